This design comes from an exercise in tuning for small area and a short achievable clock period on the open sky130 flow, not from production work.
RTL that was checked went through simulation tests only; none was proved equivalent to the original.
Runs are listed by start time; runs that overlapped did not see each other's results, and the first one shown may already differ from the original design.
Not every run is shown, and edits may drop behaviour that the tests do not exercise.
Function not checked in run 3: the RTL went through the layout flow alone.
Power and IR drop assume default switching activity.

==> design/flow/design.v <==
`timescale 1ns / 1ps
module darkriscv
#(
    parameter CPTR = 0
)
(
    input             CLK,    
    input             RES,    
    input             HLT,    
    input      [31:0] IDATA,  
    output     [31:0] IADDR,  
    input      [31:0] DATAI,  
    output     [31:0] DATAO,  
    output     [31:0] DADDR,  
    output     [ 2:0] DLEN,  
    output            DRW,   
    output            DRD,   
    output            DWR,   
    output            DAS,   
    output [3:0]  DEBUG        
);
    wire [31:0] ALL0  = 0;
    wire [31:0] ALL1  = -1;
    reg XRES;
    reg        HLT2;
    reg [31:0] IDATA2;
    always@(posedge CLK)
    begin
        HLT2 <= HLT;
        if(HLT2^HLT) IDATA2 <= IDATA;    
    end
    wire[31:0] IDATAX = XRES ? 0 : HLT2 ? IDATA2 : IDATA;
    reg [31:0] XIDATA;
    reg XLUI, XAUIPC, XJAL, XJALR, XBCC, XLCC, XSCC, XMCC, XRCC, XCUS, XSYS;  
    reg [31:0] XSIMM;
    reg [31:0] XUIMM;
    always@(posedge CLK)
    begin
        XIDATA <= HLT ? XIDATA : IDATAX;
        XLUI   <= HLT ? XLUI   : IDATAX[6:0]==7'b01101_11;
        XAUIPC <= HLT ? XAUIPC : IDATAX[6:0]==7'b00101_11;
        XJAL   <= HLT ? XJAL   : IDATAX[6:0]==7'b11011_11;
        XJALR  <= HLT ? XJALR  : IDATAX[6:0]==7'b11001_11;
        XBCC   <= HLT ? XBCC   : IDATAX[6:0]==7'b11000_11;
        XLCC   <= HLT ? XLCC   : IDATAX[6:0]==7'b00000_11;
        XSCC   <= HLT ? XSCC   : IDATAX[6:0]==7'b01000_11;
        XMCC   <= HLT ? XMCC   : IDATAX[6:0]==7'b00100_11;
        XRCC   <= HLT ? XRCC   : IDATAX[6:0]==7'b01100_11;
        XCUS   <= HLT ? XRCC   : IDATAX[6:0]==7'b00010_11;
        XSYS   <= HLT ? XSYS   : IDATAX[6:0]==7'b11100_11;
        XSIMM  <= HLT ? XSIMM :
                 IDATAX[6:0]==7'b01000_11 ? { IDATAX[31] ? ALL1[31:12]:ALL0[31:12], IDATAX[31:25],IDATAX[11:7] } :  
                 IDATAX[6:0]==7'b11000_11 ? { IDATAX[31] ? ALL1[31:13]:ALL0[31:13], IDATAX[31],IDATAX[7],IDATAX[30:25],IDATAX[11:8],ALL0[0] } :  
                 IDATAX[6:0]==7'b11011_11 ? { IDATAX[31] ? ALL1[31:21]:ALL0[31:21], IDATAX[31], IDATAX[19:12], IDATAX[20], IDATAX[30:21], ALL0[0] } :  
                 IDATAX[6:0]==7'b01101_11||
                 IDATAX[6:0]==7'b00101_11 ? { IDATAX[31:12], ALL0[11:0] } :  
                                      { IDATAX[31] ? ALL1[31:12]:ALL0[31:12], IDATAX[31:20] };  
        XUIMM  <= HLT ? XUIMM :
                 IDATAX[6:0]==7'b01000_11 ? { ALL0[31:12], IDATAX[31:25],IDATAX[11:7] } :  
                 IDATAX[6:0]==7'b11000_11 ? { ALL0[31:13], IDATAX[31],IDATAX[7],IDATAX[30:25],IDATAX[11:8],ALL0[0] } :  
                 IDATAX[6:0]==7'b11011_11 ? { ALL0[31:21], IDATAX[31], IDATAX[19:12], IDATAX[20], IDATAX[30:21], ALL0[0] } :  
                 IDATAX[6:0]==7'b01101_11||
                 IDATAX[6:0]==7'b00101_11 ? { IDATAX[31:12], ALL0[11:0] } :  
                                      { ALL0[31:12], IDATAX[31:20] };  
    end
    reg [1:0] FLUSH;   
        wire [4:0] DPTR   = XIDATA[11: 7];  
        wire [4:0] S1PTR  = XIDATA[19:15];
        wire [4:0] S2PTR  = XIDATA[24:20];
    wire [6:0] OPCODE = FLUSH ? 0 : XIDATA[6:0];
    wire [2:0] FCT3   = XIDATA[14:12];
    wire [6:0] FCT7   = XIDATA[31:25];
    wire [31:0] SIMM  = XSIMM;
    wire [31:0] UIMM  = XUIMM;
    wire    LUI = FLUSH ? 0 : XLUI;    
    wire  AUIPC = FLUSH ? 0 : XAUIPC;  
    wire    JAL = FLUSH ? 0 : XJAL;    
    wire   JALR = FLUSH ? 0 : XJALR;   
    wire    BCC = FLUSH ? 0 : XBCC;  
    wire    LCC = FLUSH ? 0 : XLCC;  
    wire    SCC = FLUSH ? 0 : XSCC;  
    wire    MCC = FLUSH ? 0 : XMCC;  
    wire    RCC = FLUSH ? 0 : XRCC;  
    wire    CUS = FLUSH ? 0 : XCUS;  
    wire    SYS = FLUSH ? 0 : XSYS;  
        reg [31:0] NXPC2;        
    reg [31:0] REGS [0:32-1];	 
    reg [31:0] NXPC;         
    reg [31:0] PC;		     
    wire          [31:0] U1REG = REGS[S1PTR];
    wire          [31:0] U2REG = REGS[S2PTR];
    wire signed   [31:0] S1REG = U1REG;
    wire signed   [31:0] S2REG = U2REG;
    wire [31:0] LDATA = FCT3[1:0]==0 ? { FCT3[2]==0&&DATAI[ 7] ? ALL1[31: 8]:ALL0[31: 8] , DATAI[ 7: 0] } :
                        FCT3[1:0]==1 ? { FCT3[2]==0&&DATAI[15] ? ALL1[31:16]:ALL0[31:16] , DATAI[15: 0] } :
                                        DATAI;
    wire EBRK = SYS && FCT3==0 && XIDATA[31:20]==12'b000000000001;  
    wire signed [31:0] S2REGX = XMCC ? SIMM : S2REG;
    wire        [31:0] U2REGX = XMCC ? UIMM : U2REG;
    wire [31:0] RMDATA = FCT3==7 ? U1REG&S2REGX :
                         FCT3==6 ? U1REG|S2REGX :
                         FCT3==4 ? U1REG^S2REGX :
                         FCT3==3 ? U1REG<U2REGX :  
                         FCT3==2 ? S1REG<S2REGX :  
                         FCT3==0 ? (XRCC&&FCT7[5] ? U1REG-S2REGX : U1REG+S2REGX) :
                         FCT3==1 ? S1REG<<U2REGX[4:0] :
                         !FCT7[5] ? S1REG>>U2REGX[4:0] :
                                   $signed(S1REG>>>U2REGX[4:0]);   
    wire BMUX       = FCT3==7 && U1REG>=U2REG  ||  
                      FCT3==6 && U1REG< U2REGX ||  
                      FCT3==5 && S1REG>=S2REG  ||  
                      FCT3==4 && S1REG< S2REGX ||  
                      FCT3==1 && U1REG!=U2REGX ||  
                      FCT3==0 && U1REG==U2REGX;  
    wire [31:0] PCSIMM = PC+SIMM;
    wire        JREQ = JAL||JALR||(BCC && BMUX);
    wire [31:0] JVAL = JALR ? DADDR : PCSIMM;  
    always@(posedge CLK)
    begin
        XRES <= RES;
	    FLUSH <= XRES ? 2 : HLT ? FLUSH :         
	                       FLUSH ? FLUSH-1 :
	                       JREQ ? 2 : 0;   
        REGS[DPTR] <=   XRES||DPTR[4:0]==0 ? 0  :         
                       HLT ? REGS[DPTR] :         
                       LCC ? LDATA :
                     AUIPC ? PCSIMM :
                      JAL||
                      JALR ? NXPC :
                       LUI ? SIMM :
                  MCC||RCC ? RMDATA:
                             REGS[DPTR];
        NXPC <=   HLT ? NXPC : NXPC2;
	    NXPC2 <=  XRES ? 32'd0 : HLT ? NXPC2 :    
	                 JREQ ? JVAL :                     
	                        NXPC2+4;                    
        PC   <=   HLT ? PC : NXPC;  
    end
    assign DATAO = U2REG;
    assign DADDR = U1REG + SIMM;
    assign DRW      = !SCC;
    assign DLEN[0] = (SCC||LCC)&&FCT3[1:0]==0;  
    assign DLEN[1] = (SCC||LCC)&&FCT3[1:0]==1;  
    assign DLEN[2] = (SCC||LCC)&&FCT3[1:0]==2;  
    assign DWR     = SCC;
    assign DRD     = LCC;
    assign DAS     = SCC||LCC;
        assign IADDR = NXPC2;
    assign DEBUG = { XRES, |FLUSH, SCC, LCC };
endmodule
==> design/flow/run.sh <==
#!/bin/bash
# synth_recipe.tcl (not shown) runs the flow's synth.tcl, then flattens the netlist and writes it again
# the make line also repeats each setting of config.mk as NAME=value (left out here)
make -C /OpenROAD-flow-scripts/flow DESIGN_CONFIG=/design/flow/config.mk WORK_HOME=/design/flow/orfs CLKGATE_MAP_FILE= SYNTH_SCRIPT=/design/flow/synth_recipe.tcl finish
==> design/flow/config.mk <==
export PLATFORM = sky130hd
export DESIGN_NAME = darkriscv
export DESIGN_NICKNAME = darkriscv
export VERILOG_FILES = /design/flow/design.v
export SDC_FILE = /design/flow/constraint.sdc
export NUM_CORES = 4
export LEC_CHECK = 0
export CAP_MARGIN = 20
export CORE_MARGIN = 2
export CORE_UTILIZATION = 40
export SLEW_MARGIN = 20
==> design/flow/constraint.sdc <==
create_clock -name core_clock -period 11.0 [get_ports {CLK}]
set_input_delay 2.2000 -clock core_clock [delete_from_list [all_inputs] [get_ports {CLK}]]
set_output_delay 2.2000 -clock core_clock [all_outputs]
set_load 0.01 [all_outputs]
==> results.py, run 1 <==
metrics = {
    "logic_synthesis": {
        "yosys.area.top_type_share": 0.499,
        "synth_warnings": 1,
        "synth_edf_count": 1200,
        "synth_xor_area_frac": 0.00897,
        "syn_area_um2": 72200,
        "synth_cell_types": 123,
        "synthSimpleGateAreaFrac": 0.0731,
        "yosysSeqAreaShare": 0.512,
        "synth-compound-area-share": 0.118,
        "synth_top_cell_by_area": "edfxtp_1",
        "synthesis.nets": 5652,
        "muxShareOfSynthArea": 0.215,
        "synth_fa_ha_area_frac": 0.0365,
        "synth-seq-cells": 1246,
        "yosys-top-cells-area": "edfxtp_1 50%, mux4_2 15%, mux2i_1 5.2%, ha_1 3.5%, nor2_1 2.0%",
        "syn_avg_cell_area_um2": 13.4,
        "synth_cells": 5378,
        "synth_top_family_by_area": "multiplexers",
        "async_flop_share": 0,
        "synthFlopType": "edfxtp_1",
    },
    "pwr": {
        "power_per_cell_area_nw_per_um2": 182,
        "p_sw_mw": 5.20,
        "leakage_nw": 28.0,
        "power_mw": 14.9,
        "p_seq_frac": 0.378,
        "p_int_mw": 9.70,
        "peakVddDrop_mv": 0.188,
        "p_clk_frac": 0.311,
        "power_switching_share": 0.349,
        "power.share.combinational": 0.311,
    },
    "die": {
        "fp.coreArea_um2": 179000,
        "die_h_um": 429,
        "die_area_um2": 184000,
        "ios": 174,
        "initial_core_util": 0.404,
        "die_x_um": 429,
        "rows": 155,
    },
    "timing": {
        "worstMarginPinSlew_ps": 1220,
        "slew_violations": 0,
        "min_period_ps": 10610,
        "fin_tns_setup_ps": 0,
        "skew_ps": 54.3,
        "period_share": 0.964,
        "hold_viol": 0,
        "max_freq_mhz": 94.3,
        "max_slew_margin": 0.179,
        "rsz0062_at_grt": "false",
        "setup_viol": 0,
    },
    "detailed_routing": {
        "drc_errors": 0,
        "ant_nets": 0,
        "drt-initial-drc-count": 7668,
        "avgViaCountPerCell": 6.74,
        "num_vias": 54093,
        "routed_wirelength_mm": 298,
        "wl_per_cell_um": 37.2,
        "drt_pass1_iterations": 7,
    },
    "finish": {
        "drive_gt1_frac": 0.201,
        "syn_to_final_growth_pct": 13.2,
        "layout_commonest_cell": "edfxtp_1",
        "mostFrequentLayoutCells": "1,200 x edfxtp_1, 472 x mux4_2, 373 x mux2i_1",
        "fin_nets": 5824,
    },
    "setup_path": {
        "cp_max_fo": 53,
        "cp-start-kind": "register",
        "worstSetupEndpointType": "primary output",
        "crit_type": "reg -> out",
        "required_ps": 8800,
        "path_cells": "buf_4 > mux4_2 > mux2i_1 > o221ai_2 > ha_1 > a211o_1 > a2111oi_0 > o32ai_1 > buf_4 > o211ai_1 > a31oi_1 > a31oi_1 > o21ba_2 > o22ai_1 > or4_1 > a31oi_1 > xnor2_1 > clkdlybuf4s50_1",
        "cp.arrival_ps": 8410,
        "cpMaxStageDelayCell": "dfxtp_4",
        "crit_path_frequent_cell": "a31oi_1",
        "slowest_delay_ps": 990,
    },
    "min_path": {
        "hold_class": "reg -> reg",
    },
    "global_route": {
        "grt-ovfl-total": 0,
        "grt_usage": 0.318,
        "grt_max_degree": 102,
        "antenna_found_initial": 17,
        "grt_first_pass_wirelength_mm": 413,
        "grt_pass1_vias": 51981,
    },
    "run_status": {
        "status": "no timing/DRC/antenna violations",
    },
    "placed_design": {
        "dp_hpwl_mm": 200,
        "port_buffers": 173,
        "place.gp.congestion": 1.05,
    },
    "job": {
        "maxCapViolCount": 0,
    },
    "clock_tree": {
        "cts_tree": "done",
        "cts_sinks": 1246,
        "htree_levels": 4,
        "cts_buffer_depth": 3,
        "root_buffer": "clkbuf_16",
        "postCtsSetupBuffers": 0,
        "clk_latency_ps": 850,
        "cts_buffers": 139,
        "post_cts_resized": 0,
        "path_clk_slew_ps": 60,
        "postCtsHoldBufs": 0,
    },
}
## critical path, delay by kind of cell (launching register included)
kind | cells | cell delay [ps]
adders and majority gates | 1 | 500
and+or+nand+nor | 1 | 430
xor gates and xnor gates | 1 | 240
muxes | 2 | 750
AOI/OAI and AO/OA | 10 | 3240
DFF | 1 | 990
buffers and inverters | 3 | 1360
## logic make-up (layout without fill, tap and decap cells)
logic type	count (synthesis)	after routing
flops	1246	1246
compound gates	1241	1241
simple gates	1124	1124
mux	928	928
buf+inv	556	843
fa+ha+maj	209	209
xor+xnor	74	74
other cells	0	5
## cell usage after synthesis (all sizes together) (86+ instances only)
cell,n
ha,203
o21ai,263
a21oi,267
edfxtp,1200
nand2,302
nor2,379
nor3,86
buf,166
mux4,486
inv,191
a22oi,94
clkbuf,193
mux2i,378
## cell type report
cell class / count / area (um^2)
timing repair buffer: 392 / 3450
multi-input combinational: 3576 / 33100
inverter: 195 / 738
clock buffer: 172 / 3640
antenna: 5 / 12.5
sequential: 1246 / 37000
clock inverter: 84 / 866
tap: 2355 / 2950
fill: 15850 / 97200
## power by group through the flow
stage               sequential (mW)  combinational (mW)  clock [mW]
floorplan                      5.64                2.70           0
global placement               5.72                4.48           0
detailed placement             5.72                4.48           0
CTS                            5.62                4.50        4.68
global route                   5.63                4.81        4.88
finish                         5.62                4.64        4.63
## sequential cells by signal, summed over array words and instances (netlist names), 2 cells and up, named ones only
register / cells
FLUSH: 2
IDATA2: 32
NXPC: 32
NXPC2: 32
PC: 32
REGS: 1024
XIDATA: 19
XSIMM: 32
XUIMM: 20
## worst paths after layout
| check | start | endpoint | slack, ps | cells past startpoint |
|---|---|---|---|---|
| worst max-delay path | register | DADDR[31] | 390 | 18 |
| worst min-delay path | XIDATA[24] | register | 460 | 2 |
| worst max register to register | register | REGS[31][27] | 2080 | 23 |
| worst min register to register | XIDATA[24] | register | 460 | 2 |
## metal layers
metal,vias up,GRT usage,part of all wire
met5,-,0,0.00031
met4,10,0.167,0.062
met3,773,0.0743,0.11
met2,3640,0.495,0.45
met1,27754,0.413,0.38
li1,21916,-,-
## through the flow
stage,instances,setup slack [ps],hold slack (ps),util,instance area (um^2)
floorplan,5378,2760,421,-,72200
global placement,7764,1440,442,0.431,77200
detailed placement,7764,1470,451,0.432,77200
CTS,8020,506,465,0.457,81800
global route,8023,51.3,477,0.457,81800
finish,8025,392,463,0.457,81800
==> run 2, diff against run 1 <==
==> design/flow/design.v (replaced) <==
`timescale 1ns / 1ps
module darkriscv
(
    input             CLK,    
    input             RES,    
    input             HLT,    
    input      [31:0] IDATA,  
    output     [31:0] IADDR,  
    input      [31:0] DATAI,  
    output     [31:0] DATAO,  
    output     [31:0] DADDR,  
    output     [ 2:0] DLEN,  
    output            DRW,   
    output            DRD,   
    output            DWR,   
    output            DAS,   
    output [3:0]  DEBUG        
);
    reg XRES;
    reg        HLT2;
    reg [31:0] IDATA2;
    always@(posedge CLK)
    begin
        HLT2 <= HLT;
        if(HLT2^HLT) IDATA2 <= IDATA;
    end
    wire [31:0] IDATAX = XRES ? 0 : HLT2 ? IDATA2 : IDATA;
    wire [6:0] NOP  = IDATAX[6:0];
    wire [2:0] NF3  = IDATAX[14:12];
    wire [4:0] NRS1 = IDATAX[19:15];
    wire [4:0] NRS2 = IDATAX[24:20];
    wire NLUI   = NOP==7'b01101_11;
    wire NAUIPC = NOP==7'b00101_11;
    wire NJAL   = NOP==7'b11011_11;
    wire NJALR  = NOP==7'b11001_11;
    wire NBCC   = NOP==7'b11000_11;
    wire NLCC   = NOP==7'b00000_11;
    wire NSCC   = NOP==7'b01000_11;
    wire NMCC   = NOP==7'b00100_11;
    wire NRCC   = NOP==7'b01100_11;
    wire [31:0] NSIMM =
                 NSCC ? { {20{IDATAX[31]}}, IDATAX[31:25],IDATAX[11:7] } :
                 NBCC ? { {19{IDATAX[31]}}, IDATAX[31],IDATAX[7],IDATAX[30:25],IDATAX[11:8],1'b0 } :
                 NJAL ? { {11{IDATAX[31]}}, IDATAX[31], IDATAX[19:12], IDATAX[20], IDATAX[30:21], 1'b0 } :
                 NLUI||NAUIPC ? { IDATAX[31:12], 12'd0 } :
                        { {20{IDATAX[31]}}, IDATAX[31:20] };
    reg [4:0]  DPTR;
    reg [2:0]  FCT3;
    reg        F7B5;
    reg [31:0] SIMM;
    reg        XLUI, XAUIPC, XJAL, XJALR, XBCC, XLCC, XSCC, XWR, XSGN, XSUB;
    reg        SADD, SSLL, SLT, SXOR, SSR, SOR, SAND, SLD, SPC, SLNK, SIMMS;
    reg [1:0]  FLUSH;
    reg [31:0] NXPC2;
    reg [31:0] A, B;      
    reg [31:0] REGS [1:31];
    wire        NF = FLUSH==0;
    wire    LUI = NF && XLUI;
    wire  AUIPC = NF && XAUIPC;
    wire    JAL = NF && XJAL;
    wire   JALR = NF && XJALR;
    wire    BCC = NF && XBCC;
    wire    LCC = NF && XLCC;
    wire    SCC = NF && XSCC;
    wire [31:0] LDATA = FCT3[1:0]==0 ? { FCT3[2]==0&&DATAI[ 7] ? 24'hffffff : 24'd0 , DATAI[ 7: 0] } :
                        FCT3[1:0]==1 ? { FCT3[2]==0&&DATAI[15] ? 16'hffff   : 16'd0 , DATAI[15: 0] } :
                                        DATAI;
    wire [31:0] ADDSUB = XSUB ? A-B : A+B;
    wire [32:0] CMPD = {XSGN&A[31],A} - {XSGN&B[31],B};
    wire        LT = CMPD[32];
    wire        EQ = A==B;
    wire [31:0] SLL = A << B[4:0];
    wire [31:0] SRX = $signed({F7B5&A[31],A}) >>> B[4:0];
    wire [31:0] RMDATA = (SADD ? ADDSUB : 0) |
                         (SSLL ? SLL : 0) |
                         (SLT  ? {31'd0,LT} : 0) |
                         (SXOR ? A^B : 0) |
                         (SSR  ? SRX : 0) |
                         (SOR  ? A|B : 0) |
                         (SAND ? A&B : 0);
    wire BMUX = FCT3[2] ? LT^FCT3[0] : !FCT3[1] && (EQ^FCT3[0]);
    wire [31:0] PC     = NXPC2 - 8;
    wire [31:0] NXPC   = NXPC2 - 4;
    wire [31:0] PCSIMM = PC + SIMM;
    assign DADDR = A + SIMM;
    wire        JREQ = JAL||JALR||(BCC && BMUX);
    wire [31:0] JVAL = JALR ? DADDR : PCSIMM;
    wire [31:0] WDATA = SLD   ? LDATA :
                        SPC   ? PCSIMM :
                        SLNK  ? NXPC :
                        SIMMS ? SIMM :
                                RMDATA;
    wire WEN = NF && XWR && !XRES && !HLT;
    integer i;
    always@(posedge CLK)
    begin
        XRES <= RES;
        FLUSH <= XRES ? 2 : HLT ? FLUSH :
                 FLUSH ? FLUSH-1 :
                 JREQ ? 2 : 0;
        NXPC2 <= XRES ? 32'd0 : HLT ? NXPC2 :
                 JREQ ? JVAL :
                        NXPC2+4;
        for(i=1;i!=32;i=i+1)
            if(WEN && DPTR==i) REGS[i] <= WDATA;
        if(!HLT)
        begin
            DPTR   <= IDATAX[11:7];
            FCT3   <= NF3;
            F7B5   <= IDATAX[30];
            SIMM   <= NSIMM;
            XLUI   <= NLUI;
            XAUIPC <= NAUIPC;
            XJAL   <= NJAL;
            XJALR  <= NJALR;
            XBCC   <= NBCC;
            XLCC   <= NLCC;
            XSCC   <= NSCC;
            XWR    <= IDATAX[11:7]!=0 && (NLCC||NAUIPC||NJAL||NJALR||NLUI||NMCC||NRCC);
            XSGN   <= NBCC ? !NF3[1] : !NF3[0];
            XSUB   <= NRCC && NF3==0 && IDATAX[30];
            SLD    <= NLCC;
            SPC    <= NAUIPC;
            SLNK   <= NJAL||NJALR;
            SIMMS  <= NLUI;
            SADD   <= NF3==0;
            SSLL   <= NF3==1;
            SLT    <= NF3==2||NF3==3;
            SXOR   <= NF3==4;
            SSR    <= NF3==5;
            SOR    <= NF3==6;
            SAND   <= NF3==7;
            A <= NRS1==0 ? 0 :
                 WEN && DPTR==NRS1 ? WDATA : REGS[NRS1];
            B <= NMCC ? (NF3==3 ? { 20'd0, IDATAX[31:20] } : NSIMM) :
                 NRS2==0 ? 0 :
                 WEN && DPTR==NRS2 ? WDATA : REGS[NRS2];
        end
    end
    assign DATAO = B;
    assign DRW     = !SCC;
    assign DLEN[0] = (SCC||LCC)&&FCT3[1:0]==0;  
    assign DLEN[1] = (SCC||LCC)&&FCT3[1:0]==1;  
    assign DLEN[2] = (SCC||LCC)&&FCT3[1:0]==2;  
    assign DWR     = SCC;
    assign DRD     = LCC;
    assign DAS     = SCC||LCC;
    assign IADDR = NXPC2;
    assign DEBUG = { XRES, |FLUSH, SCC, LCC };
endmodule
==> results.py, run 2 <==
metrics = {
    "detailed_routing": {
        "routed_wirelength_mm": 356,
        "drt-initial-drc-count": 12968,
        "wl_per_cell_um": 44.1,
        "drc_errors": 0,
        "drt_pass1_iterations": 13,
        "avgViaCountPerCell": 7.64,
        "num_vias": 61609,
        "ant_nets": 0,
    },
    "timing": {
        "max_freq_mhz": 139,
        "period_share": 0.654,
        "min_period_ps": 7190,
        "hold_viol": 0,
        "rsz0062_at_grt": "false",
        "slew_violations": 0,
        "fin_tns_setup_ps": 0,
        "max_slew_margin": 0.126,
        "worstMarginPinSlew_ps": 1300,
        "skew_ps": 100,
        "finalWorstSetupSlack_ps": 3810,
        "setup_viol": 0,
    },
    "die": {
        "die_h_um": 407,
        "die_x_um": 407,
        "die_area_um2": 166000,
        "initial_core_util": 0.404,
        "ios": 174,
        "rows": 147,
        "fp.coreArea_um2": 161000,
    },
    "clock_tree": {
        "root_buffer": "clkbuf_16",
        "cts_sinks": 1183,
        "cts_tree": "done",
        "cts_buffer_depth": 3,
        "htree_levels": 3,
        "post_cts_resized": 0,
        "postCtsSetupBuffers": 0,
        "clk_latency_ps": 800,
        "postCtsHoldBufs": 0,
        "cts_buffers": 121,
        "path_clk_slew_ps": 70,
    },
    "setup_path": {
        "cpMaxStageDelayCell": "clkdlybuf4s50_1",
        "cp-start-kind": "register",
        "crit_end": "DADDR[30]",
        "r2r-start": "B[2]",
        "worstSetupEndpointType": "primary output",
        "ff2ff_path_depth": 13,
        "cp.arrival_ps": 4990,
        "required_ps": 8800,
        "r2r_slack_ps": 4730,
        "r2r-end": "REGS[17][24]",
        "crit_type": "reg -> out",
        "crit_path_frequent_cell": "a211oi_1",
        "cp_max_fo": 6,
        "slowest_delay_ps": 620,
        "path_cells": "ha_1 > fa_1 > a211oi_1 > o21a_1 > o31a_1 > o21ai_0 > a211oi_1 > o31ai_1 > nand2_1 > nand2b_1 > a21oi_1 > xnor2_1 > clkdlybuf4s50_1",
        "cp-startpoint": "A[0]",
    },
    "global_route": {
        "grt_max_degree": 74,
        "grt_first_pass_wirelength_mm": 475,
        "antenna_found_initial": 19,
        "grt-ovfl-total": 0,
        "grt_pass1_vias": 56745,
        "grt_usage": 0.411,
    },
    "placed_design": {
        "place_area_um2": 70300,
        "dp_hpwl_mm": 220,
        "placedCellCount": 7818,
        "port_buffers": 173,
        "dpl_worst_slack_ps": 4390,
        "place.gp.congestion": 1.04,
    },
    "logic_synthesis": {
        "yosys.area.top_type_share": 0.530,
        "synthesis.nets": 5945,
        "synthFlopType": "edfxtp_1",
        "synth_cell_types": 92,
        "synth_edf_count": 1147,
        "synth-seq-cells": 1183,
        "yosys-top-cells-area": "edfxtp_1 53%, a22oi_1 4.4%, a221oi_1 4.0%, ha_1 3.7%, a22o_1 3.3%",
        "synth_top_cell_by_area": "edfxtp_1",
        "synth_commonest_cells": "1,147 x edfxtp_1, 382 x a22oi_1, 346 x nor2_1",
        "synth_most_common_cell": "edfxtp_1",
        "synth_cells": 5682,
        "syn_area_um2": 65000,
        "async_flop_share": 0,
        "yosysSeqAreaShare": 0.541,
        "syn_avg_cell_area_um2": 11.4,
        "synth_warnings": 34,
    },
    "finish": {
        "syn_to_final_growth_pct": 14.6,
        "fin_nets": 6048,
        "largest_register_ffs": 992,
        "final_area_um2": 74500,
        "fin_cells": 8067,
        "layout_commonest_cell": "edfxtp_1",
        "mostFrequentLayoutCells": "1,147 x edfxtp_1, 382 x a22oi_1, 308 x nand2_1",
        "top_register": "REGS",
        "drive_gt1_frac": 0.113,
    },
    "pwr": {
        "power_mw": 12.8,
        "power_per_cell_area_nw_per_um2": 172,
        "peakVddDrop_mv": 0.159,
        "leakage_nw": 24.9,
    },
    "run_status": {
        "status": "no timing/DRC/antenna violations",
    },
    "job": {
        "maxCapViolCount": 0,
    },
    "min_path": {
        "hold_class": "reg -> reg",
    },
}
[run 2: changes by cell type in the layout (fill, tap and decap cells not counted), moves of 76 or more]
cell,delta
a221oi_1,+269
a22oi_1,+288
nand4_1,+136
mux2i_1,-272
mux4_2,-419
a22o_1,+226
inv_1,+76
[run 2: area by class of cell]
| cell class | instances | area (um^2) |
|---|---|---|
| Inverter | 264 | 996 |
| Sequential cell | 1183 | 35200 |
| Timing Repair Buffer | 389 | 3440 |
| Tap cell | 2160 | 2700 |
| Antenna cell | 18 | 45.0 |
| Clock inverter | 83 | 946 |
| Multi-Input combinational cell | 3826 | 28000 |
| Fill cell | 14592 | 86400 |
| Clock buffer | 144 | 3160 |
[run 2: routing by layer]
metal | global-route usage | vias to the layer above | share of wire
met5 | 0.00144 | - | 0.00051
met4 | 0.331 | 18 | 0.11
met1 | 0.479 | 29577 | 0.33
li1 | - | 23084 | -
met3 | 0.189 | 2247 | 0.17
met2 | 0.580 | 6683 | 0.40
[run 2: per-stage QoR]
| step | utilization | hold slack [ps] |
|---|---|---|
| CTS | 0.462 | 473 |
| floorplan | - | 442 |
| finish | 0.463 | 470 |
| global route | 0.463 | 520 |
| detailed placement | 0.437 | 461 |
| global placement | 0.436 | 451 |
[run 2: how the worst min path moves through the flow]
| stage | to | depth (start not counted) | slack [ps] | start |
|---|---|---|---|---|
| finish | FLUSH[0] | 2 | 470 | FLUSH[1] |
| global route | FLUSH[0] | 2 | 520 | FLUSH[1] |
| CTS | FLUSH[0] | 2 | 470 | FLUSH[1] |
| detailed placement | FLUSH[0] | 2 | 460 | FLUSH[1] |
| global placement | FLUSH[0] | 2 | 450 | FLUSH[1] |
| floorplan | FLUSH[0] | 2 | 440 | FLUSH[1] |
[run 2: cell families (layout without fill, tap and decap cells)]
kind of cell	after synthesis	in the layout	synth area share
adder cells (fa/ha/maj)	196	196	0.0382
AND/OR/NAND/NOR	1344	1344	0.100
XOR/XNOR	112	112	0.0151
buffers and inverters	673	880	0.0410
multiplexers	185	185	0.0393
AO/OA/AOI/OAI	1989	1989	0.225
other	0	18	0
flip-flops	1183	1183	0.541
[run 2: critical path, delay by kind of cell (launching register included)]
family | cells | cell delay, ps
and+or+nand+nor | 2 | 190
buffers and inverters | 1 | 620
adders and majority gates | 2 | 760
AOI/OAI and AO/OA | 7 | 1840
xor gates and xnor gates | 1 | 250
DFF | 1 | 580
[run 2: report_power, final]
part / switching, mW / internal [mW] / leakage, nW
Sequential: 0.163 / 5.22 / 10.7
Combinational: 2.15 / 0.969 / 12.2
Clock: 1.90 / 2.43 / 2.00
Total: 4.22 / 8.62 / 24.9
==> run 3, diff against run 2 <==
--- a/design/flow/design.v
+++ b/design/flow/design.v
@@ -49,7 +49,7 @@
     reg        F7B5;
     reg [31:0] SIMM;
     reg        XLUI, XAUIPC, XJAL, XJALR, XBCC, XLCC, XSCC, XWR, XSGN, XSUB;
-    reg        SADD, SSLL, SLT, SXOR, SSR, SOR, SAND, SLD, SPC, SLNK, SIMMS;
+    reg        SADD, SSH, SLT, SXOR, SOR, SAND, SLD, SPC, SLNK, SIMMS;
     reg [1:0]  FLUSH;
     reg [31:0] NXPC2;
     reg [31:0] A, B;      
@@ -65,24 +65,54 @@
     wire [31:0] LDATA = FCT3[1:0]==0 ? { FCT3[2]==0&&DATAI[ 7] ? 24'hffffff : 24'd0 , DATAI[ 7: 0] } :
                         FCT3[1:0]==1 ? { FCT3[2]==0&&DATAI[15] ? 16'hffff   : 16'd0 , DATAI[15: 0] } :
                                         DATAI;
-    wire [31:0] ADDSUB = XSUB ? A-B : A+B;
-    wire [32:0] CMPD = {XSGN&A[31],A} - {XSGN&B[31],B};
-    wire        LT = CMPD[32];
+    wire [32:0] ASX = {XSGN&A[31],A};
+    wire [32:0] BSX = {XSGN&B[31],B} ^ {33{XSUB}};
+    wire [32:0] ADDSUB = ASX + BSX + {32'd0,XSUB};
+    wire        LT = ADDSUB[32];
     wire        EQ = A==B;
-    wire [31:0] SLL = A << B[4:0];
-    wire [31:0] SRX = $signed({F7B5&A[31],A}) >>> B[4:0];
-    wire [31:0] RMDATA = (SADD ? ADDSUB : 0) |
-                         (SSLL ? SLL : 0) |
+    wire        SLEFT = !FCT3[2];
+    wire [31:0] SHIN;
+    wire [31:0] SHOUT;
+    wire [31:0] SRX = $signed({F7B5&A[31]&!SLEFT,SHIN}) >>> B[4:0];
+    genvar g;
+    generate
+        for(g=0;g!=32;g=g+1)
+        begin : rev
+            assign SHIN[g]  = SLEFT ? A[31-g]   : A[g];
+            assign SHOUT[g] = SLEFT ? SRX[31-g] : SRX[g];
+        end
+    endgenerate
+    wire [31:0] RMDATA = (SADD ? ADDSUB[31:0] : 0) |
+                         (SSH  ? SHOUT : 0) |
                          (SLT  ? {31'd0,LT} : 0) |
                          (SXOR ? A^B : 0) |
-                         (SSR  ? SRX : 0) |
                          (SOR  ? A|B : 0) |
                          (SAND ? A&B : 0);
     wire BMUX = FCT3[2] ? LT^FCT3[0] : !FCT3[1] && (EQ^FCT3[0]);
     wire [31:0] PC     = NXPC2 - 8;
     wire [31:0] NXPC   = NXPC2 - 4;
     wire [31:0] PCSIMM = PC + SIMM;
-    assign DADDR = A + SIMM;
+    wire [12:0] DLO   = {1'b0,A[11:0]} + {1'b0,SIMM[11:0]};
+    wire [19:0] AHINC;
+    wire [19:0] AHDEC;
+    genvar h;
+    generate
+        for(h=0;h!=20;h=h+1)
+        begin : incdec
+            if(h==0)
+            begin
+                assign AHINC[h] = !A[12];
+                assign AHDEC[h] = !A[12];
+            end
+            else
+            begin
+                assign AHINC[h] = A[12+h] ^  (&A[12+h-1:12]);
+                assign AHDEC[h] = A[12+h] ^ !(|A[12+h-1:12]);
+            end
+        end
+    endgenerate
+    wire [19:0] DHI   = DLO[12]==SIMM[11] ? A[31:12] : DLO[12] ? AHINC : AHDEC;
+    assign DADDR = { DHI, DLO[11:0] };
     wire        JREQ = JAL||JALR||(BCC && BMUX);
     wire [31:0] JVAL = JALR ? DADDR : PCSIMM;
     wire [31:0] WDATA = SLD   ? LDATA :
@@ -118,16 +148,15 @@
             XSCC   <= NSCC;
             XWR    <= IDATAX[11:7]!=0 && (NLCC||NAUIPC||NJAL||NJALR||NLUI||NMCC||NRCC);
             XSGN   <= NBCC ? !NF3[1] : !NF3[0];
-            XSUB   <= NRCC && NF3==0 && IDATAX[30];
+            XSUB   <= NRCC && NF3==0 && IDATAX[30] || NF3==2 || NF3==3 || NBCC;
             SLD    <= NLCC;
             SPC    <= NAUIPC;
             SLNK   <= NJAL||NJALR;
             SIMMS  <= NLUI;
             SADD   <= NF3==0;
-            SSLL   <= NF3==1;
+            SSH    <= NF3==1||NF3==5;
             SLT    <= NF3==2||NF3==3;
             SXOR   <= NF3==4;
-            SSR    <= NF3==5;
             SOR    <= NF3==6;
             SAND   <= NF3==7;
             A <= NRS1==0 ? 0 :
--- a/design/flow/config.mk
+++ b/design/flow/config.mk
@@ -8,4 +8,5 @@
 export CAP_MARGIN = 20
 export CORE_MARGIN = 2
 export CORE_UTILIZATION = 40
+export SETUP_SLACK_MARGIN = 4
 export SLEW_MARGIN = 20
==> results.py, run 3 <==
metrics = {
    "logic_synthesis": {
        "synth_top_family_by_area": "compound AO/OA/AOI/OAI gates",
        "yosysSeqAreaShare": 0.559,
        "synthesis.nets": 5564,
        "yosys.area.top_type_share": 0.548,
        "synth-seq-cells": 1182,
        "syn_area_um2": 62800,
        "syn_avg_cell_area_um2": 11.8,
        "synth_fa_ha_area_frac": 0.0364,
        "synth_commonest_cells": "1,146 x edfxtp_1, 465 x a22oi_1, 306 x nand2_1",
        "synth_edf_count": 1146,
        "synth_most_common_cell": "edfxtp_1",
        "synthSimpleGateAreaFrac": 0.0942,
        "async_flop_share": 0,
        "synthFlopType": "edfxtp_1",
        "yosys-top-cells-area": "edfxtp_1 55%, a22oi_1 5.6%, ha_1 3.5%, a221oi_1 3.2%, a22o_1 2.5%",
        "synth_warnings": 34,
        "synth-compound-area-share": 0.213,
        "synth_xor_area_frac": 0.0227,
        "synth_cell_types": 97,
        "muxShareOfSynthArea": 0.0346,
        "synth_top_cell_by_area": "edfxtp_1",
        "synth_cells": 5316,
    },
    "pwr": {
        "peakVddDrop_mv": 0.133,
        "leakage_nw": 24.0,
        "power_mw": 12.5,
        "power_per_cell_area_nw_per_um2": 173,
    },
    "timing": {
        "skew_ps": 54.6,
        "max_freq_mhz": 142,
        "finalWorstSetupSlack_ps": 3980,
        "hold_viol": 0,
        "max_slew_margin": 0.0789,
        "rsz0062_at_grt": "false",
        "slew_violations": 0,
        "period_share": 0.638,
        "setup_viol": 0,
        "worstMarginPinSlew_ps": 1380,
        "min_period_ps": 7020,
        "fin_tns_setup_ps": 0,
    },
    "setup_path": {
        "required_ps": 8800,
        "crit_family": "compound AO/OA/AOI/OAI gates",
        "path_cells": "ha_1 > a211oi_2 > o21a_1 > o31ai_2 > a31oi_2 > nor2_1 > a31oi_1 > xnor2_1 > clkdlybuf4s50_1",
        "cp.arrival_ps": 4820,
        "cp_num_buf_inv": 1,
        "cp-start-kind": "register",
        "cpMaxStageDelayCell": "edfxtp_1",
        "worstSetupEndpointType": "primary output",
        "cp_max_fo": 9,
        "slowest_delay_ps": 670,
        "crit_type": "reg -> out",
    },
    "die": {
        "die_h_um": 400,
        "fp.coreArea_um2": 156000,
        "rows": 145,
        "die_area_um2": 160000,
        "initial_core_util": 0.403,
        "die_x_um": 400,
        "ios": 174,
    },
    "clock_tree": {
        "root_buffer": "clkbuf_16",
        "cts_buffer_depth": 3,
        "htree_levels": 3,
        "cts_tree": "done",
        "cts_buffers": 121,
        "path_clk_slew_ps": 60,
        "postCtsHoldBufs": 0,
        "clk_latency_ps": 800,
        "cts_sinks": 1182,
    },
    "finish": {
        "layout_commonest_cell": "edfxtp_1",
        "largest_register_ffs": 992,
        "mostFrequentLayoutCells": "1,146 x edfxtp_1, 465 x a22oi_1, 306 x nand2_1",
        "final_area_um2": 72200,
        "fin_util": 0.463,
        "syn_to_final_growth_pct": 15.0,
        "top_register": "REGS",
        "fin_nets": 5689,
        "drive_gt1_frac": 0.120,
    },
    "placed_design": {
        "port_buffers": 173,
        "place_area_um2": 68000,
        "place.gp.congestion": 1.02,
        "dpl_worst_slack_ps": 4260,
        "dp_hpwl_mm": 213,
    },
    "global_route": {
        "grt_max_degree": 71,
        "grt_first_pass_wirelength_mm": 463,
        "grt_pass1_vias": 53458,
        "grt-ovfl-total": 0,
        "antenna_found_initial": 14,
        "grt_usage": 0.420,
    },
    "detailed_routing": {
        "num_vias": 58057,
        "drt-initial-drc-count": 11556,
        "drt_pass1_iterations": 14,
        "routed_wirelength_mm": 349,
        "wl_per_cell_um": 45.8,
        "avgViaCountPerCell": 7.63,
        "ant_nets": 0,
        "drc_errors": 0,
    },
    "min_path": {
        "hold_class": "reg -> reg",
    },
    "job": {
        "maxCapViolCount": 0,
    },
    "run_status": {
        "status": "no timing/DRC/antenna violations",
    },
}
-- run 3: changes by cell type after synthesis, sizes merged, moves of 27 or more --
cell    change
a221oi     -66
a22o       -69
a22oi      +83
buf        +63
clkbuf     -84
inv        -35
mux2i      -27
nor2       -56
nor3       -32
o21ai      -59
xor2       +38
-- run 3: power breakdown --
group	total, mW	leakage, nW	internal (mW)	switching [mW]
combinational	2.88	11.3	0.899	1.98
sequential	5.41	10.8	5.23	0.182
clock	4.21	1.91	2.32	1.89
total	12.5	24.0	8.45	4.06
-- run 3: layout make-up --
type | instances | area [um^2]
inverter | 223 | 842
multi-input combinational | 3523 | 26200
timing repair buffer | 390 | 3440
fill | 14168 | 83800
antenna | 12 | 30.0
clock buffer | 145 | 3130
tap | 2058 | 2570
sequential | 1182 | 35100
clock inverter | 81 | 857
-- run 3: what timing repair did --
action,4_1_cts,5_1_grt
setup endpoints to repair,19,18
endpoints found under the hold margin,0,0
setup buffers,2,3
gates resized for setup,10,5
-- run 3: stage by stage --
stage,cells,hold WS [ps]
2_1_floorplan,5316,442
3_3_place_gp,7367,452
3_5_place_dp,7369,467
4_1_cts,7597,474
5_1_grt,7602,506
6_report,7614,474
-- run 3: kinds of logic after synthesis --
group,after synthesis
flops,1182
mux,153
compound gates,1808
fa+ha+maj,181
buf+inv,611
simple gates,1219
xor+xnor,162
-- run 3: layer usage --
metal / routed length [um] / vias up / global-route usage
met3: 54100 / 2031 / 0.159
met4: 36700 / 16 / 0.332
met1: 115000 / 28044 / 0.497
li1: - / 21760 / -
met2: 143000 / 6206 / 0.611
met5: 157 / - / 0
-- run 3: worst paths after layout --
check	startpoint	endpoint	slack, ps	cells past startpoint
min	FLUSH[1]	FLUSH[0]	470	2
min reg2reg	FLUSH[1]	FLUSH[0]	470	2
max reg2reg	B[0]	REGS[6][30]	4470	13
max	A[2]	DADDR[20]	3980	9
-- run 3: worst register-to-register path: stages, from the launching register on --
cell and delay, ps:
edfxtp_1 330, buf_4 560, mux2i_1 540, fa_1 570, nand3b_1 190, a21oi_1 140, nor2b_1 110, o31ai_1 570
a21oi_1 230, xnor2_1 200, a221oi_1 650, a2111oi_0 160, o22ai_1 1010, inv_1 790
==> run 4, diff against run 3 <==
--- a/design/flow/design.v
+++ b/design/flow/design.v
@@ -24,7 +24,7 @@
         HLT2 <= HLT;
         if(HLT2^HLT) IDATA2 <= IDATA;
     end
-    wire [31:0] IDATAX = XRES ? 0 : HLT2 ? IDATA2 : IDATA;
+    wire [31:0] IDATAX = HLT2 ? IDATA2 : IDATA;
     wire [6:0] NOP  = IDATAX[6:0];
     wire [2:0] NF3  = IDATAX[14:12];
     wire [4:0] NRS1 = IDATAX[19:15];
@@ -69,7 +69,7 @@
     wire [32:0] BSX = {XSGN&B[31],B} ^ {33{XSUB}};
     wire [32:0] ADDSUB = ASX + BSX + {32'd0,XSUB};
     wire        LT = ADDSUB[32];
-    wire        EQ = A==B;
+    wire        EQ = ADDSUB[31:0]==0;  
     wire        SLEFT = !FCT3[2];
     wire [31:0] SHIN;
     wire [31:0] SHOUT;
@@ -92,7 +92,8 @@
     wire [31:0] PC     = NXPC2 - 8;
     wire [31:0] NXPC   = NXPC2 - 4;
     wire [31:0] PCSIMM = PC + SIMM;
-    wire [12:0] DLO   = {1'b0,A[11:0]} + {1'b0,SIMM[11:0]};
+    reg  [5:0]  DLO;
+    reg         DC6;
     wire [19:0] AHINC;
     wire [19:0] AHDEC;
     genvar h;
@@ -111,8 +112,13 @@
             end
         end
     endgenerate
-    wire [19:0] DHI   = DLO[12]==SIMM[11] ? A[31:12] : DLO[12] ? AHINC : AHDEC;
-    assign DADDR = { DHI, DLO[11:0] };
+    wire [6:0]  DMID0 = {1'b0,A[11:6]} + {1'b0,SIMM[11:6]};
+    wire [6:0]  DMID1 = {1'b0,A[11:6]} + {1'b0,SIMM[11:6]} + 7'd1;
+    wire [6:0]  DMID  = DC6 ? DMID1 : DMID0;
+    wire        DINC  = DMID[6] && !SIMM[11];
+    wire        DDEC  = !DMID[6] && SIMM[11];
+    wire [19:0] DHI = DINC ? AHINC : DDEC ? AHDEC : A[31:12];
+    assign DADDR = { DHI, DMID[5:0], DLO };
     wire        JREQ = JAL||JALR||(BCC && BMUX);
     wire [31:0] JVAL = JALR ? DADDR : PCSIMM;
     wire [31:0] WDATA = SLD   ? LDATA :
@@ -121,6 +127,8 @@
                         SIMMS ? SIMM :
                                 RMDATA;
     wire WEN = NF && XWR && !XRES && !HLT;
+    wire [31:0] ANEXT   = NRS1==0 ? 0 : WEN && DPTR==NRS1 ? WDATA : REGS[NRS1];
+    wire [6:0]  DLONEXT = {1'b0,ANEXT[5:0]} + {1'b0,NSIMM[5:0]};
     integer i;
     always@(posedge CLK)
     begin
@@ -159,8 +167,9 @@
             SXOR   <= NF3==4;
             SOR    <= NF3==6;
             SAND   <= NF3==7;
-            A <= NRS1==0 ? 0 :
-                 WEN && DPTR==NRS1 ? WDATA : REGS[NRS1];
+            A    <= ANEXT;
+            DLO  <= DLONEXT[5:0];
+            DC6  <= DLONEXT[6];
             B <= NMCC ? (NF3==3 ? { 20'd0, IDATAX[31:20] } : NSIMM) :
                  NRS2==0 ? 0 :
                  WEN && DPTR==NRS2 ? WDATA : REGS[NRS2];
==> design/flow/flow/run.sh (new file) <==
#!/bin/bash
# Layout flow: the standard flow (standard synthesis and every ORFS step
# unchanged), except that the input and output port buffers are buf_4 cells
# instead of ORFS's default choice, a slow delay-cell buffer.
set -euo pipefail
export BUFFER_PORTS_ARGS="-buffer_cell sky130_fd_sc_hd__buf_4"
bash standard.sh > "$PWD/log_standard_flow.log" 2>&1
==> design/flow/standard.sh (new file) <==
#!/bin/bash
# synth_recipe.tcl (not shown) runs the flow's synth.tcl, then flattens the netlist and writes it again
# the make line also repeats each setting of config.mk as NAME=value (left out here)
make -C /OpenROAD-flow-scripts/flow DESIGN_CONFIG=/design/flow/config.mk WORK_HOME=/design/flow/orfs CLKGATE_MAP_FILE= SYNTH_SCRIPT=/design/flow/synth_recipe.tcl "${@:-finish}"
--- a/design/flow/config.mk
+++ b/design/flow/config.mk
@@ -7,6 +7,7 @@
 export LEC_CHECK = 0
 export CAP_MARGIN = 20
 export CORE_MARGIN = 2
-export CORE_UTILIZATION = 40
-export SETUP_SLACK_MARGIN = 4
+export CORE_UTILIZATION = 30
+export PLACE_DENSITY = 0.5
+export SETUP_SLACK_MARGIN = 5
 export SLEW_MARGIN = 20
removed: design/flow/run.sh
==> results.py, run 4 <==
metrics = {
    "setup_path": {
        "slowest_delay_ps": 860,
        "cp-start-kind": "input pin",
        "crit_type": "in -> reg",
        "cp_max_fo": 18,
        "required_ps": 11530,
        "cpMaxStageDelayCell": "nor2_4",
        "worstSetupEndpointType": "register",
        "path_cells": "buf_4 > o32ai_1 > nand2_1 > nor2_4 > buf_4 > a22o_1 > a221oi_1 > nand4_1 > o221ai_1 > o21ai_0 > ha_1 > a21o_1 > a21oi_1 > nor2b_1 > o21ai_0 > nand2b_1",
        "cp.arrival_ps": 6710,
    },
    "die": {
        "initial_core_util": 0.302,
        "rows": 167,
        "die_area_um2": 212000,
        "ios": 174,
        "die_x_um": 460,
        "die_h_um": 460,
        "fp.coreArea_um2": 207000,
    },
    "logic_synthesis": {
        "syn_area_um2": 62500,
        "yosys.area.top_type_share": 0.554,
        "synth_most_common_cell": "edfxtp_1",
        "synthFlopType": "edfxtp_1",
        "synth_edf_count": 1153,
        "synth_top_cell_by_area": "edfxtp_1",
        "synth_warnings": 34,
        "yosysSeqAreaShare": 0.566,
        "synth-seq-cells": 1189,
        "yosys-top-cells-area": "edfxtp_1 55%, a22oi_1 5.8%, ha_1 3.6%, a221oi_1 2.9%, a22o_1 2.7%",
        "synth_commonest_cells": "1,153 x edfxtp_1, 483 x a22oi_1, 287 x clkbuf_1",
        "syn_avg_cell_area_um2": 12.0,
        "synthesis.nets": 5442,
        "synth_cell_types": 101,
        "async_flop_share": 0,
        "synth_cells": 5189,
    },
    "clock_tree": {
        "cts_buffers": 131,
        "clk_latency_ps": 800,
        "cts_tree": "done",
        "path_clk_slew_ps": 60,
        "root_buffer": "clkbuf_16",
        "htree_levels": 4,
        "cts_buffer_depth": 3,
        "cts_sinks": 1189,
    },
    "pwr": {
        "power_per_cell_area_nw_per_um2": 189,
        "p_clk_frac": 0.326,
        "p_seq_frac": 0.400,
        "power_switching_share": 0.345,
        "p_int_mw": 9.11,
        "p_sw_mw": 4.79,
        "power_mw": 13.9,
        "peakVddDrop_mv": 0.178,
        "power.share.combinational": 0.274,
        "leakage_nw": 24.7,
    },
    "finish": {
        "syn_to_final_growth_pct": 18.1,
        "fin_util": 0.356,
        "fin_nets": 5649,
        "layout_commonest_cell": "edfxtp_1",
        "mostFrequentLayoutCells": "1,153 x edfxtp_1, 481 x a22oi_1, 422 x buf_4",
        "n_fill_cell": 20108,
        "final_area_um2": 73700,
        "largest_register_ffs": 992,
        "top_register": "REGS",
        "drive_gt1_frac": 0.172,
    },
    "timing": {
        "period_share": 0.561,
        "max_slew_margin": 0.0982,
        "hold_viol": 0,
        "worstMarginPinSlew_ps": 1340,
        "min_period_ps": 6170,
        "slew_violations": 0,
        "skew_ps": 43.2,
        "rsz0062_at_grt": "true",
        "fin_tns_setup_ps": 0,
        "setup_viol": 0,
        "max_freq_mhz": 162,
    },
    "detailed_routing": {
        "wl_per_cell_um": 40.1,
        "num_vias": 56571,
        "drc_errors": 0,
        "routed_wirelength_mm": 332,
        "drt_pass1_iterations": 12,
        "ant_nets": 0,
        "drt-initial-drc-count": 12438,
        "avgViaCountPerCell": 6.82,
    },
    "global_route": {
        "grt_max_degree": 89,
        "grt_usage": 0.302,
        "antenna_found_initial": 18,
        "grt_pass1_vias": 52437,
        "grt-ovfl-total": 0,
        "grt_first_pass_wirelength_mm": 445,
    },
    "placed_design": {
        "dp_hpwl_mm": 201,
        "port_buffers": 173,
        "place.gp.congestion": 1.02,
        "place_area_um2": 68300,
    },
    "job": {
        "maxCapViolCount": 0,
    },
    "min_path": {
        "hold_class": "reg -> reg",
    },
    "run_status": {
        "status": "no timing/DRC/antenna violations",
    },
}
==> run 4: cell types whose count changed after synthesis, sizes merged, moves of 16 or more <==
cell    previous run  this run
a21o              57        39
a21oi            275       257
a221oi           230       208
a222oi            50        66
a22oi            465       483
a32oi              7        23
buf              180        74
clkbuf           208       288
inv              221       243
nand2            307       237
nand3            155       128
o211ai            40        69
==> run 4: final cells by class <==
class                           count  area, um^2  area share
Sequential cell                  1189       35300       0.479
Multi-Input combinational cell   3394       26300       0.357
Tap cell                         2788        3490      0.0473
Clock buffer                      160        3450      0.0468
Timing Repair Buffer              433        3330      0.0452
Inverter                          246         932      0.0126
Clock inverter                     76         861      0.0117
Antenna cell                       11        27.5    0.000373
Timing Repair inverter              1        7.51    0.000102
==> run 4: worst paths after layout <==
path                   from  slack [ps]       end  depth (start not counted)
hold / removal     FLUSH[1]         480  FLUSH[0]                          2
hold reg to reg    FLUSH[1]         480  FLUSH[0]                          2
setup / recovery  IDATA[18]        4830       DC6                         16
setup reg to reg    FCT3[2]        5140       DC6                         19
==> run 4: worst max-delay path, delay by kind of cell <==
family | cells | cell delay (ps)
AO/OA/AOI/OAI | 8 | 1940
buffers and inverters | 2 | 700
AND/OR/NAND/NOR | 5 | 1490
adder cells (fa/ha/maj) | 1 | 330
==> run 4: what timing repair did <==
item,4_1_cts,5_1_grt
pin swaps,16,18
buffers inserted,38,21
gates cloned,2,1
hold buffers,0,0
resized for setup,54,43
endpoints found under the setup margin,53,85
==> run 4: power by group through the flow <==
stage | clock network, mW | logic [mW] | registers [mW]
finish | 4.53 | 3.80 | 5.56
global route | 4.72 | 3.96 | 5.56
CTS | 4.55 | 3.57 | 5.55
detailed placement | 0 | 3.45 | 5.67
global placement | 0 | 3.44 | 5.67
floorplan | 0 | 2.00 | 5.54
==> run 4: logic make-up (layout without fill, tap and decap cells) <==
logic type	after synthesis	after routing	synth area share
buffers and inverters	608	916	0.0376
xor gates and xnor gates	150	150	0.0213
other	0	11	0
and+or+nand+nor	1131	1133	0.0895
muxes	154	154	0.0370
DFF	1189	1189	0.566
AOI/OAI and AO/OA	1770	1770	0.211
adders and majority gates	187	187	0.0379
==> run 4: through the flow <==
step                hold WS (ps)  setup slack (ps)  cells
floorplan                    442              5560   5189
global placement             450              4390   7985
detailed placement           474              4410   7987
CTS                          482              4950   8263
global route                 534              4860   8288
finish                       483              4830   8298
==> run 4: layer usage <==
metal  GRT usage  up-vias  wire length (um)  part of all wire
met3       0.126     1598             52000              0.16
met2       0.437     5704            136000              0.41
met4       0.172       20             25200             0.076
met5     0.00276        -               222           0.00067
met1       0.378    27743            119000              0.36
li1            -    21506                 -                 -
==> run 5, diff against run 4 <==
--- a/design/flow/design.v
+++ b/design/flow/design.v
@@ -93,7 +93,7 @@
     wire [31:0] NXPC   = NXPC2 - 4;
     wire [31:0] PCSIMM = PC + SIMM;
     reg  [5:0]  DLO;
-    reg         DC6;
+    reg         DC6, DCS0, DCS1;
     wire [19:0] AHINC;
     wire [19:0] AHDEC;
     genvar h;
@@ -112,13 +112,12 @@
             end
         end
     endgenerate
-    wire [6:0]  DMID0 = {1'b0,A[11:6]} + {1'b0,SIMM[11:6]};
-    wire [6:0]  DMID1 = {1'b0,A[11:6]} + {1'b0,SIMM[11:6]} + 7'd1;
-    wire [6:0]  DMID  = DC6 ? DMID1 : DMID0;
-    wire        DINC  = DMID[6] && !SIMM[11];
-    wire        DDEC  = !DMID[6] && SIMM[11];
+    wire [5:0]  DMID = A[11:6] + SIMM[11:6] + {5'd0,DC6};
+    wire        DC12 = DC6 ? DCS1 : DCS0;
+    wire        DINC = DC12 && !SIMM[11];
+    wire        DDEC = !DC12 && SIMM[11];
     wire [19:0] DHI = DINC ? AHINC : DDEC ? AHDEC : A[31:12];
-    assign DADDR = { DHI, DMID[5:0], DLO };
+    assign DADDR = { DHI, DMID, DLO };
     wire        JREQ = JAL||JALR||(BCC && BMUX);
     wire [31:0] JVAL = JALR ? DADDR : PCSIMM;
     wire [31:0] WDATA = SLD   ? LDATA :
@@ -129,6 +128,8 @@
     wire WEN = NF && XWR && !XRES && !HLT;
     wire [31:0] ANEXT   = NRS1==0 ? 0 : WEN && DPTR==NRS1 ? WDATA : REGS[NRS1];
     wire [6:0]  DLONEXT = {1'b0,ANEXT[5:0]} + {1'b0,NSIMM[5:0]};
+    wire [6:0]  DHNEXT0 = {1'b0,ANEXT[11:6]} + {1'b0,NSIMM[11:6]};          
+    wire [6:0]  DHNEXT1 = {1'b0,ANEXT[11:6]} + {1'b0,NSIMM[11:6]} + 7'd1;   
     integer i;
     always@(posedge CLK)
     begin
@@ -170,6 +171,8 @@
             A    <= ANEXT;
             DLO  <= DLONEXT[5:0];
             DC6  <= DLONEXT[6];
+            DCS0 <= DHNEXT0[6];
+            DCS1 <= DHNEXT1[6];
             B <= NMCC ? (NF3==3 ? { 20'd0, IDATAX[31:20] } : NSIMM) :
                  NRS2==0 ? 0 :
                  WEN && DPTR==NRS2 ? WDATA : REGS[NRS2];
==> design/flow/flow/run.sh (replaced) <==
#!/bin/bash
# Layout flow: the standard flow (standard synthesis and every ORFS step
# unchanged), except:
#  - the input and output port buffers are buf_4 cells instead of ORFS's
#    default choice, a slow delay-cell buffer;
set -euo pipefail
export BUFFER_PORTS_ARGS="-buffer_cell sky130_fd_sc_hd__buf_4"
export MAKEFLAGS="SETUP_SLACK_MARGIN=6"
bash standard.sh > "$PWD/log_standard_flow.log" 2>&1
--- a/design/flow/config.mk
+++ b/design/flow/config.mk
@@ -8,6 +8,8 @@
 export CAP_MARGIN = 20
 export CORE_MARGIN = 2
 export CORE_UTILIZATION = 30
+export CTS_CLUSTER_DIAMETER = 75
+export CTS_CLUSTER_SIZE = 25
 export PLACE_DENSITY = 0.5
-export SETUP_SLACK_MARGIN = 5
 export SLEW_MARGIN = 20
+export TNS_END_PERCENT = 10
==> results.py, run 5 <==
metrics = {
    "run_status": {
        "status": "no timing/DRC/antenna violations",
    },
    "setup_path": {
        "path_cells": "buf_4 > mux2i_4 > nand2_4 > nor2_4 > buf_4 > buf_8 > a22oi_1 > nand3_1 > nor4_2 > nor3_1 > a31oi_1 > nor2_2 > ha_1 > a21o_1 > a21o_1 > a21o_1 > a21oi_2 > xor2_1 > nor4_1 > xor2_1",
        "cp-start-kind": "input pin",
        "r2r-end": "DCS1",
        "required_ps": 11490,
        "slowest_delay_ps": 360,
        "crit_end": "DCS1",
        "cpMaxStageDelayCell": "mux2i_4",
        "cp_max_fo": 18,
        "ff2ff_path_depth": 22,
        "crit_path_frequent_cell": "a21o_1",
        "crit_type": "in -> reg",
        "r2r-start": "A[12]",
        "cp.arrival_ps": 6120,
        "worstSetupEndpointType": "register",
        "cp-startpoint": "IDATA[16]",
        "r2r_slack_ps": 5550,
    },
    "placed_design": {
        "place.gp.congestion": 1.01,
        "dpl_worst_slack_ps": 3980,
        "port_buffers": 173,
        "placedCellCount": 7884,
        "dp_hpwl_mm": 203,
    },
    "detailed_routing": {
        "drt_pass1_iterations": 13,
        "avgViaCountPerCell": 6.84,
        "drc_errors": 0,
        "num_vias": 56068,
        "ant_nets": 0,
        "drt-initial-drc-count": 11706,
        "routed_wirelength_mm": 334,
        "wl_per_cell_um": 40.7,
    },
    "finish": {
        "fin_util": 0.356,
        "fin_nets": 5691,
        "n_fill_cell": 20023,
        "mostFrequentLayoutCells": "1,155 x edfxtp_1, 469 x a22oi_1, 436 x buf_4",
        "seq_area_um2": 35400,
        "largest_register_ffs": 992,
        "multiInputGateArea_um2": 26400,
        "fin_cells": 8200,
        "top_register": "REGS",
        "drive_gt1_frac": 0.189,
        "syn_to_final_growth_pct": 18.4,
        "layout_commonest_cell": "edfxtp_1",
    },
    "timing": {
        "skew_ps": 69.1,
        "rsz0062_at_grt": "true",
        "setup_viol": 0,
        "hold_viol": 0,
        "max_freq_mhz": 178,
        "max_slew_margin": 0.135,
        "worstMarginPinSlew_ps": 1290,
        "fin_tns_setup_ps": 0,
        "min_period_ps": 5630,
        "finalWorstSetupSlack_ps": 5370,
        "slew_violations": 0,
        "period_share": 0.511,
    },
    "clock_tree": {
        "htree_levels": 3,
        "cts_tree": "done",
        "cts_buffers": 81,
        "path_clk_slew_ps": 90,
        "root_buffer": "clkbuf_16",
        "cts_sinks": 1191,
        "cts_buffer_depth": 3,
        "clk_latency_ps": 780,
    },
    "min_path": {
        "hold_class": "reg -> reg",
    },
    "logic_synthesis": {
        "yosys.area.top_type_share": 0.558,
        "synthSimpleGateAreaFrac": 0.0901,
        "synth-seq-cells": 1191,
        "synth_xor_area_frac": 0.0207,
        "muxShareOfSynthArea": 0.0321,
        "yosys-top-cells-area": "edfxtp_1 56%, a22oi_1 5.7%, ha_1 3.7%, a221oi_1 3.1%, a22o_1 2.7%",
        "synth_commonest_cells": "1,155 x edfxtp_1, 470 x a22oi_1, 298 x clkbuf_1",
        "synthFlopType": "edfxtp_1",
        "async_flop_share": 0,
        "synth_top_cell_by_area": "edfxtp_1",
        "synth_top_family_by_area": "compound AO/OA/AOI/OAI gates",
        "synth-compound-area-share": 0.211,
        "syn_area_um2": 62100,
        "syn_avg_cell_area_um2": 12.0,
        "yosysSeqAreaShare": 0.570,
        "synthesis.nets": 5453,
        "synth_cell_types": 86,
        "synth_cells": 5195,
        "synth_warnings": 34,
        "synth_fa_ha_area_frac": 0.0392,
        "synth_most_common_cell": "edfxtp_1",
        "synth_edf_count": 1155,
    },
    "global_route": {
        "grt_usage": 0.305,
        "grt_first_pass_wirelength_mm": 447,
        "antenna_found_initial": 20,
        "grt_max_degree": 79,
        "grt-ovfl-total": 0,
        "grt_pass1_vias": 52560,
    },
    "die": {
        "die_h_um": 459,
        "initial_core_util": 0.301,
        "ios": 174,
        "die_area_um2": 211000,
        "die_x_um": 459,
        "rows": 167,
        "fp.coreArea_um2": 206000,
    },
    "pwr": {
        "p_seq_frac": 0.427,
        "p_int_mw": 8.23,
        "power_per_cell_area_nw_per_um2": 176,
        "power_mw": 13.0,
        "p_sw_mw": 4.75,
        "peakVddDrop_mv": 0.122,
        "power.share.combinational": 0.306,
        "p_clk_frac": 0.267,
        "power_switching_share": 0.366,
        "leakage_nw": 24.7,
    },
    "job": {
        "maxCapViolCount": 0,
    },
}
run 5: cell count changes in the layout (fill, tap and decap cells not counted), moves of 15 or more:
cell | previous run | this run
a21o_1 | 38 | 60
a21oi_1 | 244 | 226
buf_12 | 1 | 29
buf_6 | 5 | 26
clkbuf_1 | 26 | 1
clkbuf_16 | 134 | 82
clkinv_1 | 28 | 4
nor3_1 | 94 | 66
o21ai_0 | 158 | 178
o311ai_1 | 17 | 2
run 5: worst max-delay path, delay by kind of cell:
| kind | cells | cell delay, ps |
|---|---|---|
| buf+inv | 3 | 840 |
| compound gates | 6 | 850 |
| xor+xnor | 2 | 200 |
| fa+ha+maj | 1 | 270 |
| mux | 1 | 360 |
| simple gates | 7 | 1370 |
run 5: area by class of cell:
| class | instances | area share |
|---|---|---|
| Sequential cell | 1191 | 0.481 |
| Multi-Input combinational cell | 3403 | 0.358 |
| Timing Repair Buffer | 505 | 0.0612 |
| Tap cell | 2704 | 0.0460 |
| Clock buffer | 83 | 0.0279 |
| Inverter | 246 | 0.0130 |
| Clock inverter | 55 | 0.0115 |
| Timing Repair inverter | 5 | 0.000442 |
| Antenna cell | 8 | 0.000272 |
run 5: worst min-delay path by stage:
stage | from | slack [ps] | endpoint | cells past startpoint
CTS | FLUSH[1] | 480 | FLUSH[0] | 2
global placement | FLUSH[1] | 460 | FLUSH[0] | 2
global route | FLUSH[1] | 530 | FLUSH[0] | 2
floorplan | FLUSH[1] | 440 | FLUSH[0] | 2
detailed placement | FLUSH[1] | 470 | FLUSH[0] | 2
finish | FLUSH[1] | 470 | FLUSH[0] | 2
run 5: repair_timing:
item                       CTS  global route
hold buffers                 0             0
gates cloned                15             1
resized for setup          228            39
pin swaps                   81            16
setup endpoints to repair  983           484
buffers inserted           129            23
run 5: per-stage QoR:
step	hold WS [ps]	cell area, um^2
after floorplan	442	62400
after global placement	456	67700
after detailed placement	472	67800
after CTS	480	73100
after global routing	530	73600
final	475	73600
run 5: metal layers:
metal	routed length (um)	vias up	GRT usage
met5	793	-	0.0262
met4	26500	24	0.177
met3	49300	1596	0.121
met2	137000	5447	0.448
met1	120000	27523	0.378
li1	-	21478	-
run 5: cells by family (layout without fill, tap and decap cells):
kind of cell | after synthesis | count (layout)
adder cells (fa/ha/maj) | 191 | 191
AO/OA/AOI/OAI | 1779 | 1780
XOR/XNOR | 147 | 147
multiplexers | 139 | 140
AND/OR/NAND/NOR | 1144 | 1145
buffers and inverters | 604 | 894
other | 0 | 8
flip-flops | 1191 | 1191
run 5: power by group through the flow:
stage / registers [mW] / logic (mW) / clock network (mW)
after floorplan: 5.52 / 2.02 / 0
after global placement: 5.67 / 3.41 / 0
after detailed placement: 5.67 / 3.42 / 0
after CTS: 5.53 / 3.73 / 3.48
after global routing: 5.54 / 4.12 / 3.62
final: 5.54 / 3.97 / 3.47
==> run 6, diff against run 5 <==
--- a/design/flow/config.mk
+++ b/design/flow/config.mk
@@ -8,8 +8,8 @@
 export CAP_MARGIN = 20
 export CORE_MARGIN = 2
 export CORE_UTILIZATION = 30
-export CTS_CLUSTER_DIAMETER = 75
-export CTS_CLUSTER_SIZE = 25
+export CTS_CLUSTER_DIAMETER = 60
+export CTS_CLUSTER_SIZE = 20
 export PLACE_DENSITY = 0.5
 export SLEW_MARGIN = 20
 export TNS_END_PERCENT = 10
==> results.py, run 6 <==
metrics = {
    "logic_synthesis": {
        "async_flop_share": 0,
        "synth_commonest_cells": "1,155 x edfxtp_1, 470 x a22oi_1, 298 x clkbuf_1",
        "synth_cell_types": 86,
        "muxShareOfSynthArea": 0.0321,
        "synth_most_common_cell": "edfxtp_1",
        "synth_top_cell_by_area": "edfxtp_1",
        "synth_xor_area_frac": 0.0207,
        "syn_avg_cell_area_um2": 12.0,
        "yosys.area.top_type_share": 0.558,
        "synth_top_family_by_area": "compound AO/OA/AOI/OAI gates",
        "synthSimpleGateAreaFrac": 0.0901,
        "synthFlopType": "edfxtp_1",
        "synthesis.nets": 5453,
        "yosysSeqAreaShare": 0.570,
        "synth_warnings": 34,
        "yosys-top-cells-area": "edfxtp_1 56%, a22oi_1 5.7%, ha_1 3.7%, a221oi_1 3.1%, a22o_1 2.7%",
        "syn_area_um2": 62100,
        "synth-compound-area-share": 0.211,
        "synth-seq-cells": 1191,
        "synth_cells": 5195,
        "synth_fa_ha_area_frac": 0.0392,
        "synth_edf_count": 1155,
    },
    "die": {
        "die_area_um2": 211000,
        "fp.coreArea_um2": 206000,
        "rows": 167,
        "die_x_um": 459,
        "ios": 174,
        "die_h_um": 459,
        "initial_core_util": 0.301,
    },
    "job": {
        "maxCapViolCount": 0,
    },
    "pwr": {
        "peakVddDrop_mv": 0.135,
        "power_per_cell_area_nw_per_um2": 182,
        "leakage_nw": 24.9,
    },
    "finish": {
        "mostFrequentLayoutCells": "1,155 x edfxtp_1, 470 x a22oi_1, 423 x buf_4",
        "drive_gt1_frac": 0.191,
        "fin_cells": 8219,
        "largest_register_ffs": 992,
        "fin_nets": 5691,
        "syn_to_final_growth_pct": 19.0,
        "layout_commonest_cell": "edfxtp_1",
        "top_register": "REGS",
    },
    "run_status": {
        "status": "no timing/DRC/antenna violations",
    },
    "timing": {
        "max_freq_mhz": 178,
        "fin_tns_setup_ps": 0,
        "max_slew_margin": 0.150,
        "setup_viol": 0,
        "worstMarginPinSlew_ps": 1270,
        "period_share": 0.512,
        "hold_viol": 0,
        "rsz0062_at_grt": "true",
        "slew_violations": 0,
        "min_period_ps": 5630,
        "skew_ps": 91.4,
    },
    "detailed_routing": {
        "drt-initial-drc-count": 12128,
        "drt_pass1_iterations": 13,
        "drc_errors": 0,
        "wl_per_cell_um": 40.5,
        "avgViaCountPerCell": 6.81,
        "routed_wirelength_mm": 333,
        "ant_nets": 0,
        "num_vias": 55960,
    },
    "clock_tree": {
        "clk_latency_ps": 820,
        "path_clk_slew_ps": 80,
        "root_buffer": "clkbuf_16",
        "cts_tree": "done",
        "cts_buffers": 101,
        "cts_sinks": 1191,
        "cts_buffer_depth": 3,
        "htree_levels": 3,
    },
    "placed_design": {
        "port_buffers": 173,
        "place.gp.congestion": 1.01,
        "placedCellCount": 7884,
        "dp_hpwl_mm": 203,
    },
    "setup_path": {
        "cp_num_buf_inv": 3,
        "crit_type": "reg -> out",
        "worstSetupEndpointType": "primary output",
        "cpMaxStageDelayCell": "edfxtp_1",
        "cp.arrival_ps": 3430,
        "slowest_delay_ps": 550,
        "cp_max_fo": 4,
        "crit_family": "simple AND/OR/NAND/NOR gates",
        "required_ps": 8800,
        "path_cells": "buf_6 > clkinvlp_4 > ha_4 > and3_4 > nand3_4 > nand4b_1 > nor2_2 > nand2_2 > or4_4 > o21ai_4 > xnor2_2 > buf_4",
        "cp-start-kind": "register",
    },
    "global_route": {
        "grt_pass1_vias": 52495,
        "grt-ovfl-total": 0,
        "grt_usage": 0.304,
        "grt_max_degree": 79,
        "grt_first_pass_wirelength_mm": 445,
        "antenna_found_initial": 21,
    },
    "min_path": {
        "hold_class": "reg -> reg",
    },
}
## run 6: cell types whose count changed in the layout (fill, tap and decap cells not counted), moves of 3 or more
cell / change
a221oi_1: +3
clkbuf_16: +20
inv_8: +9
nor3_4: -3
inv_16: -9
clkinv_8: +4
inv_12: +7
buf_12: -6
a221oi_2: -3
buf_4: -13
bufbuf_16: -3
## run 6: layer usage
metal	vias up	part of all wire	GRT usage
met1	27513	0.36	0.377
met5	-	0.00033	0
li1	21480	-	-
met2	5407	0.41	0.445
met4	14	0.077	0.177
met3	1546	0.15	0.121
## run 6: cell type report
| cell class | count | area [um^2] |
|---|---|---|
| Antenna cell | 6 | 15.0 |
| Clock buffer | 104 | 2560 |
| Clock inverter | 75 | 1070 |
| Fill cell | 19970 | 132000 |
| Inverter | 246 | 956 |
| Multi-Input combinational cell | 3403 | 26300 |
| Sequential cell | 1191 | 35400 |
| Tap cell | 2704 | 3380 |
| Timing Repair Buffer | 485 | 4210 |
| Timing Repair inverter | 5 | 30.0 |
## run 6: worst reg2reg max path, cell delays in order, from the launching register on
cell and delay (ps):
edfxtp_1 760, mux4_2 650, mux4_2 540, mux4_2 490
inv_1 100, o21ai_0 100, a21oi_2 290, a21oi_1 80
a211oi_1 380, a211oi_4 90, buf_6 250, o2bb2ai_1 190
ha_1 350, a21o_1 220, a21o_1 170, a21oi_2 130
xor2_1 80, nor4_2 260, xor2_1 110
## run 6: report_power, final
part           total [mW]  switching [mW]  internal, mW  leakage [nW]
Sequential           5.55           0.225          5.32          10.8
Combinational        3.91            2.62          1.29          12.4
Clock                3.97            1.99          1.98          1.75
## run 6: worst paths after layout
| kind | cells past startpoint | startpoint | to | slack (ps) |
|---|---|---|---|---|
| min reg2reg | 2 | FLUSH[1] | FLUSH[0] | 480 |
| max reg2reg | 18 | A[24] | DCS1 | 5520 |
| min | 2 | FLUSH[1] | FLUSH[0] | 480 |
| max | 12 | A[12] | DADDR[25] | 5370 |
## run 6: logic make-up after synthesis
group                    after synthesis
adder cells (fa/ha/maj)              191
buffers and inverters                604
AND/OR/NAND/NOR                     1144
flip-flops                          1191
multiplexers                         139
XOR/XNOR                             147
AO/OA/AOI/OAI                       1779
## run 6: through the flow
stage	hold slack, ps	area (um^2)	utilization	total power, mW	setup slack [ps]
after floorplan	442	62400	-	7.54	5610
after global placement	456	67700	0.328	9.07	4000
after detailed placement	472	67800	0.328	9.08	3980
after CTS	482	73400	0.356	13.2	5410
after global routing	531	73900	0.358	13.8	5280
final	476	73900	0.358	13.4	5370
## run 6: what timing repair did
action / in CTS / in global routing
setup endpoints to repair: 899 / 516
hold buffers: 0 / 0
pin swaps: 61 / 18
setup buffers: 107 / 27
gates resized for setup: 199 / 40
cloned: 12 / 1
==> run 7, diff against run 6 <==
==> design/flow/flow/run.sh (replaced) <==
#!/bin/bash
# Layout flow: the standard flow (standard synthesis and every ORFS step
# unchanged), except:
#  - the input and output port buffers are buf_2 cells instead of ORFS's
#    default choice, a slow delay-cell buffer;
set -euo pipefail
export BUFFER_PORTS_ARGS="-buffer_cell sky130_fd_sc_hd__buf_2"
export MAKEFLAGS="SETUP_SLACK_MARGIN=6"
bash standard.sh > "$PWD/log_standard_flow.log" 2>&1
==> design/flow/config.mk (replaced) <==
export PLATFORM = sky130hd
export DESIGN_NAME = darkriscv
export DESIGN_NICKNAME = darkriscv
export VERILOG_FILES = /design/flow/design.v
export SDC_FILE = /design/flow/constraint.sdc
export NUM_CORES = 4
export LEC_CHECK = 0
export CAP_MARGIN = 10
export CORE_MARGIN = 2
export CORE_UTILIZATION = 30
export CTS_CLUSTER_DIAMETER = 75
export CTS_CLUSTER_SIZE = 25
export PLACE_DENSITY = 0.5
export SLEW_MARGIN = 10
export TNS_END_PERCENT = 10
==> results.py, run 7 <==
metrics = {
    "finish": {
        "final_area_um2": 74800,
        "fin_nets": 5828,
        "drive_gt1_frac": 0.216,
        "syn_to_final_growth_pct": 20.4,
        "n_fill_cell": 20104,
        "top_register": "REGS",
        "mostFrequentLayoutCells": "1,155 x edfxtp_1, 464 x a22oi_1, 366 x buf_4",
        "fin_util": 0.362,
        "largest_register_ffs": 992,
        "layout_commonest_cell": "edfxtp_1",
        "fin_cells": 8343,
    },
    "clock_tree": {
        "htree_levels": 3,
        "cts_buffer_depth": 3,
        "cts_tree": "done",
        "postCtsHoldBufs": 0,
        "root_buffer": "clkbuf_16",
        "cts_sinks": 1191,
        "path_clk_slew_ps": 70,
        "cts_buffers": 83,
        "clk_latency_ps": 780,
    },
    "timing": {
        "max_freq_mhz": 185,
        "period_share": 0.492,
        "min_period_ps": 5410,
        "max_slew_margin": 0.108,
        "finalWorstSetupSlack_ps": 5590,
        "timing.hold.ws_ps": 472,
        "hold_viol": 0,
        "skew_ps": 90.6,
        "slew_violations": 0,
        "setup_viol": 0,
        "fin_tns_setup_ps": 0,
        "rsz0062_at_grt": "true",
        "worstMarginPinSlew_ps": 1330,
    },
    "placed_design": {
        "place.gp.congestion": 0.978,
        "place_area_um2": 67400,
        "dpl_worst_slack_ps": 3840,
        "placedCellCount": 7894,
        "port_buffers": 173,
        "dp_hpwl_mm": 208,
    },
    "logic_synthesis": {
        "synth_most_common_cell": "edfxtp_1",
        "synth_cells": 5195,
        "yosys-top-cells-area": "edfxtp_1 56%, a22oi_1 5.7%, ha_1 3.7%, a221oi_1 3.1%, a22o_1 2.7%",
        "synth_warnings": 34,
        "yosysSeqAreaShare": 0.570,
        "async_flop_share": 0,
        "synth_top_cell_by_area": "edfxtp_1",
        "synthFlopType": "edfxtp_1",
        "synthesis.nets": 5453,
        "synth_cell_types": 86,
        "synth_edf_count": 1155,
        "syn_avg_cell_area_um2": 12.0,
        "yosys.area.top_type_share": 0.558,
        "synth_commonest_cells": "1,155 x edfxtp_1, 470 x a22oi_1, 298 x clkbuf_1",
        "synth-seq-cells": 1191,
        "syn_area_um2": 62100,
    },
    "global_route": {
        "grt_max_degree": 79,
        "grt_pass1_vias": 52433,
        "grt-ovfl-total": 0,
        "antenna_found_initial": 28,
        "grt_first_pass_wirelength_mm": 452,
        "grt_usage": 0.310,
    },
    "setup_path": {
        "r2r-start": "A[13]",
        "cp_max_fo": 3,
        "path_cells": "buf_6 > inv_4 > ha_4 > and3_4 > nand3_4 > nand4b_1 > nor2_2 > nand2_2 > or4_4 > o21ai_4 > xnor2_2 > buf_2",
        "ff2ff_path_depth": 15,
        "required_ps": 8800,
        "cp.depth": 12,
        "cp.arrival_ps": 3210,
        "crit_type": "reg -> out",
        "r2r_slack_ps": 5630,
        "cpMaxStageDelayCell": "or4_4",
        "crit_end": "DADDR[25]",
        "cp-start-kind": "register",
        "worstSetupEndpointType": "primary output",
        "crit_family": "simple AND/OR/NAND/NOR gates",
        "r2r-end": "REGS[25][24]",
        "slowest_delay_ps": 510,
        "cp-startpoint": "A[13]",
        "cp_num_buf_inv": 3,
    },
    "pwr": {
        "peakVddDrop_mv": 0.125,
        "leakage_nw": 25.4,
        "power_mw": 13.1,
        "power_per_cell_area_nw_per_um2": 176,
    },
    "detailed_routing": {
        "avgViaCountPerCell": 6.80,
        "drt-initial-drc-count": 11686,
        "num_vias": 56752,
        "ant_nets": 0,
        "routed_wirelength_mm": 343,
        "drc_errors": 0,
        "drt_pass1_iterations": 12,
        "wl_per_cell_um": 41.1,
    },
    "die": {
        "die_h_um": 459,
        "die_x_um": 459,
        "die_area_um2": 211000,
        "rows": 167,
        "ios": 174,
        "initial_core_util": 0.301,
        "fp.coreArea_um2": 206000,
    },
    "min_path": {
        "hold_class": "reg -> reg",
        "hold_depth": 2,
    },
    "job": {
        "maxCapViolCount": 0,
    },
    "run_status": {
        "status": "no timing/DRC/antenna violations",
    },
}
-- run 7: final cells by class --
class                           count  area (um^2)  share of cell area
Clock inverter                     59          865              0.0116
Antenna cell                       11         27.5            0.000368
Timing Repair inverter              5         30.0            0.000401
Clock buffer                       84         2080              0.0278
Inverter                          246          962              0.0129
Multi-Input combinational cell   3404        26600               0.356
Timing Repair Buffer              639         5410              0.0723
Sequential cell                  1191        35400               0.473
Tap cell                         2704         3380              0.0452
-- run 7: report_power, final --
part	internal, mW	leakage, nW	switching, mW	total [mW]
sequential	5.32	10.8	0.187	5.51
combinational	1.36	13.2	2.76	4.11
clock	1.60	1.42	1.92	3.52
-- run 7: logic make-up after synthesis --
logic type	after synthesis	share of synthesized area
AOI/OAI and AO/OA	1779	0.211
DFF	1191	0.570
and+or+nand+nor	1144	0.0901
buffers and inverters	604	0.0373
adders and majority gates	191	0.0392
xor gates and xnor gates	147	0.0207
muxes	139	0.0321
-- run 7: timing repair --
action | 4_1_cts | 5_1_grt
cloned | 6 | 15
resized for setup | 191 | 203
buffers inserted | 144 | 129
pin swaps | 52 | 82
endpoints found under the setup margin | 974 | 691
-- run 7: worst min path at each step --
stage                  start        to  slack, ps
CTS                 FLUSH[1]  FLUSH[0]        480
global placement    FLUSH[1]  FLUSH[0]        450
detailed placement  FLUSH[1]  FLUSH[0]        470
global route        FLUSH[1]  FLUSH[0]        510
floorplan           FLUSH[1]  FLUSH[0]        440
finish              FLUSH[1]  FLUSH[0]        470
-- run 7: worst reg2reg max path: stages, from the launching register on --
cell and delay (ps):
edfxtp_1 440, buf_6 180, buf_4 150, buf_4 150, buf_4 190, ha_1 460
a211oi_1 290, o21bai_1 140, o21ai_0 180, and2_1 230, o211ai_1 130, xor2_1 230
a221oi_1 680, a311oi_1 180, o221ai_4 660, clkinvlp_4 670
-- run 7: routing by layer --
layer | GRT usage | wire (um)
met2 | 0.462 | 143000
met3 | 0.112 | 48400
met1 | 0.387 | 124000
met4 | 0.175 | 26900
met5 | 0.00413 | 297
==> run 8, diff against run 7 <==
--- a/design/flow/config.mk
+++ b/design/flow/config.mk
@@ -10,6 +10,6 @@
 export CORE_UTILIZATION = 30
 export CTS_CLUSTER_DIAMETER = 75
 export CTS_CLUSTER_SIZE = 25
-export PLACE_DENSITY = 0.5
+export PLACE_DENSITY = 0.62
 export SLEW_MARGIN = 10
 export TNS_END_PERCENT = 10
==> results.py, run 8 <==
metrics = {
    "pwr": {
        "power_per_cell_area_nw_per_um2": 171,
        "peakVddDrop_mv": 0.112,
        "leakage_nw": 24.7,
    },
    "clock_tree": {
        "cts_tree": "done",
        "cts_buffer_depth": 3,
        "cts_buffers": 70,
        "path_clk_slew_ps": 100,
        "root_buffer": "clkbuf_16",
        "clk_latency_ps": 750,
        "htree_levels": 3,
        "cts_sinks": 1191,
    },
    "setup_path": {
        "crit_type": "in -> reg",
        "ff2ff_path_depth": 19,
        "r2r_slack_ps": 5660,
        "cp.arrival_ps": 5980,
        "crit_family": "buffers and inverters",
        "required_ps": 11470,
        "r2r-start": "B[4]",
        "path_cells": "buf_2 > mux2_4 > or3_4 > nor2_4 > buf_6 > buf_12 > buf_4 > a221oi_1 > nand4_1 > nor3_1 > buf_4 > o22ai_1 > ha_1 > a21oi_2 > xor2_1 > nor4_2 > xor2_1",
        "slowest_delay_ps": 420,
        "cp-start-kind": "input pin",
        "cp_num_buf_inv": 5,
        "cp_max_fo": 14,
        "cp-startpoint": "IDATA[19]",
        "r2r-end": "DCS1",
        "worstSetupEndpointType": "register",
        "crit_end": "DCS1",
        "cpMaxStageDelayCell": "or3_4",
        "cp.depth": 17,
    },
    "logic_synthesis": {
        "yosysSeqAreaShare": 0.570,
        "synth_warnings": 34,
        "synth_most_common_cell": "edfxtp_1",
        "synthesis.nets": 5453,
        "yosys-top-cells-area": "edfxtp_1 56%, a22oi_1 5.7%, ha_1 3.7%, a221oi_1 3.1%, a22o_1 2.7%",
        "synth-seq-cells": 1191,
        "synth_edf_count": 1155,
        "yosys.area.top_type_share": 0.558,
        "synthFlopType": "edfxtp_1",
        "async_flop_share": 0,
        "synth_top_cell_by_area": "edfxtp_1",
        "synth_cells": 5195,
        "synth_cell_types": 86,
        "syn_avg_cell_area_um2": 12.0,
        "syn_area_um2": 62100,
        "synth_commonest_cells": "1,155 x edfxtp_1, 470 x a22oi_1, 298 x clkbuf_1",
    },
    "finish": {
        "drive_gt1_frac": 0.193,
        "mostFrequentLayoutCells": "1,155 x edfxtp_1, 467 x a22oi_1, 300 x buf_4",
        "syn_to_final_growth_pct": 17.7,
        "layout_commonest_cell": "edfxtp_1",
        "largest_register_ffs": 992,
        "fin_nets": 5731,
        "n_fill_cell": 20029,
        "fin_util": 0.354,
        "top_register": "REGS",
    },
    "global_route": {
        "grt_first_pass_wirelength_mm": 432,
        "grt_max_degree": 84,
        "grt-ovfl-total": 0,
        "antenna_found_initial": 23,
        "grt_pass1_vias": 52320,
        "grt_usage": 0.292,
    },
    "timing": {
        "worstMarginPinSlew_ps": 1720,
        "rsz0062_at_grt": "true",
        "max_freq_mhz": 181,
        "skew_ps": 57.9,
        "period_share": 0.502,
        "min_period_ps": 5520,
        "timing.hold.ws_ps": 475,
        "slew_violations": 5,
        "fin_tns_setup_ps": 0,
        "setup_viol": 0,
        "hold_viol": 0,
        "max_slew_margin": -0.145,
    },
    "detailed_routing": {
        "top_layer": "met5",
        "drt-initial-drc-count": 12807,
        "routed_wirelength_mm": 325,
        "num_vias": 57109,
        "avgViaCountPerCell": 6.95,
        "wl_met1_mm": 112,
        "wl_per_cell_um": 39.5,
        "wl_met3_mm": 55.1,
        "dr_wl_met2_mm": 128,
        "ant_nets": 0,
        "drc_errors": 0,
        "drt_pass1_iterations": 14,
    },
    "run_status": {
        "status": "finished with violations",
        "failed_checks": "max-capacitance violations, max-slew violations",
    },
    "die": {
        "ios": 174,
        "die_h_um": 459,
        "fp.coreArea_um2": 206000,
        "die_area_um2": 211000,
        "die_x_um": 459,
        "initial_core_util": 0.301,
        "rows": 167,
    },
    "min_path": {
        "hold_class": "reg -> reg",
        "hp-start": "FLUSH[1]",
    },
    "placed_design": {
        "port_buffers": 173,
        "dp_hpwl_mm": 197,
        "place.gp.congestion": 1.03,
    },
    "job": {
        "maxCapViolCount": 2,
    },
}
==> run 8: cell types whose count changed in the layout (fill, tap and decap cells not counted), moves of 6 or more <==
cell        delta
a21oi_2        -6
buf_4         -66
clkinvlp_4     -7
clkbuf_16     -15
a21oi_1        +7
buf_6         -10
buf_12         -6
nand2_2        -6
==> run 8: metal layers <==
| layer | global-route usage | vias up |
|---|---|---|
| li1 | - | 21516 |
| met4 | 0.194 | 31 |
| met1 | 0.356 | 27589 |
| met5 | 0.000689 | - |
| met3 | 0.136 | 1918 |
| met2 | 0.409 | 6055 |
==> run 8: cell families after synthesis <==
family	synth area share
AO/OA/AOI/OAI	0.211
flip-flops	0.570
AND/OR/NAND/NOR	0.0901
buffers and inverters	0.0373
adder cells (fa/ha/maj)	0.0392
XOR/XNOR	0.0207
multiplexers	0.0321
==> run 8: repair_timing <==
item / 4_1_cts / 5_1_grt
gates resized for setup: 218 / 112
gates cloned: 6 / 8
setup endpoints to repair: 504 / 543
pin swaps: 62 / 56
hold buffers: 0 / 0
buffers inserted: 124 / 72
==> run 8: report_power, final <==
part           leakage, nW  total, mW  switching (mW)  internal [mW]
clock                 1.13       3.03            1.71           1.31
sequential            10.8       5.52           0.202           5.32
combinational         12.7       3.96            2.67           1.29
==> run 8: final cells by class <==
class / count / area, um^2 / area share
Timing Repair Buffer: 557 / 4600 / 0.0629
Multi-Input combinational cell: 3403 / 26400 / 0.361
Antenna cell: 8 / 20.0 / 0.000274
Sequential cell: 1191 / 35400 / 0.484
Tap cell: 2704 / 3380 / 0.0463
Timing Repair inverter: 4 / 22.5 / 0.000308
Clock buffer: 76 / 1840 / 0.0251
Clock inverter: 34 / 498 / 0.00681
Inverter: 246 / 946 / 0.0129
==> run 8: worst min-delay path by stage <==
stage / end / slack (ps) / cells after the start
floorplan: FLUSH[0] / 440 / 2
global placement: FLUSH[0] / 450 / 2
detailed placement: FLUSH[0] / 470 / 2
CTS: FLUSH[0] / 480 / 2
global route: FLUSH[0] / 510 / 2
finish: FLUSH[0] / 480 / 2
==> run 8: worst reg2reg max path: stages (launching register included) <==
cell and delay, ps:
edfxtp_1 360, buf_4 350, xor2_1 240, ha_1 330, a21oi_1 320, o22ai_1 160, nor3b_1 330, xnor2_1 270
a221oi_2 520, o211ai_1 320, a31oi_1 290, nor2_2 80, ha_1 300, a21o_1 160, a21o_1 180, a21o_1 170
a21oi_2 140, xor2_1 100, nor4_2 310, xor2_1 110
==> run 8: stage by stage <==
stage	total power, mW	instance area, um^2	setup WS (ps)	cells
finish	12.5	73100	5480	8223
global route	12.8	73100	5510	8217
CTS	12.1	71800	5630	8133
detailed placement	8.99	67400	4010	7893
global placement	8.97	67400	3970	7893
floorplan	7.54	62400	5610	5195
==> run 9, diff against run 8 <==
--- a/design/flow/config.mk
+++ b/design/flow/config.mk
@@ -10,6 +10,6 @@
 export CORE_UTILIZATION = 30
 export CTS_CLUSTER_DIAMETER = 75
 export CTS_CLUSTER_SIZE = 25
-export PLACE_DENSITY = 0.62
+export PLACE_DENSITY = 0.5
 export SLEW_MARGIN = 10
-export TNS_END_PERCENT = 10
+export TNS_END_PERCENT = 0
==> results.py, run 9 <==
metrics = {
    "logic_synthesis": {
        "yosys-top-cells-area": "edfxtp_1 56%, a22oi_1 5.7%, ha_1 3.7%, a221oi_1 3.1%, a22o_1 2.7%",
        "synth_most_common_cell": "edfxtp_1",
        "syn_area_um2": 62100,
        "async_flop_share": 0,
        "syn_avg_cell_area_um2": 12.0,
        "synth_warnings": 34,
        "yosysSeqAreaShare": 0.570,
        "synth_cells": 5195,
        "synthesis.nets": 5453,
        "yosys.area.top_type_share": 0.558,
        "synth_top_cell_by_area": "edfxtp_1",
        "synth-seq-cells": 1191,
        "synthFlopType": "edfxtp_1",
        "synth_cell_types": 86,
        "synth_edf_count": 1155,
        "synth_commonest_cells": "1,155 x edfxtp_1, 470 x a22oi_1, 298 x clkbuf_1",
    },
    "setup_path": {
        "crit_type": "in -> reg",
        "worstSetupEndpointType": "register",
        "cp.arrival_ps": 6080,
        "ff2ff_path_depth": 17,
        "cp_max_fo": 21,
        "cp-start-kind": "input pin",
        "required_ps": 11530,
    },
    "detailed_routing": {
        "num_vias": 55978,
        "avgViaCountPerCell": 6.83,
        "wl_per_cell_um": 41.3,
        "drt_pass1_iterations": 14,
        "drc_errors": 0,
        "routed_wirelength_mm": 339,
        "drt-initial-drc-count": 11584,
        "ant_nets": 0,
    },
    "pwr": {
        "power.share.combinational": 0.302,
        "power_per_cell_area_nw_per_um2": 178,
        "p_clk_frac": 0.272,
        "leakage_nw": 24.5,
        "p_int_mw": 8.16,
        "peakVddDrop_mv": 0.127,
        "p_seq_frac": 0.426,
        "p_sw_mw": 4.79,
        "power_switching_share": 0.370,
    },
    "placed_design": {
        "dp_hpwl_mm": 208,
        "place.gp.congestion": 0.978,
        "port_buffers": 173,
    },
    "min_path": {
        "hold_depth": 2,
        "hold_class": "reg -> reg",
    },
    "timing": {
        "rsz0062_at_grt": "true",
        "slew_violations": 0,
        "worstMarginPinSlew_ps": 1340,
        "max_freq_mhz": 180,
        "period_share": 0.505,
        "setup_viol": 0,
        "max_slew_margin": 0.101,
        "fin_tns_setup_ps": 0,
        "timing.hold.ws_ps": 472,
        "skew_ps": 87.2,
        "hold_viol": 0,
        "min_period_ps": 5550,
    },
    "finish": {
        "mostFrequentLayoutCells": "1,155 x edfxtp_1, 470 x a22oi_1, 283 x buf_4",
        "layout_commonest_cell": "edfxtp_1",
        "top_register": "REGS",
        "drive_gt1_frac": 0.180,
        "largest_register_ffs": 992,
        "syn_to_final_growth_pct": 17.0,
        "fin_nets": 5688,
    },
    "global_route": {
        "grt_usage": 0.308,
        "grt_pass1_vias": 52103,
        "grt_first_pass_wirelength_mm": 450,
        "grt-ovfl-total": 0,
        "antenna_found_initial": 29,
        "grt_max_degree": 79,
    },
    "die": {
        "die_area_um2": 211000,
        "rows": 167,
        "initial_core_util": 0.301,
        "die_x_um": 459,
        "die_h_um": 459,
        "fp.coreArea_um2": 206000,
        "ios": 174,
    },
    "run_status": {
        "status": "no timing/DRC/antenna violations",
    },
    "clock_tree": {
        "cts_tree": "done",
        "cts_sinks": 1191,
        "root_buffer": "clkbuf_16",
        "cts_buffer_depth": 3,
        "htree_levels": 3,
        "path_clk_slew_ps": 60,
        "clk_latency_ps": 790,
        "cts_buffers": 83,
    },
    "job": {
        "maxCapViolCount": 0,
    },
}
==> run 9: cell count changes in the layout (fill, tap and decap cells not counted), sizes merged <==
cell	before	now
bufinv	1	4
nor2	296	295
buf	549	498
bufbuf	2	1
inv	260	270
or3	17	16
clkinvlp	8	13
clkinv	15	22
clkbuf	82	88
diode	8	9
==> run 9: cell families after synthesis <==
family          Yosys count  share of synthesized area
compound gates         1779                      0.211
flops                  1191                      0.570
simple gates           1144                     0.0901
buf+inv                 604                     0.0373
fa+ha+maj               191                     0.0392
xor+xnor                147                     0.0207
mux                     139                     0.0321
==> run 9: metal layers <==
layer | vias to the layer above | track usage | share of wire
met4 | 18 | 0.170 | 0.076
met1 | 27538 | 0.389 | 0.36
li1 | 21447 | - | -
met3 | 1622 | 0.106 | 0.14
met5 | - | 0.00367 | 0.00043
met2 | 5353 | 0.461 | 0.42
==> run 9: layout make-up <==
type | instances | area, um^2
multi-input cells | 3401 | 26100
flip-flops and latches | 1191 | 35400
diodes | 9 | 22.5
clock buffers | 84 | 2080
repair buffers | 503 | 3850
well taps | 2704 | 3380
clock inverters | 59 | 865
fillers | 20250 | 134000
inverters | 246 | 961
repair inverters | 4 | 27.5
==> run 9: critical path: stages <==
cell and delay (ps):
buf_2 120, nor2b_1 140, a21oi_1 530, nand2_1 580
nor2_4 740, buf_4 630, a22oi_1 190, nand4_1 120
or4_1 450, o211ai_1 180, o211ai_1 160
==> run 9: power groups by stage <==
stage          Sequential [mW]  Clock [mW]  Combinational, mW
2_1_floorplan             5.52           0               2.02
3_3_place_gp              5.68           0               3.40
3_5_place_dp              5.68           0               3.40
4_1_cts                   5.51        3.53               3.66
5_1_grt                   5.52        3.69               4.06
6_report                  5.52        3.53               3.91
==> run 9: metrics by stage <==
stage                     area, um^2   util  cells  total power, mW  worst slack (ps)
final                          72600  0.352   8201             13.0              5450
after global routing           72600  0.352   8193             13.3              5490
after CTS                      71900  0.348   8153             12.7              5640
after detailed placement       67400  0.326   7894             9.08              3840
after global placement         67400  0.326   7894             9.07              3860
after floorplan                62400      -   5195             7.54              5610
==> run 9: path summary, 6_finish.rpt <==
check	end	startpoint	slack, ps
min	FLUSH[0]	FLUSH[1]	470
min reg2reg	FLUSH[0]	FLUSH[1]	470
max	B[24]	IDATA[21]	5450
max reg2reg	NXPC2[18]	XSUB	5660
==> run 9: repair_timing <==
action                     in CTS  in global routing
pin swaps                      38                 23
setup endpoints to repair     974                720
hold buffers                    0                  0
gates resized for setup       128                 73
gates cloned                    4                  5
buffers inserted              112                 33
==> run 10, diff against run 9 <==
==> design/flow/config.mk (replaced) <==
export PLATFORM = sky130hd
export DESIGN_NAME = darkriscv
export DESIGN_NICKNAME = darkriscv
export VERILOG_FILES = /design/flow/design.v
export SDC_FILE = /design/flow/constraint.sdc
export NUM_CORES = 4
export LEC_CHECK = 0
export CAP_MARGIN = 15
export CORE_MARGIN = 2
export CORE_UTILIZATION = 30
export CTS_CLUSTER_DIAMETER = 75
export CTS_CLUSTER_SIZE = 25
export PLACE_DENSITY = 0.55
export SLEW_MARGIN = 10
export TNS_END_PERCENT = 10
==> results.py, run 10 <==
metrics = {
    "finish": {
        "fin_cells": 8211,
        "layout_commonest_cell": "edfxtp_1",
        "drive_gt1_frac": 0.185,
        "n_fill_cell": 20066,
        "fin_nets": 5716,
        "top_register": "REGS",
        "syn_to_final_growth_pct": 16.8,
        "final_area_um2": 72500,
        "mostFrequentLayoutCells": "1,155 x edfxtp_1, 470 x a22oi_1, 302 x buf_4",
        "fin_util": 0.351,
        "largest_register_ffs": 992,
    },
    "timing": {
        "worstMarginPinSlew_ps": 1350,
        "slew_violations": 0,
        "min_period_ps": 5620,
        "max_slew_margin": 0.0922,
        "max_freq_mhz": 178,
        "period_share": 0.511,
        "finalWorstSetupSlack_ps": 5380,
        "setup_viol": 0,
        "fin_tns_setup_ps": 0,
        "rsz0062_at_grt": "true",
        "skew_ps": 62.1,
        "hold_viol": 0,
        "timing.hold.ws_ps": 475,
    },
    "logic_synthesis": {
        "synth-seq-cells": 1191,
        "synth_commonest_cells": "1,155 x edfxtp_1, 470 x a22oi_1, 298 x clkbuf_1",
        "synth_top_cell_by_area": "edfxtp_1",
        "synth_warnings": 34,
        "synth_cells": 5195,
        "yosys.area.top_type_share": 0.558,
        "syn_area_um2": 62100,
        "syn_avg_cell_area_um2": 12.0,
        "synthFlopType": "edfxtp_1",
        "yosys-top-cells-area": "edfxtp_1 56%, a22oi_1 5.7%, ha_1 3.7%, a221oi_1 3.1%, a22o_1 2.7%",
        "yosysSeqAreaShare": 0.570,
        "async_flop_share": 0,
        "synth_cell_types": 86,
        "synthesis.nets": 5453,
        "synth_edf_count": 1155,
        "synth_most_common_cell": "edfxtp_1",
    },
    "setup_path": {
        "cp.arrival_ps": 6090,
        "path_cells": "buf_2 > mux2i_1 > nor2_1 > nand2_1 > nor2_4 > buf_4 > a22o_1 > a221oi_1 > nand4_1 > nor3_1 > o21ai_0 > a21o_1",
        "slowest_delay_ps": 940,
        "crit_type": "in -> reg",
        "cp-startpoint": "IDATA[22]",
        "cpMaxStageDelayCell": "nor3_1",
        "r2r-start": "A[17]",
        "ff2ff_path_depth": 18,
        "r2r-end": "DCS1",
        "required_ps": 11470,
        "worstSetupEndpointType": "register",
        "r2r_slack_ps": 5600,
        "cp_max_fo": 17,
        "cp-start-kind": "input pin",
        "crit_end": "B[12]",
    },
    "global_route": {
        "grt_max_degree": 84,
        "grt_usage": 0.300,
        "grt-ovfl-total": 0,
        "grt_pass1_vias": 52730,
        "grt_first_pass_wirelength_mm": 441,
        "antenna_found_initial": 25,
    },
    "pwr": {
        "p_clk_frac": 0.237,
        "leakage_nw": 24.5,
        "p_seq_frac": 0.445,
        "p_sw_mw": 4.55,
        "power_per_cell_area_nw_per_um2": 171,
        "power_switching_share": 0.366,
        "p_int_mw": 7.87,
        "peakVddDrop_mv": 0.122,
        "power.share.combinational": 0.317,
        "power_mw": 12.4,
    },
    "placed_design": {
        "dpl_worst_slack_ps": 3910,
        "dp_hpwl_mm": 200,
        "port_buffers": 173,
        "place.gp.congestion": 1.05,
        "place_area_um2": 67500,
        "placedCellCount": 7905,
    },
    "die": {
        "initial_core_util": 0.301,
        "die_x_um": 459,
        "ios": 174,
        "die_area_um2": 211000,
        "die_h_um": 459,
        "rows": 167,
        "fp.coreArea_um2": 206000,
    },
    "clock_tree": {
        "htree_levels": 3,
        "root_buffer": "clkbuf_16",
        "postCtsHoldBufs": 0,
        "cts_tree": "done",
        "clk_latency_ps": 770,
        "path_clk_slew_ps": 70,
        "cts_buffer_depth": 3,
        "cts_sinks": 1191,
        "cts_buffers": 71,
    },
    "detailed_routing": {
        "drt_pass1_iterations": 20,
        "avgViaCountPerCell": 6.96,
        "drt-initial-drc-count": 13080,
        "num_vias": 57133,
        "wl_per_cell_um": 40.3,
        "routed_wirelength_mm": 331,
        "ant_nets": 0,
        "drc_errors": 0,
    },
    "run_status": {
        "status": "no timing/DRC/antenna violations",
    },
    "job": {
        "maxCapViolCount": 0,
    },
    "min_path": {
        "hold_class": "reg -> reg",
    },
}
[run 10: worst min-delay path by stage]
stage,start,end,cells past startpoint
floorplan,FLUSH[1],FLUSH[0],2
global placement,FLUSH[1],FLUSH[0],2
detailed placement,FLUSH[1],FLUSH[0],2
CTS,FLUSH[1],FLUSH[0],2
global route,FLUSH[1],FLUSH[0],2
finish,FLUSH[1],FLUSH[0],2
[run 10: kinds of logic after synthesis]
family / share of synthesized area
XOR/XNOR: 0.0207
multiplexers: 0.0321
buffers and inverters: 0.0373
adder cells (fa/ha/maj): 0.0392
AND/OR/NAND/NOR: 0.0901
flip-flops: 0.570
AO/OA/AOI/OAI: 0.211
[run 10: worst max-delay path: cells and delay by family]
kind	cells	cell delay [ps]
muxes	1	490
and+or+nand+nor	5	1860
AOI/OAI and AO/OA	4	950
buffers and inverters	2	520
[run 10: power groups by stage]
stage	logic, mW	clock network [mW]	registers (mW)
floorplan	2.02	0	5.52
global route	4.08	3.10	5.52
CTS	3.69	2.95	5.51
finish	3.94	2.95	5.53
global placement	3.35	0	5.66
detailed placement	3.35	0	5.66
[run 10: area by class of cell]
type	count	area (um^2)	share of cell area
inverter	246	950	0.0131
timing repair inverter	5	30.0	0.000414
tap	2704	3380	0.0466
timing repair buffer	541	4350	0.0599
clock inverter	36	430	0.00593
antenna	12	30.0	0.000414
sequential	1191	35400	0.488
multi-input combinational	3402	26200	0.361
clock buffer	74	1810	0.0249
[run 10: per-layer routing]
layer / track usage / part of all wire
met1: 0.369 / 0.35
met2: 0.427 / 0.40
met3: 0.130 / 0.16
met4: 0.193 / 0.090
met5: 0.00390 / 0.00096
[run 10: what timing repair did]
item	4_1_cts	5_1_grt
resized for setup	220	41
endpoints found under the setup margin	463	544
pin swaps	75	13
hold endpoints to repair	0	0
buffers inserted	152	17
gates cloned	9	3

[afterwards: timing with drivers on the ports]
No port has a modelled driver above. Below, the same layouts with a new extraction and two added sets of constraints.
Step 1 (the two cells are an assumption about what drives the block):
set clk [get_ports {CLK}]
set_driving_cell -lib_cell sky130_fd_sc_hd__clkbuf_16 $clk
set_driving_cell -lib_cell sky130_fd_sc_hd__buf_2 [delete_from_list [all_inputs] $clk]
Step 2 adds t to the input delays and takes it off the output delays; t is the mean of the earliest and latest rising clock arrival at the registers after step 1. Input paths then give back, and output paths get back, about the clock's delay inside the block.
Slacks: no drivers / after step 1 / after step 2; pairs: no drivers / after step 1.
run	shift t [ns]	setup slack, ns	worst slew at a driven data input, ns
run 1	0.900	0.392 / 0.314 / 1.214	0.07
run 2	0.833	3.807 / 3.725 / 4.016	0.07
run 3	0.849	3.980 / 3.900 / 3.803	0.06
run 4	0.871	4.826 / 4.805 / 4.011	0.11
run 5	0.837	5.374 / 5.299 / 4.600	0.07
run 6	0.858	5.368 / 5.282 / 4.661	0.07
run 7	0.827	5.588 / 5.500 / 4.847	0.05
run 8	0.816	5.482 / 5.520 / 4.731	0.07
run 9	0.837	5.446 / 5.481 / 4.664	0.05
run 10	0.820	5.381 / 5.437 / 4.627	0.06
The setup slack of run 4, which loses most, moves by -0.021 ns with the drivers and by -0.815 ns with both steps.
